This is an optimization exercise on Yosys and OpenROAD, whose aim is small area, a short achievable clock period and few clock cycles per item, not a production implementation. Function was checked by simulation only, so behaviour that the tests miss may differ from the original. Order is by start time. A run may have started before the one above it ended, and the first run may already hold edits. Not every run is shown, and edits may drop behaviour that the tests do not exercise. No activity file was given, so power comes from the tool's default toggle rates.

==> design/flow/design.v <==
`timescale 1ns / 1ps
module open_list_queue #(
    parameter QUEUE_SIZE = 16,
    parameter DATA_WIDTH = 32,
    parameter MAP_WIDTH = 16,
    parameter MAP_HEIGHT = 16,
    parameter MAX_F = 32'hFFFFFFFF
) (
    input logic CLK,
    input logic RSTn,
    input logic i_wrt,
    input logic i_read,
    input logic i_valid,
    input logic [DATA_WIDTH-1:0] i_node_f,
    output logic o_ready_deq,
    output logic o_ready_enq,
    output logic o_ready_rep,
    output logic o_full,
    output logic o_empty,
    output logic o_valid,
    output logic [DATA_WIDTH-1:0] o_node_f
);
  localparam N = QUEUE_SIZE;
  logic [N-1:0][DATA_WIDTH-1:0] key;
  logic [N-1:0] valid;
  logic [N:0] lt;
  wire push = i_wrt & ~i_read;
  wire pop = i_read & ~i_wrt;
  wire rep = i_wrt & i_read;
  assign o_ready_deq = 1'b1;
  assign o_ready_enq = 1'b1;
  assign o_ready_rep = 1'b1;
  assign o_valid = valid[0];
  assign o_node_f = key[0];
  assign o_full = (valid[N-1] & ~pop) | (valid[N-2] & ~valid[N-1] & push);
  assign o_empty = (~valid[0] & ~push) | (valid[0] & ~valid[1] & pop);
  genvar g;
  generate
    for (g = 0; g < N; g = g + 1) begin : g_cmp
      assign lt[g] = valid[g] & (key[g] < i_node_f);
    end
  endgenerate
  assign lt[N] = 1'b0;
  always_ff @(posedge CLK) begin
    if (!RSTn) valid <= '0;
    else if (push) valid <= {valid[N-2:0], 1'b1};
    else if (pop) valid <= {1'b0, valid[N-1:1]};
  end
  generate
    for (g = 0; g < N; g = g + 1) begin : g_slot
      wire lt_prev = (g == 0) ? 1'b1 : lt[g-1];
      wire [DATA_WIDTH-1:0] left = (g == 0) ? i_node_f : key[g-1];
      wire [DATA_WIDTH-1:0] right = (g == N - 1) ? key[g] : key[g+1];
      always_ff @(posedge CLK) begin
        if (push) begin
          if (!lt[g]) key[g] <= lt_prev ? i_node_f : left;
        end else if (pop) begin
          key[g] <= right;
        end else if (rep) begin
          if (lt[g+1]) key[g] <= right;
          else if (g == 0 || lt[g]) key[g] <= i_node_f;
        end
      end
    end
  endgenerate
endmodule
==> design/flow/run.sh <==
#!/bin/bash
# synth_recipe.tcl (not shown) runs the flow's synth.tcl, then flattens the netlist and writes it again
# the make line also repeats each setting of config.mk as NAME=value (left out here)
make -C /OpenROAD-flow-scripts/flow DESIGN_CONFIG=/design/flow/config.mk WORK_HOME=/design/flow/orfs CLKGATE_MAP_FILE= SYNTH_SCRIPT=/design/flow/synth_recipe.tcl finish
==> design/flow/config.mk <==
export PLATFORM = sky130hd
export DESIGN_NAME = open_list_queue
export DESIGN_NICKNAME = open_list_queue
export VERILOG_FILES = /design/flow/design.v
export SDC_FILE = /design/flow/constraint.sdc
export NUM_CORES = 4
export LEC_CHECK = 0
export CAP_MARGIN = 20
export CORE_MARGIN = 2
export CORE_UTILIZATION = 40
export SLEW_MARGIN = 20
==> design/flow/constraint.sdc <==
create_clock -name core_clock -period 6.5 [get_ports {CLK}]
set_input_delay 1.3000 -clock core_clock [delete_from_list [all_inputs] [get_ports {CLK}]]
set_output_delay 1.3000 -clock core_clock [all_outputs]
set_load 0.01 [all_outputs]
==> metrics.md, run 1 <==
| Metric | Value |
|---|---|
| Status | complete, no violations |
| Synthesized area | 47,490 µm² |
| Hold wc startpoint | valid[12] |
| Cts hold-fix bufs | 0 |
| Slew HR | 25.63% |
| Dpl cells | 6,372 |
| Reg2reg start | key[183] |
| Worst Skew | 0.02134 ns |
| DRT iter0 DRCs | 4,610 |
| RR Endpoint | key[158] |
| Core ar. | 117,900 µm² |
| Crit Path Class | in -> reg |
| Area Growth Syn to Fin | 10.72% |
| Worst hold path cell count | 1 |
| Clock Path Buffers | 3 |
| Global Route Usage Sum | 26.44% |
| RSZ-0062 raised after global routing | no |
| CP endpoint kind | register |
| Cells on worst reg2reg path | 10 |
| Layout cell share with drive strength beyond 1 | 10.67% |
| Drt drc | 0 |
| Sequential share of the synthesized area | 33.05% |
| Chip Height | 348.6 µm |
| IO Count | 75 |
| Critical Path Start Type | input pin |
| Cells after Synth | 5,014 |
| Max-Cap Viols | 0 |
| Rows | 126 |
| Total power | 0.01774 W |
| Power density cells | 337.4 nW/µm² |
| VDD IR-drop max | 197.5 µV |
| Sink of the worst hold path | valid[12] |
| Initial cell density of the core | 40.27% |
| Via density | 6.740 |
| Setup Fix Bufs, Post-CTS | 0 |
| DIE WIDTH | 348.6 µm |
| Required time worst endpoint | 6.89 ns |
| CTS root buf | clkbuf_16 |
| Antenna Nets Post-Route | 0 |
| Most used DFF post-synth | edfxtp_1 |
| Final setup viols | 0 |
| R2r setup slk | 1.89 ns |
| CTS resizes | 0 |
| CTS clk-pin slew, worst paths | 0.05 ns |
| EDFF count, synth | 512 |
| Critical path fanouts, max | 41 |
| Gr ovfl total | 0 |
| CTS Buf Count | 72 |
| GP Congestion | 0.8837 |
| Final hold violations | 0 |
| # H-tree levels | 3 |
| Final min period | 5.460 ns |
| Worst skew pair latency | 0.65 ns |
| Post-Synthesis Mean Instance Area | 9.471 µm² |
| CTS tree | done |
| Largest net degree at the start of global routing | 176 |
| Max-slew violations | 0 |
| Area of the die | 121,500 µm² |
| Post-synth ARST share | 0% |
| DPL Wire Length | 120,000 µm |
| Via count | 43,790 |
| Critical path arrival | 5.85 ns |
| First drt pass iteration count | 6 |
| Nets | 5,448 |
| PortBufs | 70 |
| Layout Cells excl Fill | 6,496 |
| WL per Instance | 25.54 µm |
| #FFs+latches synth | 528 |
| Antenna violations before repair | 4 |
| Pleak | 20.52 nW |
| Vias in the first global route | 41,750 |
| Ys Warns | 1 |
| Clk sinks | 528 |
| Final wirelength | 165,900 µm |
| Fmax | 0.1831 GHz |
| First-pass GRT wire length | 255,500 µm |
| Worst-margin pin slew | 1.116 ns |
| Worst hold path class | reg -> reg |
| Ratio of final minimum period to clock period | 84.01% |
| Netlist cell types | 85 |
[registers in the layout, summed over array words and instances, names as in the netlist]
| signal | cells |
|---|---|
| valid | 16 |
| key | 512 |
[report_power, final]
group | total [W] | internal (W) | switching [W]
Clock | 0.00379 | 0.00213 | 0.00165
Sequential | 0.00640 | 0.00518 | 0.00122
Combinational | 0.00755 | 0.00330 | 0.00425
Total | 0.0177 | 0.0106 | 0.00712
[logic make-up (layout without fill, tap and decap cells)]
family	count (synthesis)	after routing	synth area share, %
AO/OA/AOI/OAI	2015	2015	30.05
AND/OR/NAND/NOR	950	950	9.772
buffers and inverters	623	566	5.246
flip-flops	528	528	33.05
adder cells (fa/ha/maj)	500	500	13.17
multiplexers	397	397	8.697
other	1	4	0.007897
[stage by stage]
step	util, %	hold slack (ns)	TNS [ns]	worst slack [ns]	instance area (µm²)
after CTS	44.56	0.5287	0	1.125	52550
after floorplan	-	0.4892	-669.98	-1.611	47530
after detailed placement	42.79	0.5157	0	0.4819	50460
final	44.59	0.5309	0	1.040	52580
after global placement	42.77	0.5061	0	0.3102	50440
after global routing	44.59	0.5660	0	0.9730	52580
[worst max-delay path, stage by stage]
cell and delay, ns:
clkdlybuf4s50_1 0.48, inv_1 0.17, ha_1 0.36, nand4_1 0.22, nor4_1 0.64, o311ai_1 0.42
a31oi_1 0.34, o21a_4 0.51, buf_4 0.63, nand2_1 0.11, buf_4 0.28, o221a_2 0.33
[layer usage]
metal / GRT usage [%] / wire [µm] / share of wire, % / up-vias
met5: 0 / 25 / 0.015 / -
met4: 8.075 / 5383 / 3.2 / 4
met3: 3.874 / 11920 / 7.2 / 284
met2: 41.22 / 73890 / 45 / 1765
met1: 37.63 / 74720 / 45 / 21640
li1: - / - / - / 20090
[worst max path at each step]
stage | start | depth (start not counted) | end | slack, ns
floorplan | i_read | 3 | key[100] | -1.61
global placement | i_node_f[23] | 12 | key[485] | 0.31
detailed placement | i_node_f[23] | 12 | key[158] | 0.48
CTS | i_node_f[23] | 12 | key[158] | 1.13
global route | i_node_f[25] | 11 | key[378] | 0.97
finish | i_node_f[23] | 12 | key[158] | 1.04
[cell usage in the layout, fill, tap and decap left out, drive strengths merged, types with 63 or more instances in the layout]
master	Yosys	final
inv	153	153
nor3	146	146
edfxtp	512	512
a2111oi	98	98
nand3	120	120
o22ai	130	130
o32ai	97	97
a22o	66	66
a221oi	73	73
nor2	251	251
a21o	118	118
ha	500	500
a211oi	277	277
clkdlybuf4s50	0	70
a311oi	66	66
buf	88	218
mux2	125	125
clkbuf	379	98
nand4	63	63
nand2	180	180
o21ai	318	318
mux2i	272	272
a21oi	386	386
[area by class of cell]
type | instances | area (µm²)
Clock buffer | 98 | 1962
Inverter | 156 | 614.3
Tap cell | 1536 | 1922
Clock inverter | 24 | 132.6
Sequential cell | 528 | 15700
Fill cell | 11260 | 65340
Timing Repair Buffer | 288 | 2570
Antenna cell | 1 | 2.502
Multi-Input combinational cell | 3865 | 29680
[synthesized netlist by cell type (14+ instances only)]
master     instances  area (µm²)
a2bb2oi_1         32       280.3
nand4_1           63       394.1
clkbuf_1         378        1419
o21ai_0          282        1411
a21oi_1          385        1927
ha_1             500        6256
o21a_1            16       120.1
nor2b_1           14       87.58
o21ai_1           35       175.2
a31oi_1           34       212.7
a21boi_0          34       255.2
a211oi_1         277        2079
o32ai_1           97       849.6
mux2_2           125        1408
nor2_1           250       938.4
or3_1             36       225.2
nand2_1          180       675.7
o2bb2ai_1         32       280.3
nor3_1           145       725.7
a221oi_1          72       630.6
a2111oi_0         97       849.6
o221a_2           17       191.4
o22ai_1          130       813.3
a211o_1           36       315.3
edfxtp_1         512       15370
buf_1             14       52.55
o221a_1           17       191.4
nand2b_1          49       306.5
or4_1             36       270.3
buf_2             58       290.3
o2111ai_1         35       306.5
dfxtp_1           16       320.3
o211a_1           46       460.4
nand3_1          120       600.6
inv_1            152       570.6
a22o_1            66       578.1
a311oi_1          65       569.3
a21o_1           118       885.9
a221o_1           38       380.4
mux2i_1          272        2723
Testbench counts, summed over its fixed seeds: cycles 24,000, items 24,000.
==> run 2, diff against run 1 <==
--- a/design/flow/design.v
+++ b/design/flow/design.v
@@ -35,8 +35,20 @@
   assign o_full = (valid[N-1] & ~pop) | (valid[N-2] & ~valid[N-1] & push);
   assign o_empty = (~valid[0] & ~push) | (valid[0] & ~valid[1] & pop);
+  function automatic logic less(input logic [DATA_WIDTH-1:0] a, input logic [DATA_WIDTH-1:0] b);
+    logic [DATA_WIDTH-1:0] l, m;
+    integer s, k;
+    l = ~a & b;
+    m = a & ~b;
+    for (s = 1; s < DATA_WIDTH; s = s * 2)
+      for (k = 0; k + s < DATA_WIDTH; k = k + 2 * s) begin
+        l[k] = l[k+s] | (~m[k+s] & l[k]);
+        m[k] = m[k+s] | (~l[k+s] & m[k]);
+      end
+    less = l[0];
+  endfunction
   genvar g;
   generate
     for (g = 0; g < N; g = g + 1) begin : g_cmp
-      assign lt[g] = valid[g] & (key[g] < i_node_f);
+      assign lt[g] = valid[g] & less(key[g], i_node_f);
     end
   endgenerate
@@ -50,15 +62,13 @@
     for (g = 0; g < N; g = g + 1) begin : g_slot
       wire lt_prev = (g == 0) ? 1'b1 : lt[g-1];
-      wire [DATA_WIDTH-1:0] left = (g == 0) ? i_node_f : key[g-1];
-      wire [DATA_WIDTH-1:0] right = (g == N - 1) ? key[g] : key[g+1];
+      wire [DATA_WIDTH-1:0] left = (g == 0) ? {DATA_WIDTH{1'b0}} : key[g-1];
+      wire [DATA_WIDTH-1:0] right = (g == N - 1) ? {DATA_WIDTH{1'b0}} : key[g+1];
+      wire sel_l = push & ~lt[g] & ~lt_prev;
+      wire sel_r = pop | (rep & lt[g+1]);
+      wire sel_k = (push & ~lt[g] & lt_prev) | (rep & ~lt[g+1] & (lt[g] | (g == 0)));
+      wire [DATA_WIDTH-1:0] nxt = ({DATA_WIDTH{sel_l}} & left) | ({DATA_WIDTH{sel_r}} & right) |
+                                  ({DATA_WIDTH{sel_k}} & i_node_f);
       always_ff @(posedge CLK) begin
-        if (push) begin
-          if (!lt[g]) key[g] <= lt_prev ? i_node_f : left;
-        end else if (pop) begin
-          key[g] <= right;
-        end else if (rep) begin
-          if (lt[g+1]) key[g] <= right;
-          else if (g == 0 || lt[g]) key[g] <= i_node_f;
-        end
+        if (sel_l | sel_r | sel_k) key[g] <= nxt;
       end
     end
--- a/design/flow/config.mk
+++ b/design/flow/config.mk
@@ -9,3 +9,4 @@
 export CORE_MARGIN = 2
 export CORE_UTILIZATION = 40
+export SETUP_SLACK_MARGIN = 2.5
 export SLEW_MARGIN = 20
==> run 2 against run 1 <==
Still clean on timing, DRC and antenna. Clock power fell by 2%. Synthesized area fell by 18%. Power fell by 41%. Critical path depth rose by 3. Cell count fell by 15%. Fmax rose by 27%. Via count fell by 15%. Core utilization rose by 5.8 points. First-iteration DRC count rose by 18%. Critical path type unchanged. Largest power group is now sequential cells. Highest routed layer is now met4.
==> metrics.md, run 2 <==
| Metric | Value |
|---|---|
| DIE WIDTH | 316.1 µm |
| VDD IR-drop max | 162.4 µV |
| Sequential share of the synthesized area | 40.29% |
| Critical path arrival | 4.66 ns |
| Status | complete, no violations |
| Synth top area share | 39.47% |
| Dpl cells | 5,131 |
| Total stage count of the critical path | 15 |
| Top cell by count, worst path | buf_12 |
| Rows | 114 |
| Post-Synthesis Mean Instance Area | 9.668 µm² |
| Critical path capture point | key[161] |
| Layout Cells excl Fill | 5,493 |
| Highest cell delay on the worst timing path | 0.39 ns |
| Max-Cap Viols | 0 |
| PortBufs | 70 |
| Gr ovfl total | 0 |
| CTS tree | done |
| Crit Path Class | in -> reg |
| Xor/xnor share of the synthesized area | 0% |
| CTS Buf Count | 66 |
| Required time worst endpoint | 6.87 ns |
| Antenna violations before repair | 0 |
| Synth top cells by count | edfxtp_1, maj3_1, nand2_1 |
| Worst hold path class | reg -> reg |
| Ys Warns | 1 |
| Final setup TNS | 0 ns |
| First-pass GRT wire length | 231,500 µm |
| RSZ-0062 raised after global routing | yes |
| Dpl cell area | 41,330 µm² |
| Finished Cell Area | 48,670 µm² |
| Top reg by flops | key |
| Slew HR | 29.18% |
| Multiplexer area fraction after synthesis | 1.886% |
| Largest net degree at the start of global routing | 89 |
| Chip Height | 316.1 µm |
| CP max stage cell | o211ai_1 |
| Final wirelength | 165,100 µm |
| Clk sinks | 528 |
| Ratio of final minimum period to clock period | 65.96% |
| Most frequent cells in the layout | edfxtp_1, nand2_1, maj3_1 |
| Cells on worst reg2reg path | 14 |
| Total power | 0.01050 W |
| Max-slew violations | 0 |
| WL per Instance | 30.06 µm |
| Flip-flop count of the largest register after layout | 512 |
| Layout cell share with drive strength beyond 1 | 21.82% |
| Final min period | 4.288 ns |
| Antenna Nets Post-Route | 0 |
| Area leader, netlist | edfxtp_1 |
| Global Route Usage Sum | 30.62% |
| Via count | 37,380 |
| Synth Area in Adders | 11.32% |
| CTS clk-pin slew, worst paths | 0.06 ns |
| CP endpoint kind | register |
| Compound-cell area share of the yosys netlist | 27.24% |
| Largest regs | key x512, valid x16 |
| Family with the most delay on the worst path | compound AO/OA/AOI/OAI gates |
| Area of the die | 99,890 µm² |
| GP Congestion | 0.9001 |
| Drt drc | 0 |
| Count leader, synth | edfxtp_1 |
| Top cells by area, synth | edfxtp_1, maj3_1, a221o_1 |
| Initial cell density of the core | 40.34% |
| Via density | 6.804 |
| EDFF count, synth | 512 |
| CTS root buf | clkbuf_16 |
| Nets | 4,205 |
| Worst skew pair latency | 0.64 ns |
| #FFs+latches synth | 528 |
| Cts hold-fix bufs | 0 |
| Final core occ | 50.40% |
| Post-synth ARST share | 0% |
| Buffers and inverters on the worst path | 6 |
| Main combinational cell family by area after synthesis | compound AO/OA/AOI/OAI gates |
| Pleak | 16.48 nW |
| Cells after Synth | 4,029 |
| IO Count | 75 |
| Reg2reg start | key[164] |
| Critical Path Start Type | input pin |
| Crit path from | i_node_f[13] |
| Area Growth Syn to Fin | 24.94% |
| Worst-margin pin slew | 1.061 ns |
| Core ar. | 96,570 µm² |
| Clock Path Buffers | 3 |
| Netlist cell types | 95 |
| Power density cells | 215.7 nW/µm² |
| Synthesized area | 38,950 µm² |
| First drt pass iteration count | 7 |
| DPL Wire Length | 104,000 µm |
| Crit path cell chain | buf_12 -> buf_12 -> maj3_2 -> maj3_2 -> maj3_2 -> a211oi_4 -> o211ai_1 -> a31oi_4 -> buf_6 -> nand2b_4 -> buf_6 -> buf_12 -> buf_12 -> o22ai_4 -> a221o_1 |
| Critical path fanouts, max | 5 |
| Most used DFF post-synth | edfxtp_1 |
| Post-Synth Simple-Gate Area | 13.18% |
| # H-tree levels | 3 |
| DRT iter0 DRCs | 5,455 |
| Worst Skew | 0.03132 ns |
| Fmax | 0.2332 GHz |
| R2r setup slk | 2.52 ns |
| Final setup viols | 0 |
| Final hold violations | 0 |
| RR Endpoint | key[147] |
| Vias in the first global route | 34,440 |
| Commonest non-fill, non-tap cell in the layout | edfxtp_1 |
## run 2: cell types whose count changed in the layout (fill, tap and decap cells not counted), moves of 166 or more
cell and change:
ha_1 -497, maj3_1 +332, a211oi_1 -268, mux2i_1 -229
a221o_1 +221, a21oi_1 -205, nand2_1 +195, o21ai_0 -166
## run 2: per-stage QoR
stage | setup WS (ns) | hold slack (ns)
4_1_cts | 2.420 | 0.5817
6_report | 2.212 | 0.5864
3_5_place_dp | 0.6683 | 0.5599
5_1_grt | 2.264 | 0.6079
3_3_place_gp | 0.6905 | 0.5622
2_1_floorplan | 1.335 | 0.5315
## run 2: layout make-up
type,count,area (µm²)
clock inverters,30,210.2
repair inverters,6,47.55
clock buffers,89,1844
well taps,1276,1597
flip-flops and latches,528,15700
inverters,137,668.1
repair buffers,426,5270
multi-input cells,3000,23330
fillers,8543,47900
diodes,1,2.502
## run 2: tightest hold or removal path, cell delays in order (launching register included)
cell and delay (ns):
edfxtp_1 0.35, a32oi_1 0.07, o31ai_1 0.06
## run 2: how the worst min path moves through the flow
stage,cells past startpoint,to,from
finish,2,key[373],key[405]
CTS,2,key[374],key[406]
global placement,2,key[374],key[406]
global route,1,key[448],key[480]
floorplan,2,key[357],key[389]
detailed placement,2,key[357],key[389]
## run 2: timing repair
| action | 4_1_cts | 5_1_grt |
|---|---|---|
| endpoints found under the setup margin | 1026 | 995 |
| gates cloned | 38 | 30 |
| gates resized for setup | 391 | 258 |
| pin swaps | 102 | 155 |
| setup buffers | 117 | 57 |
## run 2: report_power, final
| part | total (W) | internal (W) | switching [W] |
|---|---|---|---|
| logic | 0.00230 | 0.000976 | 0.00132 |
| clock network | 0.00372 | 0.00211 | 0.00161 |
| registers | 0.00448 | 0.00410 | 0.000374 |
| total | 0.0105 | 0.00719 | 0.00331 |
## run 2: kinds of logic after synthesis
group           count (synthesis)
compound gates               1405
fa+ha+maj                     435
buf+inv                       529
flops                         528
mux                            70
other cells                     1
simple gates                 1061
## run 2: per-layer routing
| metal | GRT usage (%) | vias to the layer above | wire length [µm] |
|---|---|---|---|
| met5 | 0 | - | 0 |
| met3 | 4.761 | 397 | 18470 |
| met1 | 42.90 | 18510 | 66680 |
| met2 | 47.12 | 2439 | 71810 |
| li1 | - | 16030 | - |
| met4 | 12.71 | 0 | 8141 |
Testbench counts for the RTL of run 2, summed over its fixed seeds: cycles 24,000, items 24,000.
==> run 3, diff against run 2 <==
--- a/design/flow/design.v
+++ b/design/flow/design.v
@@ -22,5 +22,5 @@
 );
   localparam N = QUEUE_SIZE;
-  logic [N-1:0][DATA_WIDTH-1:0] key;
+  logic [N-1:0][DATA_WIDTH-1:0] key;   
   logic [N-1:0] valid;
   logic [N:0] lt;
@@ -36,19 +36,14 @@
   assign o_empty = (~valid[0] & ~push) | (valid[0] & ~valid[1] & pop);
   function automatic logic less(input logic [DATA_WIDTH-1:0] a, input logic [DATA_WIDTH-1:0] b);
-    logic [DATA_WIDTH-1:0] l, m;
-    integer s, k;
-    l = ~a & b;
-    m = a & ~b;
-    for (s = 1; s < DATA_WIDTH; s = s * 2)
-      for (k = 0; k + s < DATA_WIDTH; k = k + 2 * s) begin
-        l[k] = l[k+s] | (~m[k+s] & l[k]);
-        m[k] = m[k+s] | (~l[k+s] & m[k]);
-      end
-    less = l[0];
+    logic l;
+    integer k;
+    l = 1'b0;
+    for (k = 0; k < DATA_WIDTH; k = k + 1) l = (~a[k] & b[k]) | (~a[k] & l) | (b[k] & l);
+    less = l;
   endfunction
   genvar g;
   generate
     for (g = 0; g < N; g = g + 1) begin : g_cmp
-      assign lt[g] = valid[g] & less(key[g], i_node_f);
+      assign lt[g] = valid[g] & less((g % 2) ? ~key[g] : key[g], i_node_f);
     end
   endgenerate
@@ -59,14 +54,16 @@
     else if (pop) valid <= {1'b0, valid[N-1:1]};
   end
+  wire [DATA_WIDTH-1:0] key_n = ~i_node_f;
   generate
     for (g = 0; g < N; g = g + 1) begin : g_slot
       wire lt_prev = (g == 0) ? 1'b1 : lt[g-1];
-      wire [DATA_WIDTH-1:0] left = (g == 0) ? {DATA_WIDTH{1'b0}} : key[g-1];
+      wire [DATA_WIDTH-1:0] left = (g == 0) ? key_n : key[g-1];
       wire [DATA_WIDTH-1:0] right = (g == N - 1) ? {DATA_WIDTH{1'b0}} : key[g+1];
+      wire [DATA_WIDTH-1:0] kin = (g % 2) ? i_node_f : key_n;
       wire sel_l = push & ~lt[g] & ~lt_prev;
       wire sel_r = pop | (rep & lt[g+1]);
       wire sel_k = (push & ~lt[g] & lt_prev) | (rep & ~lt[g+1] & (lt[g] | (g == 0)));
-      wire [DATA_WIDTH-1:0] nxt = ({DATA_WIDTH{sel_l}} & left) | ({DATA_WIDTH{sel_r}} & right) |
-                                  ({DATA_WIDTH{sel_k}} & i_node_f);
+      wire [DATA_WIDTH-1:0] nxt = ~(({DATA_WIDTH{sel_l}} & left) | ({DATA_WIDTH{sel_r}} & right) |
+                                    ({DATA_WIDTH{sel_k}} & kin));
       always_ff @(posedge CLK) begin
         if (sel_l | sel_r | sel_k) key[g] <= nxt;
--- a/design/flow/config.mk
+++ b/design/flow/config.mk
@@ -8,5 +8,5 @@
 export CAP_MARGIN = 20
 export CORE_MARGIN = 2
-export CORE_UTILIZATION = 40
+export CORE_UTILIZATION = 60
 export SETUP_SLACK_MARGIN = 2.5
 export SLEW_MARGIN = 20
==> run 3 against run 2 <==
Critical endpoint is now key[108]. Global-route usage rose by 12 points. Power decreased by 9.9%. Die area down 43%. Clock power fell by 8.3%. Register-to-register slack gained 0.43 ns. Non-clock buffer count fell by 140. Combinational power shrank 28%. Still clean on timing, DRC and antenna. Setup slack improved by 0.26 ns. Count of clock-buffer cells in the layout decreased by 14.
==> metrics.md, run 3 <==
| Metric | Value |
|---|---|
| Final setup margin | 2.477 ns |
| Pleak | 12.76 nW |
| Area of the die | 56,600 µm² |
| Gr ovfl total | 0 |
| Worst hold path class | reg -> reg |
| EDFF count, synth | 512 |
| Power density cells | 244.2 nW/µm² |
| Vias in the first global route | 29,610 |
| Clock Path Buffers | 3 |
| Cells on worst reg2reg path | 11 |
| First-pass GRT wire length | 186,900 µm |
| Synth top cells by count | edfxtp_1, nor2_1, clkbuf_1 |
| Crit Path Class | in -> reg |
| Worst skew pair latency | 0.65 ns |
| Crit path from | i_node_f[18] |
| Chip Height | 237.9 µm |
| Critical Path Start Type | input pin |
| Main combinational cell family by area after synthesis | compound AO/OA/AOI/OAI gates |
| Via count | 31,850 |
| Synth top area share | 46.83% |
| Required time worst endpoint | 6.87 ns |
| Post-Synthesis Mean Instance Area | 10.32 µm² |
| Antenna violations before repair | 2 |
| Max-Cap Viols | 0 |
| CP endpoint kind | register |
| First drt pass iteration count | 12 |
| Flip-flop count of the largest register after layout | 512 |
| Final core occ | 71.79% |
| Rows | 85 |
| Synthesized area | 32,830 µm² |
| Netlist cell types | 98 |
| RSZ-0062 raised after global routing | yes |
| Worst hold path cell count | 1 |
| Worst-margin pin slew | 1.046 ns |
| #FFs+latches synth | 528 |
| Sequential share of the synthesized area | 47.81% |
| Top cells by area, synth | edfxtp_1, a222oi_1, a221oi_1 |
| DRT iter0 DRCs | 6,243 |
| Final wirelength | 124,900 µm |
| Area Growth Syn to Fin | 17.91% |
| Layout cell share with drive strength beyond 1 | 16.79% |
| Multiplexer area fraction after synthesis | 1.437% |
| Ys Warns | 1 |
| Status | complete, no violations |
| Final setup TNS | 0 ns |
| Most used DFF post-synth | edfxtp_1 |
| Fmax | 0.2486 GHz |
| Final min period | 4.023 ns |
| R2r setup slk | 2.95 ns |
| Crit path cell chain | clkdlybuf4s50_1 -> buf_4 -> a22oi_1 -> nor3_1 -> a211oi_2 -> nand4_1 -> a21oi_4 -> nor2_4 -> nor2_2 -> a32o_2 -> a222oi_1 |
| GP Congestion | 0.9119 |
| Largest net degree at the start of global routing | 48 |
| N_diodes | 0 |
| CTS Buf Count | 59 |
| Cells after Synth | 3,181 |
| Critical path fanouts, max | 11 |
| Sink of the worst hold path | key[288] |
| Post-synth ARST share | 0% |
| WL per Instance | 31.49 µm |
| # H-tree levels | 2 |
| Dpl cells | 3,732 |
| Nets | 3,261 |
| DIE WIDTH | 237.9 µm |
| Final hold violations | 0 |
| Final setup viols | 0 |
| Synth Area in Adders | 1.765% |
| IO Count | 75 |
| Commonest non-fill, non-tap cell in the layout | edfxtp_1 |
| Post-Synth Simple-Gate Area | 11.18% |
| CTS tree | done |
| Xor/xnor share of the synthesized area | 0% |
| Buffers and inverters on the worst path | 2 |
| Number of fill cells in the layout | 3,884 |
| Layout Cells excl Fill | 3,966 |
| Pre-CTS WS | 0.6662 ns |
| PortBufs | 70 |
| Global Route Usage Sum | 42.61% |
| Max-slew violations | 0 |
| Critical path arrival | 4.39 ns |
| CTS clk-pin slew, worst paths | 0.06 ns |
| Via density | 8.031 |
| Antenna Nets Post-Route | 0 |
| Largest regs | key x512, valid x16 |
| Most frequent cells in the layout | edfxtp_1, nor2_1, a222oi_1 |
| Family with the most delay on the worst path | compound AO/OA/AOI/OAI gates |
| RR Endpoint | key[441] |
| VDD IR-drop max | 223.9 µV |
| Reg2reg start | key[453] |
| Core ar. | 53,920 µm² |
| Clk sinks | 528 |
| Highest cell delay on the worst timing path | 0.46 ns |
| Area leader, netlist | edfxtp_1 |
| DPL Wire Length | 80,510 µm |
| Compound-cell area share of the yosys netlist | 32.43% |
| CP max stage cell | a32o_2 |
| Initial cell density of the core | 60.88% |
| Drt drc | 0 |
| Slew HR | 30.22% |
| CTS root buf | clkbuf_16 |
| Total power | 0.009454 W |
| Ratio of final minimum period to clock period | 61.89% |
| Hold wc startpoint | key[256] |
| Top reg by flops | key |
| Count leader, synth | edfxtp_1 |
| Worst Skew | 0.02763 ns |
-- run 3: repair_timing --
action,4_1_cts,5_1_grt
gates resized for setup,267,128
hold buffers,0,0
cloned,28,8
buffers inserted,67,21
pin swaps,53,31
endpoints found under the setup margin,1026,966
-- run 3: how the worst max path moves through the flow --
| stage | depth (start not counted) | end |
|---|---|---|
| after floorplan | 11 | key[448] |
| after global placement | 11 | key[97] |
| after detailed placement | 10 | key[356] |
| after CTS | 13 | key[57] |
| after global routing | 15 | key[128] |
| final | 11 | key[108] |
-- run 3: routing by layer --
layer | GRT usage, % | share of wire [%]
met5 | 0 | 0.020
met3 | 9.995 | 14
met1 | 58.87 | 37
met4 | 15.17 | 4.4
met2 | 66.00 | 44
-- run 3: stage by stage --
step	cell area [µm²]	hold WS, ns
floorplan	33160	0.5470
global placement	34150	0.6196
detailed placement	34170	0.6133
CTS	37960	0.6173
global route	38710	0.6402
finish	38710	0.6192
-- run 3: logic make-up after synthesis --
logic type / after synthesis
AOI/OAI and AO/OA: 1362
adders and majority gates: 57
buffers and inverters: 421
DFF: 528
muxes: 47
other: 1
and+or+nand+nor: 765
-- run 3: power by group --
part / internal (W) / switching [W] / leakage, nW
combinational: 0.000678 / 0.000974 / 7.10
sequential: 0.00406 / 0.000328 / 4.74
clock: 0.00193 / 0.00148 / 0.923
-- run 3: area by class of cell --
class	instances	area (µm²)	share of cell area (%)
Multi-Input combinational cell	2258	16740	43.24
Sequential cell	528	15700	40.55
Timing Repair Buffer	286	3099	8.006
Clock buffer	75	1558	4.024
Tap cell	696	870.8	2.250
Inverter	87	401.6	1.038
Clock inverter	35	339.1	0.8759
Timing Repair inverter	1	7.507	0.01939
Testbench counts for the RTL of run 3, summed over its fixed seeds: cycles 24,000, items 24,000.
==> run 4, diff against run 3 <==
==> design/flow/flow/run.sh (new file) <==
#!/bin/bash
# The standard layout, except that the port buffers the standard flow's flow inserts are
# plain sky130_fd_sc_hd__buf_4 cells instead of the delay buffers that
# buffer_ports picks by default. Synthesis is the standard one, unchanged.
set -euo pipefail
bash standard.sh synth > synth.log 2>&1
bash standard.sh "BUFFER_PORTS_ARGS=-buffer_cell sky130_fd_sc_hd__buf_4" finish > layout.log 2>&1
==> design/flow/standard.sh (new file) <==
#!/bin/bash
# synth_recipe.tcl (not shown) runs the flow's synth.tcl, then flattens the netlist and writes it again
# the make line also repeats each setting of config.mk as NAME=value (left out here)
make -C /OpenROAD-flow-scripts/flow DESIGN_CONFIG=/design/flow/config.mk WORK_HOME=/design/flow/orfs CLKGATE_MAP_FILE= SYNTH_SCRIPT=/design/flow/synth_recipe.tcl "${@:-finish}"
removed: design/flow/run.sh
==> run 4 against run 3 <==
Routed wire length is 5.2% lower. Highest routed layer unchanged. First-iteration DRC count is 4.2% lower. Synthesized cell count stayed put. Cell area is 3.6% lower. Critical endpoint is now key[403]. Largest power group unchanged. Clock power is 1% lower. Register-to-register slack worse by 0.05 ns. Global-route usage is 2.9 points lower. Setup slack worse by 0.043 ns. Cell count is 2.2% lower. Sequential cell count stayed put. Hold slack better by 0.019 ns.
==> metrics.md, run 4 <==
| Metric | Value |
|---|---|
| Ys Warns | 1 |
| CTS root buf | clkbuf_16 |
| Fmax | 0.2459 GHz |
| Worst hold path class | reg -> reg |
| Top reg by flops | key |
| Global Route Usage Sum | 39.69% |
| Worst skew pair latency | 0.65 ns |
| Sequential share of the synthesized area | 47.81% |
| Area of the multi-input gates | 16,300 µm² |
| Number of fill cells in the layout | 3,927 |
| Worst Skew | 0.02644 ns |
| Count leader, synth | edfxtp_1 |
| Post-synth ARST share | 0% |
| Via density | 7.950 |
| Critical path arrival | 4.42 ns |
| Crit Path Class | in -> reg |
| Ratio of final minimum period to clock period | 62.56% |
| Clk sinks | 528 |
| # H-tree levels | 2 |
| CTS tree | done |
| Largest regs | key x512, valid x16 |
| Core ar. | 53,920 µm² |
| Initial cell density of the core | 60.88% |
| Netlist cell types | 98 |
| Crit path from | i_node_f[6] |
| Final wirelength | 118,400 µm |
| IO Count | 75 |
| Synth top cells by count | edfxtp_1, nor2_1, clkbuf_1 |
| Critical Path Start Type | input pin |
| Nets | 3,171 |
| Critical path fanouts, max | 21 |
| Reg2reg start | key[364] |
| CTS Buf Count | 59 |
| Worst hold path cell count | 1 |
| First drt pass iteration count | 17 |
| Finished Cell Area | 37,330 µm² |
| RR Endpoint | key[403] |
| DPL Wire Length | 79,000 µm |
| Compound-cell area share of the yosys netlist | 32.43% |
| GP Congestion | 0.8996 |
| Cells after Synth | 3,181 |
| Post-Synth Simple-Gate Area | 11.18% |
| Pre-CTS WS | 1.169 ns |
| Slew HR | 31.27% |
| R2r setup slk | 2.90 ns |
| Top cells by area, synth | edfxtp_1, a222oi_1, a221oi_1 |
| DIE WIDTH | 237.9 µm |
| PortBufs | 70 |
| Met2 usage | 62.20% |
| Post-Synthesis Mean Instance Area | 10.32 µm² |
| Area of the die | 56,600 µm² |
| Layout Cells excl Fill | 3,877 |
| Cells on worst reg2reg path | 9 |
| Final hold violations | 0 |
| DRT iter0 DRCs | 5,982 |
| Antenna Nets Post-Route | 0 |
| Synth top area share | 46.83% |
| Clock Path Buffers | 3 |
| GR Layer Usage met3 | 6.224% |
| Most frequent cells in the layout | edfxtp_1, nor2_1, a221oi_1, a222oi_1, o22ai_1 |
| Worst-margin pin slew | 1.030 ns |
| Dpl cells | 3,680 |
| Final setup margin | 2.434 ns |
| Xor/xnor share of the synthesized area | 0% |
| Drt drc | 0 |
| Max-slew violations | 0 |
| Layout cell share with drive strength beyond 1 | 14.78% |
| EDFF count, synth | 512 |
| Area Growth Syn to Fin | 13.70% |
| Synth Area in Adders | 1.765% |
| Most used DFF post-synth | edfxtp_1 |
| Rows | 85 |
| VDD IR-drop max | 217.3 µV |
| Hold wc startpoint | key[56] |
| First-pass GRT wire length | 175,600 µm |
| Multiplexer area fraction after synthesis | 1.437% |
| Sink of the worst hold path | key[24] |
| Area leader, netlist | edfxtp_1 |
| Power density cells | 249.2 nW/µm² |
| GRT met1 Usage | 56.85% |
| Main combinational cell family by area after synthesis | compound AO/OA/AOI/OAI gates |
| Max-Cap Viols | 0 |
| Total power | 0.009300 W |
| Vias in the first global route | 27,940 |
| WL per Instance | 30.53 µm |
| Dpl cell area | 33,640 µm² |
| Status | complete, no violations |
| Reg area | 15,700 µm² |
| #FFs+latches synth | 528 |
| RSZ-0062 raised after global routing | yes |
| Antenna violations before repair | 3 |
| Commonest non-fill, non-tap cell in the layout | edfxtp_1 |
| Required time worst endpoint | 6.86 ns |
| Final setup TNS | 0 ns |
| CP endpoint kind | register |
| Via count | 30,820 |
| CTS clk-pin slew, worst paths | 0.06 ns |
| Pleak | 12.11 nW |
| Final setup viols | 0 |
| Flip-flop count of the largest register after layout | 512 |
| Largest net degree at the start of global routing | 51 |
| Gr ovfl total | 0 |
| Final min period | 4.066 ns |
| Chip Height | 237.9 µm |
| Synthesized area | 32,830 µm² |
| Gr busiest metal | met2 |
[run 4: cell count changes in the layout (fill, tap and decap cells not counted), sizes merged, moves of 2 or more]
cell           change
a32o               -2
buf               -23
bufbuf             -4
clkbuf            -11
clkdlybuf4s15      -2
clkdlybuf4s50     -36
clkinv             +4
clkinvlp           +3
dlygate4sd2        -2
inv                -8
or3b               -2
[run 4: cell families (layout without fill, tap and decap cells)]
family / Yosys count / in the layout
DFF: 528 / 528
adders and majority gates: 57 / 57
buffers and inverters: 421 / 404
other: 1 / 4
and+or+nand+nor: 765 / 772
muxes: 47 / 47
AOI/OAI and AO/OA: 1362 / 1369
[run 4: routing by layer]
| metal | wire, µm | share of wire, % |
|---|---|---|
| met5 | 44 | 0.037 |
| met2 | 53980 | 46 |
| met4 | 3526 | 3.0 |
| met1 | 46280 | 39 |
| met3 | 14550 | 12 |
[run 4: critical path, cell delays in order]
cell and delay [ns]:
buf_6 0.20, buf_8 0.21, a2111oi_0 0.09, or4_1 0.42, a211o_1 0.25, o211ai_1 0.40, a41oi_2 0.33, a21oi_2 0.30
and3_4 0.31, a22o_2 0.42, a222oi_1 0.19
[run 4: worst max-delay path by stage]
stage,end,slack (ns),cells after the start
after floorplan,key[448],2.09,11
after global routing,key[245],2.40,12
after global placement,key[96],1.25,11
after detailed placement,key[97],1.17,11
after CTS,key[437],2.46,13
final,key[403],2.43,11
[run 4: timing repair]
| item | in CTS | in global routing |
|---|---|---|
| buffers inserted | 41 | 30 |
| hold endpoints to repair | 0 | 0 |
| pin swaps | 14 | 27 |
| resized for setup | 96 | 109 |
| cloned | 7 | 8 |
| setup endpoints to repair | 970 | 946 |
| hold buffers | 0 | 0 |
[run 4: per-stage QoR]
stage / utilization (%) / hold WS (ns)
2_1_floorplan: - / 0.5470
3_3_place_gp: 62.39 / 0.6129
3_5_place_dp: 62.39 / 0.6224
4_1_cts: 67.64 / 0.6326
5_1_grt: 69.22 / 0.6498
6_report: 69.22 / 0.6387
[run 4: power by group]
part           total, W  internal, W  leakage, nW  switching (W)
combinational   0.00155     0.000619         6.44       0.000928
sequential      0.00439      0.00406         4.74       0.000326
clock           0.00336      0.00191        0.926        0.00145
total           0.00930      0.00659         12.1        0.00271
[run 4: final cells by class]
class,instances,share of cell area [%]
clock buffers,75,4.143
repair buffers,207,5.809
diodes,1,0.006704
inverters,87,1.089
well taps,696,2.333
multi-input cells,2248,43.68
flip-flops and latches,528,42.05
clock inverters,35,0.8883
==> run 5, diff against run 4 <==
--- a/design/flow/design.v
+++ b/design/flow/design.v
@@ -51,6 +51,5 @@
   always_ff @(posedge CLK) begin
     if (!RSTn) valid <= '0;
-    else if (push) valid <= {valid[N-2:0], 1'b1};
-    else if (pop) valid <= {1'b0, valid[N-1:1]};
+    else valid <= (valid & {N{~pop}}) | {1'b0, valid[N-1:1]} | ({valid[N-2:0], 1'b1} & {N{push}});
   end
   wire [DATA_WIDTH-1:0] key_n = ~i_node_f;
--- a/design/flow/config.mk
+++ b/design/flow/config.mk
@@ -8,5 +8,5 @@
 export CAP_MARGIN = 20
 export CORE_MARGIN = 2
-export CORE_UTILIZATION = 60
+export CORE_UTILIZATION = 50
 export SETUP_SLACK_MARGIN = 2.5
 export SLEW_MARGIN = 20
==> run 5 against run 4 <==
Sequential cell count unchanged. Die area grew 19%. Synthesized area shrank 0.71%. Cell count up 3.2%. Non-clock buffer count is 65 higher. Sequential share of layout area decreased by 1.4 points. Synthesized cell count fell by 2.5%. Global-route usage fell by 4.3 points. Core utilization is 9.3 points lower.
==> metrics.md, run 5 <==
| Metric | Value |
|---|---|
| Reg2reg start | key[204] |
| IO Count | 75 |
| Synth top cells by count | edfxtp_1, a222oi_1, clkbuf_1 |
| R2r setup slk | 2.85 ns |
| Crit Path Class | in -> reg |
| VDD IR-drop max | 261.6 µV |
| Top cells by area, synth | edfxtp_1, a222oi_1, a221oi_1 |
| Required time worst endpoint | 6.82 ns |
| Compound-cell area share of the yosys netlist | 33.25% |
| Ys Warns | 1 |
| Area Growth Syn to Fin | 18.50% |
| Most used DFF post-synth | edfxtp_1 |
| Area leader, netlist | edfxtp_1 |
| Rows | 93 |
| N_diodes | 0 |
| Area of the die | 67,250 µm² |
| Ratio of final minimum period to clock period | 62.60% |
| PortBufs | 70 |
| Via density | 7.720 |
| Netlist cell types | 85 |
| WL per Instance | 31.93 µm |
| Total power | 0.01132 W |
| Worst hold path class | reg -> reg |
| Max-Cap Viols | 0 |
| CTS tree | done |
| Critical Path Start Type | input pin |
| Count leader, synth | edfxtp_1 |
| Post-Synthesis Mean Instance Area | 10.51 µm² |
| Max-slew violations | 0 |
| DRT iter0 DRCs | 6,441 |
| Chip Height | 259.3 µm |
| Largest net degree at the start of global routing | 67 |
| Cells on worst reg2reg path | 13 |
| Clock Path Buffers | 3 |
| RR Endpoint | key[169] |
| Commonest non-fill, non-tap cell in the layout | edfxtp_1 |
| Worst hold path cell count | 1 |
| CTS Buf Count | 66 |
| Antenna Nets Post-Route | 0 |
| Main combinational cell family by area after synthesis | compound AO/OA/AOI/OAI gates |
| Final setup TNS | 0 ns |
| GP Congestion | 0.9059 |
| Post-Synth Simple-Gate Area | 10.56% |
| Fmax | 0.2458 GHz |
| Hold wc startpoint | key[480] |
| Slew HR | 23.82% |
| Final min period | 4.069 ns |
| Final wirelength | 127,800 µm |
| CTS clk-pin slew, worst paths | 0.06 ns |
| DPL Wire Length | 85,670 µm |
| # H-tree levels | 3 |
| Xor/xnor share of the synthesized area | 0% |
| Synth top area share | 47.17% |
| Pleak | 12.50 nW |
| Flip-flop count of the largest register after layout | 512 |
| Power density cells | 293.1 nW/µm² |
| Worst-margin pin slew | 1.134 ns |
| Top reg by flops | key |
| Post-synth ARST share | 0% |
| Clk sinks | 528 |
| Status | complete, no violations |
| First-pass GRT wire length | 184,900 µm |
| Final hold violations | 0 |
| Core ar. | 64,460 µm² |
| Synth Area in Adders | 2.491% |
| Sequential share of the synthesized area | 48.15% |
| Vias in the first global route | 28,310 |
| Nets | 3,138 |
| Most frequent cells in the layout | edfxtp_1, a222oi_1, nor2_1 |
| Final setup viols | 0 |
| Critical path arrival | 4.39 ns |
| Layout cell share with drive strength beyond 1 | 17.50% |
| EDFF count, synth | 512 |
| Via count | 30,910 |
| Initial cell density of the core | 50.56% |
| #FFs+latches synth | 528 |
| Worst skew pair latency | 0.61 ns |
| Antenna violations before repair | 0 |
| Critical path fanouts, max | 8 |
| CP endpoint kind | register |
| Sink of the worst hold path | key[448] |
| CTS root buf | clkbuf_16 |
| Cells after Synth | 3,100 |
| DIE WIDTH | 259.3 µm |
| First drt pass iteration count | 13 |
| Multiplexer area fraction after synthesis | 0.1881% |
| Worst Skew | 0.01720 ns |
| Global Route Usage Sum | 35.38% |
| Drt drc | 0 |
| RSZ-0062 raised after global routing | yes |
| Largest regs | key x512, valid x16 |
| Synthesized area | 32,600 µm² |
| Gr ovfl total | 0 |
[run 5: cell count changes in the layout (fill, tap and decap cells not counted), moves of 54 or more]
cell      delta
a22o_1      -69
a32o_1      +65
a222oi_1    +98
nor2_1     -106
o22ai_1     -64
a221oi_1    -58
nand2_1     -54
[run 5: logic make-up (layout without fill, tap and decap cells)]
family          after synthesis  count (layout)
other cells                   1               3
simple gates                675             678
flops                       528             528
buf+inv                     442             475
fa+ha+maj                    81              81
compound gates             1367            1376
mux                           6               7
[run 5: worst max-delay path, cell delays in order]
cell	delay (ns)
buf_16	0.13
nor2b_4	0.13
a2111oi_4	0.36
or4b_4	0.51
a311oi_4	0.37
nor4_4	0.08
buf_4	0.18
buf_6	0.12
a32oi_4	0.23
nand3_4	0.20
o32ai_4	0.30
buf_12	0.19
clkbuf_16	0.17
a222oi_1	0.09
[run 5: layout make-up]
type	count	area [µm²]
tap	855	1070
multi-input combinational	2145	16450
timing repair buffer	272	2924
inverter	88	369.1
sequential	528	15700
clock inverter	30	294.0
fill	5380	25840
clock buffer	85	1829
[run 5: power by group]
group          switching (W)  internal (W)
logic                0.00150       0.00107
clock network        0.00153       0.00222
registers           0.000622       0.00439
total                0.00365       0.00767
[run 5: how the worst max path moves through the flow]
stage	start	end	slack, ns	cells past startpoint
floorplan	i_node_f[19]	key[416]	2.36	10
global placement	i_node_f[13]	key[203]	1.0	10
detailed placement	i_node_f[2]	key[322]	1.09	11
CTS	i_node_f[18]	key[384]	2.44	11
global route	i_node_f[10]	key[184]	2.39	14
finish	i_node_f[10]	key[169]	2.43	14
[run 5: stage by stage]
step                      cells  area, µm²  hold WS, ns  worst slack [ns]  util (%)
after global routing       4003      38630       0.6354             2.393     59.92
final                      4003      38630       0.6248             2.431     59.92
after CTS                  3955      37380       0.6269             2.442     57.99
after global placement     3788      34170       0.5935            0.9971     53.01
after floorplan            3102      33000       0.5183             2.362         -
after detailed placement   3789      34200       0.6147             1.094     53.05
[run 5: what timing repair did]
action,in CTS,in global routing
endpoints found under the setup margin,1021,972
buffers inserted,42,32
gates cloned,9,16
hold buffers,0,0
resized for setup,113,146
pin swaps,22,66
[run 5: metal layers]
metal	part of all wire, %	vias up	GRT usage, %
met5	0	-	0
li1	-	13150	-
met4	3.1	0	11.62
met2	44	2133	53.30
met3	12	189	7.342
met1	41	15430	50.87
Testbench counts for the RTL of run 5, summed over its fixed seeds: cycles 24,000, items 24,000.
==> run 6, diff against run 5 <==
--- a/design/flow/config.mk
+++ b/design/flow/config.mk
@@ -9,4 +9,5 @@
 export CORE_MARGIN = 2
 export CORE_UTILIZATION = 50
+export CTS_BUF_LIST = sky130_fd_sc_hd__clkbuf_4 sky130_fd_sc_hd__clkbuf_8
 export SETUP_SLACK_MARGIN = 2.5
 export SLEW_MARGIN = 20
==> run 6 against run 5 <==
Combinational power fell by 2%. Register-to-register slack got worse by 0.03 ns. Sequential share of layout area rose by 0.78 points. Largest power group unchanged. Sequential cell count did not move. Power fell by 5.1%. Largest cell class unchanged. Count of clock-buffer cells in the layout rose by 52. Setup slack improved by 0.082 ns. Critical endpoint is now key[195]. Routed wire length fell by 2.8%. Highest routed layer is now met5. First-iteration DRC count fell by 7.4%. Synthesized area did not move.
==> metrics.md, run 6 <==
| Metric | Value |
|---|---|
| RSZ-0062 raised after global routing | yes |
| Layout cell share with drive strength beyond 1 | 18.44% |
| Family with the most delay on the worst path | simple AND/OR/NAND/NOR gates |
| Status | complete, no violations |
| Nets | 3,149 |
| GRT met1 Usage | 50.76% |
| Antenna Nets Post-Route | 0 |
| Gr busiest metal | met2 |
| Reg area | 15,700 µm² |
| #FFs+latches synth | 528 |
| Finished Cell Area | 37,900 µm² |
| Ratio of final minimum period to clock period | 61.34% |
| Cells after Synth | 3,100 |
| Global Route Usage Sum | 35.19% |
| Sequential share of the synthesized area | 48.15% |
| Flip-flop count of the largest register after layout | 512 |
| Buffers and inverters on the worst path | 6 |
| VDD IR-drop max | 168.6 µV |
| CP max stage cell | or4b_4 |
| CTS root buf | clkbuf_8 |
| DIE WIDTH | 259.3 µm |
| First-pass GRT wire length | 184,400 µm |
| Required time worst endpoint | 6.93 ns |
| Commonest non-fill, non-tap cell in the layout | edfxtp_1 |
| Number of fill cells in the layout | 5,493 |
| Crit path cell chain | buf_16 -> nor2b_4 -> a2111oi_4 -> or4b_4 -> a311oi_4 -> nor4_4 -> buf_4 -> buf_4 -> a32oi_4 -> nand3_4 -> buf_6 -> buf_6 -> nor2_4 -> clkbuf_16 -> a222oi_1 |
| Fmax | 0.2508 GHz |
| Critical path fanouts, max | 10 |
| Worst hold path class | reg -> reg |
| Gr ovfl total | 0 |
| Rows | 93 |
| Drt drc | 0 |
| Final setup TNS | 0 ns |
| Chip Height | 259.3 µm |
| Max-Cap Viols | 0 |
| Highest cell delay on the worst timing path | 0.51 ns |
| Worst Skew | 0.02815 ns |
| # H-tree levels | 3 |
| Ys Warns | 1 |
| Final wirelength | 124,300 µm |
| Pleak | 12.28 nW |
| Area leader, netlist | edfxtp_1 |
| Worst-margin pin slew | 1.105 ns |
| Most used DFF post-synth | edfxtp_1 |
| Critical path arrival | 4.42 ns |
| Synth top area share | 47.17% |
| Worst skew pair latency | 0.71 ns |
| WL per Instance | 30.72 µm |
| Count leader, synth | edfxtp_1 |
| Dpl cell area | 34,200 µm² |
| Slew HR | 25.76% |
| CTS tree | done |
| Clock Path Buffers | 3 |
| Area of the die | 67,250 µm² |
| Post-synth ARST share | 0% |
| Top cells by area, synth | edfxtp_1, a222oi_1, a221oi_1 |
| Vias in the first global route | 28,620 |
| CTS clk-pin slew, worst paths | 0.06 ns |
| PortBufs | 70 |
| Most frequent cells in the layout | edfxtp_1, a222oi_1, nor2_1 |
| CTS Buf Count | 98 |
| Via count | 30,610 |
| IO Count | 75 |
| Initial cell density of the core | 50.56% |
| Top reg by flops | key |
| Critical Path Start Type | input pin |
| DPL Wire Length | 85,670 µm |
| Clk sinks | 528 |
| Largest regs | key x512, valid x16 |
| GP Congestion | 0.9059 |
| Post-Synthesis Mean Instance Area | 10.51 µm² |
| Synth top cells by count | edfxtp_1, a222oi_1, clkbuf_1 |
| Area Growth Syn to Fin | 16.27% |
| Via density | 7.565 |
| Final hold violations | 0 |
| Final min period | 3.987 ns |
| Area of the multi-input gates | 16,330 µm² |
| Final setup viols | 0 |
| DRT iter0 DRCs | 5,965 |
| Met2 usage | 53.04% |
| Crit Path Class | in -> reg |
| EDFF count, synth | 512 |
| Core ar. | 64,460 µm² |
| GR Layer Usage met3 | 6.239% |
| Antenna violations before repair | 2 |
| Max-slew violations | 0 |
| Largest net degree at the start of global routing | 67 |
| Power density cells | 283.3 nW/µm² |
| First drt pass iteration count | 14 |
| Synthesized area | 32,600 µm² |
| CP endpoint kind | register |
| Netlist cell types | 85 |
| Final core occ | 58.79% |
| Total power | 0.01074 W |
## run 6: cell count changes in the layout (fill, tap and decap cells not counted), sizes merged
cell / change
a221o: +1
a31o: -2
a32o: -1
buf: -13
bufinv: -5
clkbuf: +48
clkinv: +15
diode: +2
mux2: -1
nand2b: -1
## run 6: final timing paths
kind | startpoint | end | slack [ns] | cells past startpoint
max | i_node_f[10] | key[195] | 2.51 | 15
min | key[497] | key[465] | 0.62 | 1
max reg2reg | key[204] | key[195] | 2.82 | 14
min reg2reg | key[497] | key[465] | 0.62 | 1
## run 6: area by class of cell
type                       count  share of cell area, %
multi-input combinational   2141                  43.08
sequential                   528                  41.41
timing repair buffer         255                  6.784
clock buffer                 137                  4.414
tap                          855                  2.823
inverter                      88                 0.9442
clock inverter                40                 0.5282
antenna                        2                0.01321
## run 6: what timing repair did
action	CTS	global route
endpoints found under the setup margin	904	989
gates resized for setup	67	137
pin swaps	16	40
buffers inserted	24	40
gates cloned	7	7
hold buffers	0	0
## run 6: power by group
group,switching (W),internal [W]
Combinational,0.00147,0.00104
Sequential,0.000619,0.00439
Clock,0.00152,0.00169
## run 6: worst register-to-register path: stages (launching register included)
cell and delay [ns]:
edfxtp_1 0.41, inv_1 0.11, a2111oi_4 0.38, or4b_4 0.51, a311oi_4 0.43, nor4_4 0.09
buf_4 0.17, buf_4 0.14, a32oi_4 0.20, nand3_4 0.18, buf_6 0.18, buf_6 0.12
nor2_4 0.18, clkbuf_16 0.21, a222oi_1 0.09
## run 6: routing by layer
| metal | up-vias | wire (µm) | share of wire (%) |
|---|---|---|---|
| met5 | - | 13 | 0.010 |
| met4 | 2 | 3843 | 3.1 |
| met3 | 207 | 13400 | 11 |
| met2 | 2018 | 55860 | 45 |
| met1 | 15210 | 51160 | 41 |
| li1 | 13180 | - | - |
## run 6: metrics by stage
| stage | hold slack [ns] | cells | setup slack, ns |
|---|---|---|---|
| finish | 0.6179 | 4046 | 2.513 |
| global route | 0.6313 | 4046 | 2.443 |
| CTS | 0.6192 | 3997 | 2.453 |
| detailed placement | 0.6147 | 3789 | 1.094 |
| global placement | 0.5935 | 3788 | 0.9971 |
| floorplan | 0.5183 | 3102 | 2.362 |
## run 6: cells by family after synthesis
logic type | Yosys count | share of synthesized area (%)
muxes | 6 | 0.1881
and+or+nand+nor | 675 | 10.56
other | 1 | 0.01150
AOI/OAI and AO/OA | 1367 | 33.24
buffers and inverters | 442 | 5.355
DFF | 528 | 48.15
adders and majority gates | 81 | 2.491
==> run 7, diff against run 6 <==
==> design/flow/flow/run.sh (replaced) <==
#!/bin/bash
# The standard layout with two changes:
# - synthesis is the standard flow's own script, except that ABC's final mappings may
#   relax delay by 25% to recover area (abc_speed_r25.script is ORFS's
#   abc_speed.script with "&nf" replaced by "&nf -R 25"); registers, their
#   names and cells are those of the standard synthesis;
# - the port buffers are plain sky130_fd_sc_hd__buf_4 cells instead of the
#   delay buffers that buffer_ports picks by default.
set -euo pipefail
W=$PWD
{
  head -n 1 synth_recipe.tcl
  cat <<EOT
proc abc {args} {
  set i [lsearch -exact \$args -script]
  if {\$i >= 0} { lset args [expr {\$i + 1}] $W/flow/abc_speed_r25.script }
  yosys abc {*}\$args
}
EOT
  tail -n +2 synth_recipe.tcl
} > my_synth.tcl
bash standard.sh "SYNTH_SCRIPT=$W/my_synth.tcl" synth > synth.log 2>&1
bash standard.sh "BUFFER_PORTS_ARGS=-buffer_cell sky130_fd_sc_hd__buf_4" finish > layout.log 2>&1
==> design/flow/flow/abc_speed_r25.script (new file) <==
&get -n
&st
&dch
&nf -R 25
&st
&syn2
&if -g -K 6
&synch2
&nf -R 25
&st
&syn2
&if -g -K 6
&synch2
&nf -R 25
&st
&syn2
&if -g -K 6
&synch2
&nf -R 25
&st
&syn2
&if -g -K 6
&synch2
&nf -R 25
&st
&syn2
&if -g -K 6
&synch2
&nf -R 25
&put
buffer -c
topo
stime -c
upsize -c
dnsize -c
--- a/design/flow/config.mk
+++ b/design/flow/config.mk
@@ -8,5 +8,5 @@
 export CAP_MARGIN = 20
 export CORE_MARGIN = 2
-export CORE_UTILIZATION = 50
+export CORE_UTILIZATION = 60
 export CTS_BUF_LIST = sky130_fd_sc_hd__clkbuf_4 sky130_fd_sc_hd__clkbuf_8
 export SETUP_SLACK_MARGIN = 2.5
==> run 7 against run 6 <==
Hold slack worse by 0.0048 ns. Clock power decreased by 9.0%. Highest routed layer unchanged. Clock skew up 0.021 ns. Register-to-register slack improved by 0.02 ns. Die area fell by 18%.
==> metrics.md, run 7 <==
| Metric | Value |
|---|---|
| Critical Path Start Type | input pin |
| Via count | 30,460 |
| Final setup margin | 2.460 ns |
| VDD IR-drop max | 186.2 µV |
| Cells after Synth | 3,025 |
| Commonest non-fill, non-tap cell in the layout | edfxtp_1 |
| CP endpoint kind | register |
| Crit path from | i_node_f[17] |
| Slew HR | 35.22% |
| Antenna Nets Post-Route | 0 |
| WL per Instance | 31.06 µm |
| Worst Skew | 0.04923 ns |
| DIE WIDTH | 234.3 µm |
| Rows | 84 |
| Max-slew violations | 0 |
| Area Growth Syn to Fin | 16.34% |
| Clock Path Buffers | 3 |
| Initial cell density of the core | 60.66% |
| Largest net degree at the start of global routing | 63 |
| Max-Cap Viols | 0 |
| Hold_ws | 0.6131 ns |
| Post-synth ARST share | 0% |
| Via density | 8.007 |
| IO Count | 75 |
| Final setup viols | 0 |
| Antenna violations before repair | 2 |
| CTS clk-pin slew, worst paths | 0.06 ns |
| Final hold violations | 0 |
| Pleak | 12.10 nW |
| Critical path arrival | 4.52 ns |
| First drt pass iteration count | 14 |
| Netlist cell types | 83 |
| Area leader, netlist | edfxtp_1 |
| GP Congestion | 0.9186 |
| Largest regs | key x512, valid x16 |
| Most used DFF post-synth | edfxtp_1 |
| Flip-flop count of the largest register after layout | 512 |
| Clk sinks | 528 |
| Sequential share of the synthesized area | 49.33% |
| Final wirelength | 118,200 µm |
| Top cells by area, synth | edfxtp_1, a222oi_1, a221oi_1 |
| Synthesized area | 31,820 µm² |
| CTS tree | done |
| Ys Warns | 1 |
| Final min period | 4.040 ns |
| DRT iter0 DRCs | 6,518 |
| PortBufs | 70 |
| Core ar. | 52,450 µm² |
| # H-tree levels | 3 |
| Top reg by flops | key |
| #FFs+latches synth | 528 |
| DPL Wire Length | 77,690 µm |
| EDFF count, synth | 512 |
| Vias in the first global route | 28,170 |
| Post-Synthesis Mean Instance Area | 10.52 µm² |
| Worst-margin pin slew | 0.9681 ns |
| Most frequent cells in the layout | edfxtp_1, a222oi_1, nor2_1 |
| Drt drc | 0 |
| Global Route Usage Sum | 40.84% |
| First-pass GRT wire length | 173,100 µm |
| Area of the multi-input gates | 15,640 µm² |
| Synth top cells by count | edfxtp_1, a222oi_1, clkbuf_1 |
| Worst hold path class | reg -> reg |
| Ratio of final minimum period to clock period | 62.15% |
| Reg2reg start | key[448] |
| Fmax | 0.2475 GHz |
| CTS Buf Count | 92 |
| Power density cells | 243.1 nW/µm² |
| Hold wc startpoint | key[498] |
| Pre-CTS WS | 0.9228 ns |
| RSZ-0062 raised after global routing | yes |
| Count leader, synth | edfxtp_1 |
| Nets | 3,086 |
| Area of the die | 54,880 µm² |
| Final core occ | 70.58% |
| Layout cell share with drive strength beyond 1 | 19.40% |
| Crit Path Class | in -> reg |
| CTS root buf | clkbuf_8 |
| Synth top area share | 48.32% |
| Status | complete, no violations |
| Reg area | 15,700 µm² |
| Gr ovfl total | 0 |
| R2r setup slk | 2.84 ns |
| Critical path fanouts, max | 38 |
| Chip Height | 234.3 µm |
| Worst skew pair latency | 0.70 ns |
| Required time worst endpoint | 6.98 ns |
| Final setup TNS | 0 ns |
| Number of fill cells in the layout | 3,892 |
run 7: path summary, 6_finish.rpt:
kind | cells after the start | endpoint
setup / recovery | 15 | key[268]
hold / removal | 1 | key[466]
setup reg to reg | 11 | key[450]
hold reg to reg | 1 | key[466]
run 7: repair_timing:
action / 4_1_cts / 5_1_grt
pin swaps: 18 / 52
buffers inserted: 39 / 46
resized for setup: 109 / 190
endpoints found under the setup margin: 1022 / 1021
cloned: 10 / 14
hold buffers: 0 / 0
run 7: where the power goes:
part / total (W) / internal, W / leakage, nW / switching, W
logic: 0.00161 / 0.000649 / 6.44 / 0.000958
clock network: 0.00292 / 0.00148 / 0.870 / 0.00144
registers: 0.00447 / 0.00411 / 4.79 / 0.000360
run 7: cells by family (layout without fill, tap and decap cells):
kind of cell,count (synthesis),after routing,share of synthesized area (%)
AOI/OAI and AO/OA,1362,1367,32.89
muxes,5,5,0.1612
DFF,528,528,49.33
adders and majority gates,89,89,2.847
buffers and inverters,432,504,5.506
other,1,6,0.01179
and+or+nand+nor,608,617,9.254
run 7: final cells by class:
cell class	count	area share [%]
Sequential cell	528	42.40
Multi-Input combinational cell	2081	42.24
Timing Repair Buffer	256	7.416
Clock buffer	120	4.039
Tap cell	688	2.326
Inverter	90	1.136
Clock inverter	38	0.4158
Antenna cell	3	0.02028
run 7: metrics by stage:
step	area (µm²)	total power, W	std cells
6_report	37010	0.008996	3804
5_1_grt	37010	0.009273	3801
4_1_cts	35540	0.008833	3741
3_5_place_dp	32980	0.005904	3534
3_3_place_gp	32970	0.005855	3534
2_1_floorplan	32350	0.005380	3027
run 7: critical path: stages:
cell	delay [ns]
buf_6	0.27
clkinvlp_4	0.16
buf_4	0.20
buf_4	0.16
o22ai_1	0.23
nor4_2	0.11
nand2_1	0.15
a41oi_4	0.07
o211ai_1	0.42
o211ai_1	0.18
a21o_4	0.32
mux2i_4	0.22
buf_12	0.15
and2_4	0.23
a222oi_1	0.32
run 7: routing by layer:
metal / GRT usage (%) / vias to the layer above / share of wire, %
met5: 0 / - / 0.0068
met1: 56.36 / 14850 / 38
li1: - / 12790 / -
met2: 62.60 / 2524 / 45
met3: 9.849 / 294 / 13
met4: 15.41 / 2 / 3.9
==> run 8, diff against run 7 <==
--- a/design/flow/config.mk
+++ b/design/flow/config.mk
@@ -10,4 +10,4 @@
 export CORE_UTILIZATION = 60
 export CTS_BUF_LIST = sky130_fd_sc_hd__clkbuf_4 sky130_fd_sc_hd__clkbuf_8
-export SETUP_SLACK_MARGIN = 2.5
+export SETUP_SLACK_MARGIN = 2.8
 export SLEW_MARGIN = 20
==> run 8 against run 7 <==
Combinational power grew 14%. Synthesized cell count stayed put. Routed wire length increased by 11%. Via count is 4.9% higher. Non-clock buffer count up 70. Critical endpoint is now key[190].
==> metrics.md, run 8 <==
| Metric | Value |
|---|---|
| Pleak | 13.28 nW |
| Largest net degree at the start of global routing | 63 |
| Final wirelength | 130,900 µm |
| Most frequent cells in the layout | edfxtp_1, a222oi_1, nor2_1 |
| DIE WIDTH | 234.3 µm |
| Clk sinks | 528 |
| Number of fill cells in the layout | 3,218 |
| Worst-margin pin slew | 1.067 ns |
| Max-slew violations | 0 |
| Final setup TNS | 0 ns |
| Critical path fanouts, max | 37 |
| CTS tree | done |
| Chip Height | 234.3 µm |
| #FFs+latches synth | 528 |
| Sequential share of the synthesized area | 49.33% |
| Worst Skew | 0.03762 ns |
| Critical Path Start Type | input pin |
| Sw power | 0.002901 W |
| Total power | 0.009401 W |
| Nets | 3,177 |
| R2r setup slk | 2.77 ns |
| Area leader, netlist | edfxtp_1 |
| Vias in the first global route | 28,720 |
| Netlist cell types | 83 |
| Clock Path Buffers | 3 |
| Via count | 31,950 |
| Layout cell share with drive strength beyond 1 | 27.57% |
| Clk pwr share | 32.8% |
| Crit Path Class | in -> reg |
| Most used DFF post-synth | edfxtp_1 |
| Global Route Usage Sum | 42.33% |
| Post-synth ARST share | 0% |
| Critical path arrival | 4.54 ns |
| Power density cells | 233.9 nW/µm² |
| Synth top area share | 48.32% |
| Area of the die | 54,880 µm² |
| Cts hold-fix bufs | 0 |
| Worst skew pair latency | 0.71 ns |
| Largest regs | key x512, valid x16 |
| Pre-CTS WS | 0.9285 ns |
| Top reg by flops | key |
| Final setup viols | 0 |
| RSZ-0062 raised after global routing | yes |
| Core ar. | 52,450 µm² |
| GP Congestion | 0.9266 |
| Ratio of final minimum period to clock period | 62.99% |
| Status | complete, no violations |
| First drt pass iteration count | 12 |
| Flip-flop count of the largest register after layout | 512 |
| Final core occ | 76.64% |
| Internal power | 0.006500 W |
| PortBufs | 70 |
| Required time worst endpoint | 6.94 ns |
| Synth top cells by count | edfxtp_1, a222oi_1, clkbuf_1 |
| Final min period | 4.094 ns |
| Seq pwr share | 47.7% |
| Via density | 8.218 |
| Antenna Nets Post-Route | 0 |
| Ys Warns | 1 |
| Synthesized area | 31,820 µm² |
| # H-tree levels | 3 |
| Area of the multi-input gates | 17,050 µm² |
| Slew HR | 28.61% |
| Gr ovfl total | 0 |
| Top cells by area, synth | edfxtp_1, a222oi_1, a221oi_1 |
| First-pass GRT wire length | 176,000 µm |
| Post-Synthesis Mean Instance Area | 10.52 µm² |
| DRT iter0 DRCs | 6,808 |
| CTS Buf Count | 93 |
| Antenna violations before repair | 3 |
| Worst hold path class | reg -> reg |
| Initial cell density of the core | 60.66% |
| Count leader, synth | edfxtp_1 |
| Finished Cell Area | 40,200 µm² |
| Fmax | 0.2443 GHz |
| Drt drc | 0 |
| Commonest non-fill, non-tap cell in the layout | edfxtp_1 |
| Reg area | 15,700 µm² |
| IO Count | 75 |
| Switching part of the total | 30.85% |
| Dpl cell area | 33,400 µm² |
| Rows | 84 |
| Cells after Synth | 3,025 |
| Logic pwr share | 19.5% |
| Final hold violations | 0 |
| EDFF count, synth | 512 |
| CTS root buf | clkbuf_8 |
| Max-Cap Viols | 0 |
| CTS clk-pin slew, worst paths | 0.06 ns |
| VDD IR-drop max | 166.1 µV |
| WL per Instance | 33.68 µm |
| CP endpoint kind | register |
| DPL Wire Length | 75,580 µm |
| Area Growth Syn to Fin | 26.34% |
| Final setup margin | 2.406 ns |
==> run 8: stage by stage <==
step	std cells	hold slack (ns)
after global placement	3511	0.5764
after floorplan	3027	0.5213
after CTS	3783	0.6082
after detailed placement	3511	0.5943
after global routing	3888	0.6317
final	3888	0.6081
==> run 8: logic make-up (layout without fill, tap and decap cells) <==
group	count (synthesis)	after routing	share of synthesized area [%]
simple gates	608	624	9.254
mux	5	6	0.1612
buf+inv	432	572	5.506
compound gates	1362	1377	32.89
flops	528	528	49.33
fa+ha+maj	89	89	2.847
other cells	1	4	0.01179
==> run 8: power groups by stage <==
stage                     Clock, W  Sequential [W]  Combinational, W
after floorplan                  0         0.00438           0.00107
after global placement           0         0.00450           0.00135
after detailed placement         0         0.00452           0.00139
after CTS                  0.00305         0.00445           0.00159
after global routing       0.00321         0.00451           0.00192
final                      0.00308         0.00449           0.00183
==> run 8: path summary, 6_finish.rpt <==
check	from	to	cells past startpoint
hold reg to reg	key[506]	key[474]	1
setup reg to reg	key[448]	key[416]	15
hold / removal	key[506]	key[474]	1
setup / recovery	i_node_f[12]	key[190]	15
==> run 8: worst max-delay path: stages <==
cell and delay, ns:
buf_12 0.20, inv_6 0.13, maj3_1 0.37, a21oi_1 0.13, a2bb2oi_1 0.21, o41ai_1 0.10, o21ai_1 0.49, nand2_1 0.20
nor3_4 0.31, buf_6 0.16, nor2_4 0.05, buf_12 0.13, and2_4 0.20, buf_12 0.16, a222oi_1 0.36
==> run 8: final cells by class <==
cell class	instances	share of cell area [%]
inverters	90	1.261
diodes	1	0.006225
well taps	688	2.142
repair buffers	326	10.75
multi-input cells	2099	42.41
clock buffers	142	4.193
repair inverters	2	0.03735
flip-flops and latches	528	39.05
clock inverters	12	0.1494
==> run 8: metal layers <==
metal | track usage [%] | up-vias | part of all wire (%)
met2 | 65.39 | 2968 | 44
met4 | 28.48 | 2 | 8.9
met1 | 54.61 | 15300 | 33
met5 | 0 | - | 0.011
li1 | - | 13070 | -
met3 | 7.588 | 609 | 13
==> run 8: timing repair <==
| item | 4_1_cts | 5_1_grt |
|---|---|---|
| endpoints found under the setup margin | 1022 | 973 |
| pin swaps | 49 | 154 |
| gates cloned | 37 | 38 |
| endpoints found under the hold margin | 0 | 0 |
| gates resized for setup | 288 | 236 |
| buffers inserted | 81 | 66 |
==> run 9, diff against run 8 <==
--- a/design/flow/config.mk
+++ b/design/flow/config.mk
@@ -8,6 +8,6 @@
 export CAP_MARGIN = 20
 export CORE_MARGIN = 2
-export CORE_UTILIZATION = 60
+export CORE_UTILIZATION = 55
 export CTS_BUF_LIST = sky130_fd_sc_hd__clkbuf_4 sky130_fd_sc_hd__clkbuf_8
-export SETUP_SLACK_MARGIN = 2.8
+export SETUP_SLACK_MARGIN = 2.5
 export SLEW_MARGIN = 20
==> run 9 against run 8 <==
Still clean. Critical path depth shrank 10. Via count down 6.7%. Combinational power shrank 14%. Cell area is 8.3% lower. Global-route usage is 5.2 points lower. Setup slack lost 0.058 ns. Synthesized area unchanged. Largest power group unchanged.
==> metrics.md, run 9 <==
| Metric | Value |
|---|---|
| Buffers and inverters on the worst path | 2 |
| Critical path capture point | o_empty |
| First-pass GRT wire length | 173,400 µm |
| RR Endpoint | key[473] |
| Area leader, netlist | edfxtp_1 |
| Via count | 29,820 |
| Power density cells | 247.5 nW/µm² |
| Crit Path Class | in -> out |
| Max-Cap Viols | 0 |
| Layout cell share with drive strength beyond 1 | 19.11% |
| CTS root buf | clkbuf_8 |
| R2r setup slk | 2.76 ns |
| Post-Synthesis Mean Instance Area | 10.52 µm² |
| Fmax | 0.2409 GHz |
| Area of the die | 59,790 µm² |
| Pleak | 12.02 nW |
| Drt drc | 0 |
| Top cells by area, synth | edfxtp_1, a222oi_1, a221oi_1 |
| Cells on worst reg2reg path | 13 |
| Via density | 7.707 |
| First drt pass iteration count | 14 |
| DPL Wire Length | 79,040 µm |
| Status | complete, no violations |
| Flip-flop count of the largest register after layout | 512 |
| Reg2reg start | key[448] |
| # H-tree levels | 3 |
| Sequential share of the synthesized area | 49.33% |
| CTS clk-pin slew, worst paths | 0.07 ns |
| Total stage count of the critical path | 5 |
| Final hold violations | 0 |
| Hold wc startpoint | key[287] |
| CTS tree | done |
| VDD IR-drop max | 165.7 µV |
| Rows | 88 |
| PortBufs | 70 |
| Worst hold path class | reg -> reg |
| IO Count | 75 |
| Worst Skew | 0.03911 ns |
| Max-slew violations | 0 |
| Post-synth ARST share | 0% |
| Crit path from | i_wrt |
| Most frequent cells in the layout | edfxtp_1, a222oi_1, nor2_1 |
| Clock Path Buffers | 3 |
| Final wirelength | 117,500 µm |
| Most used DFF post-synth | edfxtp_1 |
| Count leader, synth | edfxtp_1 |
| Worst skew pair latency | 0.70 ns |
| Top reg by flops | key |
| Largest regs | key x512, valid x16 |
| RSZ-0062 raised after global routing | yes |
| Ys Warns | 1 |
| Vias in the first global route | 27,810 |
| Worst hold path cell count | 1 |
| Area Growth Syn to Fin | 15.80% |
| Antenna violations before repair | 2 |
| Final min period | 4.152 ns |
| Top cell by count, worst path | o21ai_0 |
| Chip Height | 244.5 µm |
| Synthesized area | 31,820 µm² |
| GP Congestion | 0.9075 |
| Critical path fanouts, max | 43 |
| Highest cell delay on the worst timing path | 0.61 ns |
| Synth top area share | 48.32% |
| Critical Path Start Type | input pin |
| Commonest non-fill, non-tap cell in the layout | edfxtp_1 |
| Worst-margin pin slew | 0.9259 ns |
| Number of fill cells in the layout | 4,608 |
| Netlist cell types | 83 |
| Gr ovfl total | 0 |
| Antenna Nets Post-Route | 0 |
| Clk sinks | 528 |
| CP endpoint kind | primary output |
| Nets | 3,074 |
| Crit path cell chain | buf_6 -> o21ai_0 -> nand2_1 -> o21ai_0 -> buf_4 |
| Cts hold-fix bufs | 0 |
| Final setup viols | 0 |
| Ratio of final minimum period to clock period | 63.87% |
| CTS Buf Count | 93 |
| Dpl cell area | 33,090 µm² |
| EDFF count, synth | 512 |
| Synth top cells by count | edfxtp_1, a222oi_1, clkbuf_1 |
| DIE WIDTH | 244.5 µm |
| Finished Cell Area | 36,840 µm² |
| Initial cell density of the core | 55.36% |
| DRT iter0 DRCs | 5,642 |
| WL per Instance | 30.38 µm |
| Slew HR | 38.04% |
| Final setup TNS | 0 ns |
| Core ar. | 57,480 µm² |
| Family with the most delay on the worst path | compound AO/OA/AOI/OAI gates |
| CP max stage cell | o21ai_0 |
| #FFs+latches synth | 528 |
| Required time worst endpoint | 5.20 ns |
| Largest net degree at the start of global routing | 70 |
| Global Route Usage Sum | 37.09% |
| Cells after Synth | 3,025 |
| Critical path arrival | 2.85 ns |
==> run 9: cell counts after synthesis <==
Identical to the previous run, type by type.
==> run 9: power by group <==
part	switching [W]	total, W	internal (W)
sequential	0.000362	0.00447	0.00411
combinational	0.000934	0.00157	0.000631
clock	0.00149	0.00309	0.00160
total	0.00279	0.00912	0.00633
==> run 9: layout make-up <==
cell class              count  area (µm²)  area share, %
diodes                      1       2.502       0.006792
clock buffers             123        1524          4.137
clock inverters            38       226.5         0.6147
inverters                  90       410.4          1.114
multi-input cells        2079       15510          42.10
flip-flops and latches    528       15700          42.60
well taps                 765       957.2          2.598
repair buffers            245        2516          6.830
==> run 9: worst min-delay path by stage <==
stage / endpoint / slack, ns
finish: key[255] / 0.61
detailed placement: key[255] / 0.59
floorplan: valid[0] / 0.52
CTS: key[255] / 0.60
global route: key[255] / 0.64
global placement: valid[4] / 0.58
==> run 9: through the flow <==
step / power [W] / std cells / hold slack, ns / setup slack [ns] / util, %
after CTS: 0.009024 / 3818 / 0.6036 / 2.489 / 62.21
after floorplan: 0.005380 / 3027 / 0.5213 / 2.289 / -
after detailed placement: 0.005913 / 3613 / 0.5936 / 1.021 / 57.58
after global placement: 0.005871 / 3611 / 0.5805 / 0.9733 / 57.53
after global routing: 0.009418 / 3869 / 0.6358 / 2.426 / 64.10
final: 0.009119 / 3869 / 0.6083 / 2.348 / 64.10
==> run 9: metal layers <==
layer,GRT usage [%],vias to the layer above,wire length (µm)
met3,6.607,214,13080
met5,0,-,13
met4,13.93,2,3854
met1,52.49,14810,47270
met2,57.08,2022,53300
li1,-,12770,-
==> run 9: cell families after synthesis <==
group	count (synthesis)	share of synthesized area, %
AOI/OAI and AO/OA	1362	32.89
and+or+nand+nor	608	9.254
DFF	528	49.33
buffers and inverters	432	5.506
adders and majority gates	89	2.847
muxes	5	0.1612
other	1	0.01179
==> run 9: timing repair <==
action / in CTS / in global routing
gates cloned: 8 / 11
gates resized for setup: 114 / 132
endpoints found under the setup margin: 979 / 969
setup buffers: 36 / 39
pin swaps: 10 / 41

port drivers added, routing unchanged:
How much do the figures lean on ideal ports? The routed layouts below were timed once more, with nothing changed but the port constraints. Step 1 (the two cells are an assumption about what drives the block):
set clk [get_ports {CLK}]
set_driving_cell -lib_cell sky130_fd_sc_hd__clkbuf_16 $clk
set_driving_cell -lib_cell sky130_fd_sc_hd__buf_2 [delete_from_list [all_inputs] $clk]
Step 2 times the ports against the registers' clock, not the clock port: input delays grow and output delays shrink by t, the midpoint of the rising clock arrivals with the driver on. Three values: ideal, step 1, step 2; two values: the first two.
| run | t (ns) | setup slack, ns | worst hold slack (ns) | slew at the worst register clock pin (ns) | cell pins on the clock port's net |
|---|---|---|---|---|---|
| run 1 | 0.704 | 1.040 / 1.084 / 0.380 | 0.531 / 0.531 / 0.531 | 0.06 / 0.06 | 1 |
| run 2 | 0.697 | 2.212 / 2.180 / 1.483 | 0.586 / 0.586 / 0.586 | 0.07 / 0.07 | 1 |
| run 3 | 0.704 | 2.477 / 2.507 / 1.803 | 0.619 / 0.619 / 0.619 | 0.07 / 0.07 | 1 |
| run 4 | 0.704 | 2.434 / 2.409 / 1.705 | 0.639 / 0.639 / 0.639 | 0.06 / 0.06 | 1 |
| run 5 | 0.663 | 2.431 / 2.340 / 1.677 | 0.625 / 0.625 / 0.625 | 0.06 / 0.06 | 1 |
| run 6 | 0.762 | 2.513 / 2.453 / 1.691 | 0.618 / 0.618 / 0.618 | 0.07 / 0.07 | 1 |
| run 7 | 0.740 | 2.460 / 2.334 / 1.594 | 0.613 / 0.613 / 0.613 | 0.07 / 0.07 | 1 |
| run 8 | 0.756 | 2.406 / 2.354 / 1.599 | 0.608 / 0.608 / 0.608 | 0.06 / 0.06 | 1 |
| run 9 | 0.740 | 2.348 / 2.240 / 1.657 | 0.608 / 0.608 / 0.608 | 0.07 / 0.07 | 1 |
After both steps every run listed still meets setup and hold. The setup slack of run 7, which loses most, moves by -0.126 ns with the drivers and by -0.866 ns with both steps.
